Source: an optimization exercise on an open RTL-to-GDS flow (aim: a short achievable clock period). Production flows keep margins and buffers that such runs may drop. Where RTL was checked, it was by simulation tests only, not by an equivalence proof against the original. Runs are listed by start time; runs that overlapped did not see each other's results, and the first one shown may already differ from the original design. The series may have gaps, and a smaller design here may also do less where the tests do not look. For runs 2 to 4, only the layout was checked, not whether the RTL still works. No activity file was given, so power comes from the tool's default toggle rates.

`config.mk`:
```
export PLATFORM = sky130hd
export DESIGN_NAME = datapath
export DESIGN_NICKNAME = datapath
export VERILOG_FILES = /design/flow/design.v
export SDC_FILE = /design/flow/constraint.sdc
export NUM_CORES = 4
export LEC_CHECK = 0
export CAP_MARGIN = 20
export CORE_MARGIN = 2
export CORE_UTILIZATION = 40
export SETUP_SLACK_MARGIN = 3.0
export SLEW_MARGIN = 20
```
`constraint.sdc`:
```
create_clock -name core_clock -period 4.0 [get_ports {Clock}]
set_input_delay 0.8000 -clock core_clock [delete_from_list [all_inputs] [get_ports {Clock}]]
set_output_delay 0.8000 -clock core_clock [all_outputs]
set_load 0.01 [all_outputs]
```
`design.v`:
```
module Mux4to1_8bits(selector, in0, in1,in2,outData);
input[1:0] selector;
input[7:0] in0,in1,in2;
output reg[7:0] outData;
always @ (*)
	if( selector == 2'b00)
		outData = in0;
	else if( selector == 2'b01)
		outData = in1;
	else if( selector == 2'b10)
		outData = in2;
	else
		outData = 8'b00000000;
endmodule
module Register_8bits(load, register_input, out,clear,clock);
input load, clock,clear;
input [7:0] register_input;
output reg[7:0] out;
always @ (posedge clock)
	if(clear == 1 )
		out <= 8'b00000000;
	else
	begin
      if(load == 1)
        out <= register_input;
      else
        out <= out;
	end
endmodule
module Register_5bits(register_in, load, out ,clear,clock);
input[4:0] register_in;
input load, clear, clock;
output reg[4:0] out;
always @ (posedge clock)
	if(clear == 1 )
		out <= 5'b00000;
	else
	begin
      if(load == 1)
        out <= register_in;
      else
        out <= out;
	end
endmodule
module RAM_8bits(address, WE,dataIn, dataOut, clock);
input [7:0] dataIn;
input [4:0] address;
input WE, clock;
output reg[7:0] dataOut;
reg [7:0] RAM[0:31];
always @ (posedge clock)
	if( WE == 1)
		RAM[address] <= dataIn;
	else
		dataOut <= RAM[address];
endmodule
module datapath(PCload,JMPmux,IRload,Meminst,MemWr,Aload,Reset,Clock,Sub,Asel,Aeq0,Apos,IR,data_in,dataOut);
input PCload, JMPmux, IRload, Meminst, MemWr,Aload,Reset,Clock,Sub;
input[7:0] data_in;
wire[7:0] data_out;
output[7:0] dataOut;
input[1:0] Asel;
output Apos,Aeq0;
output[2:0] IR;
wire[7:0] RAM_out, IR_out;
wire[7:0] mux4to1_out;
wire[4:0] increment_out, PC_out, RAM_address;
reg[4:0] JMPmux_out, Meminst_out;
reg[7:0] subadd_out;
Mux4to1_8bits mux4to1(Asel, subadd_out, data_in , RAM_out ,mux4to1_out);
Register_8bits ARegister(Aload, mux4to1_out, data_out, Reset, Clock);
assign dataOut = data_out;
assign Aeq0 = data_out == 0 ? 1:0;
assign Apos = ~data_out[7];
RAM_8bits RAM(Meminst_out, MemWr , data_out, RAM_out, Clock);
always @ (Sub, data_out, RAM_out)
	if(Sub == 1)
		subadd_out = data_out - RAM_out;
	else
		subadd_out = data_out + RAM_out;
Register_8bits IRRegister(IRload, RAM_out, IR_out, Reset, Clock);
assign IR = IR_out[7:5];
always @ (*)
    if(JMPmux == 1)
        JMPmux_out = IR_out[4:0];
    else
        JMPmux_out = increment_out;
Register_5bits registerPC(JMPmux_out, PCload, PC_out , Reset, Clock);
always @ (Meminst , IR_out[4:0] , PC_out)
    if(Meminst == 1)
        Meminst_out = IR_out[4:0];
    else
        Meminst_out = PC_out;
assign increment_out = PC_out + 1'b1;
endmodule
```
`run.sh`:
```
#!/bin/bash
# synth_recipe.tcl (not shown) runs the flow's synth.tcl, then flattens the netlist and writes it again
# the make line also repeats each setting of config.mk as NAME=value (left out here)
make -C /OpenROAD-flow-scripts/flow DESIGN_CONFIG=/design/flow/config.mk WORK_HOME=/design/flow/orfs CLKGATE_MAP_FILE= SYNTH_SCRIPT=/design/flow/synth_recipe.tcl finish
```
==> impl_metrics.py, run 1 <==
metrics = {
    "status": {
        "status": "finished clean",
    },
    "clock_tree": {
        "clock_path_buffers": 3,
        "clockRootBuffer": "clkbuf_16",
        "tritoncts": "built",
        "clk_latency_ns": 0.55,
        "clk_pin_slew_ns": 0.06,
        "clkSinkCount": 285,
        "htree_levels": 1,
        "cts_made_buffers": 30,
    },
    "sta": {
        "fmax_mhz": 385,
        "min_period_ns": 2.60,
        "finalSetupTns_ns": 0,
        "finalSetupViolations": 0,
        "clock_skew_ns": 0.0158,
        "tightest_slew_ns": 0.543,
        "hold_violations": 0,
        "slew_viol_final": 0,
        "rsz0062_at_grt": "true",
        "maxSlewHeadroom": 0.637,
        "fin_crit_sh": 0.650,
    },
    "critical_path": {
        "crit_path_end_kind": "output port",
        "reg2reg_setup_slack_ns": 1.54,
        "critPathMaxFanout": 2,
        "rr_worst_depth": 10,
        "timing.rr.start": "RAM.dataOut[0]$_DFFE_PN_",
        "reg2reg_to": "ARegister.out[6]$_SDFFE_PP0P_",
        "critPathRequiredTime_ns": 3.20,
        "cp-start-kind": "register",
        "worstSetupPathType": "reg2out",
        "cp.arrival_ns": 1.80,
    },
    "cells_and_area": {
        "drive_gt1_frac": 0.483,
        "nets": 1006,
        "n_fill_cell": 2049,
        "largest_reg_flops": 256,
        "multi_input_area_mm2": 0.00505,
        "regArea_mm2": 0.00841,
        "area_delta_synth_final_pct": 52.4,
        "regMostFlops": "RAM.RAM",
    },
    "global_route": {
        "antenna_found_initial": 2,
        "grt_first_pass_wirelength_mm": 55.1,
        "grt_usage": 0.247,
        "grt_overflow_total": 0,
        "grt_pass1_vias": 7866,
        "grt_max_degree": 23,
    },
    "yosys": {
        "async_reset_ff_frac": 0,
        "synth_cell_type_count": 54,
        "syn-cell-area_mm2": 0.0119,
        "synth_common_cells": "edfxtp_1 (264), mux2i_1 (142), nor2_1 (70)",
        "yosys.area.top_type": "edfxtp_1",
        "syn_inst": 761,
        "yosys-top-cells-area": "edfxtp_1 (67%), mux2i_1 (12%), dfxtp_1 (3.5%)",
        "avgSynthCellArea_um2": 15.6,
        "yosysMostFrequentCell": "edfxtp_1",
        "ys_seq_area_frac": 0.701,
        "synthFlopType": "edfxtp_1",
        "synth_edf_count": 264,
        "synth_nets": 790,
        "synth_seq_cells": 285,
        "synth_top_area_frac": 0.666,
        "ys_warn_count": 5,
    },
    "drt": {
        "wirelength_mm": 41.1,
        "drc": 0,
        "drtIter0Drc": 929,
        "avgViaCountPerCell": 5.96,
        "first_pass_iters": 5,
        "wire_per_inst_um": 29.6,
        "drtAntennaViolNets": 0,
        "num_vias": 8279,
    },
    "worst_hold_path": {
        "hold_depth": 2,
        "hp-class": "reg2reg",
        "whs_endpoint": "IRRegister.out[7]$_SDFFE_PP0P_",
        "hold_start": "IRRegister.out[7]$_SDFFE_PP0P_",
    },
    "power": {
        "p_leak_uw": 0.00606,
        "vdd_ir_drop_max_uv": 312,
        "power.total_uw": 7750,
        "power_density_mw_per_mm2": 427,
    },
    "floorplanning": {
        "die-width_um": 176,
        "start_util": 0.404,
        "io_pins": 32,
        "die_area_mm2": 0.0311,
        "chipHeight_um": 176,
        "rows": 63,
        "core_area_mm2": 0.0295,
    },
    "place": {
        "hpwl_mm": 18.8,
        "gp_congestion": 0.857,
        "port_buffers": 31,
    },
    "run": {
        "cap_viol_max_count": 0,
    },
}
-- area by class of cell --
class                   count  area share
inverters                  11     0.00276
diodes                      1    0.000138
multi-input cells         433       0.278
well taps                 390      0.0269
flip-flops and latches    285       0.464
repair buffers            216       0.177
clock inverters            15     0.00669
clock buffers              39      0.0444
-- worst max-delay path, cell delays in order, from the launching register on --
cell,delay [ns]
dfxtp_4,0.35
or4_4,0.54
nor2_4,0.22
buf_6,0.13
-- where the power goes --
part / internal, uW / switching (uW)
Clock: 1540 / 1110
Combinational: 864 / 806
Sequential: 3360 / 75.3
-- metrics by stage --
step           hold slack, ns  std cells  area (um2)  setup slack [ns]  utilization
5_1_grt                 0.540       1390       18100              1.40        0.615
4_1_cts                 0.507       1333       16900              1.41        0.574
3_3_place_gp            0.465       1157       13100             0.237        0.444
2_1_floorplan           0.466        761       12600              1.69            -
6_report                0.502       1390       18100              1.40        0.615
3_5_place_dp            0.478       1157       13100             0.246        0.444
-- cells by family (layout without fill, tap and decap cells) --
logic type	count (synthesis)	count (layout)	synth area share
multiplexers	145	148	0.124
XOR/XNOR	11	11	0.00809
other	0	1	0
adder cells (fa/ha/maj)	10	10	0.0111
AND/OR/NAND/NOR	140	140	0.0631
AO/OA/AOI/OAI	124	124	0.0698
buffers and inverters	46	281	0.0226
flip-flops	285	285	0.701
-- how the worst max path moves through the flow --
stage	startpoint	endpoint	slack (ns)	cells after the start
6_report	ARegister.out[6]$_SDFFE_PP0P_	Aeq0	1.40	3
5_1_grt	ARegister.out[6]$_SDFFE_PP0P_	Aeq0	1.40	3
4_1_cts	ARegister.out[3]$_SDFFE_PP0P_	Aeq0	1.41	3
3_5_place_dp	Meminst	RAM.dataOut[2]$_DFFE_PN_	0.25	7
3_3_place_gp	Meminst	RAM.dataOut[2]$_DFFE_PN_	0.24	7
2_1_floorplan	Meminst	RAM.dataOut[1]$_DFFE_PN_	1.69	8
-- timing repair --
item / in CTS / in global routing
pin swaps: 76 / 62
gates cloned: 21 / 15
hold buffers: 0 / 0
endpoints found under the setup margin: 434 / 500
gates resized for setup: 354 / 117
buffers inserted: 101 / 41
-- metal layers --
metal | global-route usage | up-vias | part of all wire
li1 | - | 3482 | -
met2 | 0.374 | 500 | 0.44
met3 | 0.0312 | 125 | 0.10
met5 | 0 | - | 0.00066
met4 | 0.0806 | 4 | 0.049
met1 | 0.371 | 4168 | 0.40
-- layout by cell type, fill, tap and decap left out, types with 5 or more instances in the layout --
| master | count |
|---|---|
| buf_16 | 26 |
| o22ai_1 | 30 |
| buf_6 | 58 |
| clkinv_1 | 9 |
| o21ai_4 | 14 |
| o22ai_2 | 31 |
| buf_2 | 6 |
| dfxtp_2 | 7 |
| mux2i_2 | 20 |
| nor2_4 | 41 |
| nor4_4 | 9 |
| xnor2_1 | 7 |
| clkbuf_16 | 41 |
| clkdlybuf4s50_1 | 11 |
| clkbuf_1 | 8 |
| edfxtp_1 | 264 |
| mux2i_4 | 45 |
| inv_1 | 7 |
| nor2_1 | 27 |
| ha_1 | 6 |
| buf_12 | 43 |
| buf_4 | 49 |
| buf_8 | 10 |
| dfxtp_4 | 13 |
| mux2i_1 | 78 |
| o21ai_1 | 5 |
| and4bb_2 | 5 |
| nor4_2 | 5 |
| nand2_1 | 13 |
==> run 2: changes to the inputs <==
==> design.v (replaced) <==
module datapath(PCload,JMPmux,IRload,Meminst,MemWr,Aload,Reset,Clock,Sub,Asel,Aeq0,Apos,IR,data_in,dataOut);
input PCload, JMPmux, IRload, Meminst, MemWr, Aload, Reset, Clock, Sub;
input [7:0] data_in;
input [1:0] Asel;
output [7:0] dataOut;
output Apos, Aeq0;
output [2:0] IR;
reg [7:0] A, IR_reg, R;
reg [4:0] PC;
reg       Aeq0_r, Apos_r;
reg [7:0] M [0:31];
reg       pend_v;
reg [4:0] pend_a;
reg [7:0] pend_d;
assign dataOut = A;
assign Aeq0 = Aeq0_r;
assign Apos = Apos_r;
assign IR = IR_reg[7:5];
wire [4:0] ia = IR_reg[4:0];
wire [7:0] rdP = (pend_v && pend_a == PC) ? pend_d : M[PC];
wire [7:0] rdI = (pend_v && pend_a == ia) ? pend_d : M[ia];
wire [7:0] sum = A + R;
wire [7:0] dif = A - R;
wire [7:0] axr = A ^ R;
wire [7:0] aor = A | R;
wire zsum = (axr == {aor[6:0], 1'b0});
wire zdif = (axr == 8'd0);
reg [7:0] A_n;
reg       z_n;
always @(*) begin
  case (Asel)
    2'd0: begin A_n = Sub ? dif : sum; z_n = Sub ? zdif : zsum; end
    2'd1: begin A_n = data_in;         z_n = (data_in == 8'd0); end
    2'd2: begin A_n = R;               z_n = (R == 8'd0); end
    default: begin A_n = 8'd0;         z_n = 1'b1; end
  endcase
end
always @(posedge Clock) begin
  if (Reset) begin
    A <= 8'd0; Aeq0_r <= 1'b1; Apos_r <= 1'b1;
  end else if (Aload) begin
    A <= A_n; Aeq0_r <= z_n; Apos_r <= ~A_n[7];
  end
  if (Reset) IR_reg <= 8'd0;
  else if (IRload) IR_reg <= R;
  if (Reset) PC <= 5'd0;
  else if (PCload) PC <= JMPmux ? ia : PC + 5'd1;
  if (!MemWr) R <= Meminst ? rdI : rdP;
  pend_v <= MemWr;
  pend_a <= Meminst ? ia : PC;
  pend_d <= A;
  if (pend_v) M[pend_a] <= pend_d;
end
endmodule
==> impl_metrics.py, run 2 <==
metrics = {
    "status": {
        "status": "finished clean",
    },
    "power": {
        "power_density_mw_per_mm2": 435,
        "power.total_uw": 8640,
        "p_leak_uw": 0.00649,
        "vdd_ir_drop_max_uv": 366,
    },
    "sta": {
        "fin_crit_sh": 0.622,
        "finalSetupTns_ns": 0,
        "finalSetupViolations": 0,
        "clock_skew_ns": 0.0210,
        "fmax_mhz": 402,
        "maxSlewHeadroom": 0.483,
        "slew_viol_final": 0,
        "rsz0062_at_grt": "true",
        "tightest_slew_ns": 0.773,
        "min_period_ns": 2.49,
        "fin_ws_ns": 1.51,
        "hold_violations": 0,
    },
    "cells_and_area": {
        "diodes": 0,
        "layout_common_cells": "edfxtp_1 (264), mux4_2 (124), buf_4 (80)",
        "area_delta_synth_final_pct": 32.2,
        "largest_reg_flops": 256,
        "layout.cells.non_filler": 1594,
        "regMostFlops": "M",
        "nets": 1136,
        "layout_commonest_cell": "edfxtp_1",
        "drive_gt1_frac": 0.489,
    },
    "critical_path": {
        "reg2reg_setup_slack_ns": 1.51,
        "cp-start-kind": "register",
        "endpoint": "A[5]$_SDFFE_PP0P_",
        "critPathMaxFanout": 4,
        "critPathLaunch": "R[0]$_DFFE_PN_",
        "timing.rr.start": "R[0]$_DFFE_PN_",
        "worstSetupPathType": "reg2reg",
        "critPathRequiredTime_ns": 4.40,
        "rr_worst_depth": 11,
        "reg2reg_to": "A[5]$_SDFFE_PP0P_",
        "cp.arrival_ns": 2.89,
        "crit_path_end_kind": "register",
    },
    "yosys": {
        "async_reset_ff_frac": 0,
        "synth_top_area_frac": 0.529,
        "ys_warn_count": 1,
        "yosysMostFrequentCell": "edfxtp_1",
        "syn-cell-area_mm2": 0.0150,
        "synth_cell_type_count": 66,
        "syn_inst": 930,
        "ys_seq_area_frac": 0.591,
        "synth_edf_count": 264,
        "yosys.area.top_type": "edfxtp_1",
        "avgSynthCellArea_um2": 16.1,
        "synth_common_cells": "edfxtp_1 (264), mux4_2 (124), nor2_1 (77)",
        "synthFlopType": "edfxtp_1",
        "yosys-top-cells-area": "edfxtp_1 (53%), mux4_2 (19%), dfxtp_1 (6.3%)",
        "synth_nets": 966,
        "synth_seq_cells": 311,
    },
    "drt": {
        "avgViaCountPerCell": 6.13,
        "drtAntennaViolNets": 0,
        "drc": 0,
        "drtIter0Drc": 1087,
        "wirelength_mm": 44.3,
        "num_vias": 9776,
        "first_pass_iters": 6,
        "wire_per_inst_um": 27.8,
    },
    "place": {
        "pre_cts_slack_ns": 0.749,
        "dp.cells": 1396,
        "gp_congestion": 0.963,
        "port_buffers": 31,
        "hpwl_mm": 27.2,
    },
    "global_route": {
        "grt_first_pass_wirelength_mm": 64.2,
        "grt_max_degree": 35,
        "grt_pass1_vias": 9806,
        "grt_overflow_total": 0,
        "grt_usage": 0.226,
        "antenna_found_initial": 0,
    },
    "floorplanning": {
        "chipHeight_um": 198,
        "start_util": 0.408,
        "die-width_um": 198,
        "core_area_mm2": 0.0368,
        "die_area_mm2": 0.0391,
        "rows": 70,
        "io_pins": 32,
    },
    "clock_tree": {
        "tritoncts": "built",
        "htree_levels": 2,
        "clockRootBuffer": "clkbuf_16",
        "clk_pin_slew_ns": 0.06,
        "clkSinkCount": 311,
        "cts_made_buffers": 35,
        "clk_latency_ns": 0.52,
        "clock_path_buffers": 3,
        "hold_buffers": 0,
    },
    "worst_hold_path": {
        "hp-class": "in2reg",
    },
    "run": {
        "cap_viol_max_count": 0,
    },
}
-- run 2: cell count changes in the layout (fill, tap and decap cells not counted), moves of 12 or more --
| cell | delta |
|---|---|
| mux4_2 | +124 |
| mux2i_2 | -16 |
| buf_16 | -22 |
| o21ai_4 | -14 |
| dfxtp_4 | +13 |
| mux2i_4 | -37 |
| o22ai_1 | -21 |
| a22oi_2 | +12 |
| nor2_1 | +15 |
| buf_4 | +31 |
| o22ai_2 | -27 |
| mux2i_1 | -61 |
| nor2b_1 | +13 |
-- run 2: how the worst min path moves through the flow --
stage | from | endpoint | slack, ns | cells after the start
after floorplan | A[0]$_SDFFE_PP0P_ | pend_d[0]$_DFF_P_ | 0.39 | 0
after global placement | A[0]$_SDFFE_PP0P_ | pend_d[0]$_DFF_P_ | 0.39 | 0
after detailed placement | A[0]$_SDFFE_PP0P_ | pend_d[0]$_DFF_P_ | 0.38 | 0
after CTS | IR_reg[7]$_SDFFE_PP0P_ | IR_reg[7]$_SDFFE_PP0P_ | 0.50 | 2
after global routing | MemWr | pend_v$_DFF_P_ | 0.44 | 1
final | MemWr | pend_v$_DFF_P_ | 0.45 | 1
-- run 2: kinds of logic after synthesis --
| logic type | synth area share |
|---|---|
| buf+inv | 0.0312 |
| mux | 0.217 |
| fa+ha+maj | 0.0147 |
| xor+xnor | 0.0140 |
| compound gates | 0.0702 |
| flops | 0.591 |
| simple gates | 0.0615 |
-- run 2: timing repair --
action	in CTS	in global routing
gates cloned	3	2
resized for setup	228	84
pin swaps	63	44
buffers inserted	104	26
setup endpoints to repair	483	360
-- run 2: where the power goes --
group,switching (uW),internal (uW)
logic,836,816
registers,148,3640
clock network,1270,1930
total,2250,6390
-- run 2: stage by stage --
step | area (um2) | hold WS, ns | utilization
2_1_floorplan | 15700 | 0.385 | -
3_3_place_gp | 16200 | 0.389 | 0.441
3_5_place_dp | 16200 | 0.382 | 0.441
4_1_cts | 19100 | 0.502 | 0.520
5_1_grt | 19800 | 0.440 | 0.539
6_report | 19800 | 0.449 | 0.539
-- run 2: critical path, cell delays in order (launching register included) --
cell and delay [ns]:
edfxtp_1 0.49, inv_2 0.13, ha_4 0.20, mux2_4 0.29, inv_4 0.06, ha_4 0.19, nor2b_4 0.12, o21a_1 0.18
o21a_1 0.22, o21a_1 0.19, o311ai_1 0.23, o2bb2ai_1 0.08
-- run 2: layout make-up --
| class | instances | area [um2] |
|---|---|---|
| clock buffer | 44 | 982 |
| clock inverter | 19 | 161 |
| fill | 2864 | 17000 |
| inverter | 18 | 73.8 |
| multi-input combinational | 532 | 6590 |
| sequential | 311 | 8980 |
| tap | 468 | 586 |
| timing repair buffer | 202 | 2460 |
-- run 2: routing by layer --
| layer | wire (um) | track usage | share of wire |
|---|---|---|---|
| met2 | 20800 | 0.362 | 0.47 |
| met1 | 17700 | 0.312 | 0.40 |
| met3 | 3960 | 0.0429 | 0.089 |
| met4 | 1830 | 0.0780 | 0.041 |
| met5 | 0 | 0 | 0 |
==> run 3: changes to the inputs <==
==> design.v (replaced) <==
module datapath(PCload,JMPmux,IRload,Meminst,MemWr,Aload,Reset,Clock,Sub,Asel,Aeq0,Apos,IR,data_in,dataOut);
input PCload, JMPmux, IRload, Meminst, MemWr, Aload, Reset, Clock, Sub;
input [7:0] data_in;
input [1:0] Asel;
output [7:0] dataOut;
output Apos, Aeq0;
output [2:0] IR;
reg [7:0]  A;         
reg        Aeq0_r;    
reg        Apos_r;    
reg [2:0]  op;        
reg [31:0] ia_oh;     
reg [31:0] pc_oh;     
reg [7:0]  R;         
assign dataOut = A;
assign Aeq0 = Aeq0_r;
assign Apos = Apos_r;
assign IR = op;
wire [31:0] we;
wire [7:0]  M [0:31];
genvar gi;
generate
  for (gi = 0; gi < 32; gi = gi + 1) begin : word
    reg [7:0] w;
    assign we[gi] = MemWr & (Meminst ? ia_oh[gi] : pc_oh[gi]);
    always @(posedge Clock)
      if (we[gi]) w <= A;
    assign M[gi] = w;
  end
endgenerate
reg [7:0] rdP, rdI;
integer k;
always @(*) begin
  rdP = 8'd0;
  rdI = 8'd0;
  for (k = 0; k < 32; k = k + 1) begin
    rdP = rdP | ({8{pc_oh[k]}} & M[k]);
    rdI = rdI | ({8{ia_oh[k]}} & M[k]);
  end
end
wire selR = MemWr;
wire selI = ~MemWr & Meminst;
wire selP = ~MemWr & ~Meminst;
wire [7:0] R_n = ({8{selR}} & R) | ({8{selI}} & rdI) | ({8{selP}} & rdP);
function [7:0] padd;
  input [7:0] a, b;
  input       cin;
  reg [7:0] g, p, G, P, G2, P2, G3, P3;
  reg [8:0] c;
  integer i;
  begin
    g = a & b;
    p = a ^ b;
    g[0] = g[0] | (p[0] & cin);
    for (i = 0; i < 8; i = i + 1) begin
      if (i >= 1) begin G[i] = g[i] | (p[i] & g[i-1]); P[i] = p[i] & p[i-1]; end
      else        begin G[i] = g[i];                   P[i] = p[i]; end
    end
    for (i = 0; i < 8; i = i + 1) begin
      if (i >= 2) begin G2[i] = G[i] | (P[i] & G[i-2]); P2[i] = P[i] & P[i-2]; end
      else        begin G2[i] = G[i];                    P2[i] = P[i]; end
    end
    for (i = 0; i < 8; i = i + 1) begin
      if (i >= 4) begin G3[i] = G2[i] | (P2[i] & G2[i-4]); P3[i] = P2[i] & P2[i-4]; end
      else        begin G3[i] = G2[i];                      P3[i] = P2[i]; end
    end
    padd[0] = a[0] ^ b[0] ^ cin;
    for (i = 1; i < 8; i = i + 1)
      padd[i] = p[i] ^ G3[i-1];
  end
endfunction
wire [7:0] sum = padd(A, R, 1'b0);
wire [7:0] dif = padd(A, ~R, 1'b1);
wire [7:0] axr = A ^ R;
wire [7:0] aor = A | R;
wire zsum = (axr == {aor[6:0], 1'b0});    
wire zdif = (axr == 8'd0);                
reg [7:0] A_n;
reg       z_n;
always @(*) begin
  case (Asel)
    2'd0:    begin A_n = Sub ? dif : sum; z_n = Sub ? zdif : zsum; end
    2'd1:    begin A_n = data_in;         z_n = (data_in == 8'd0); end
    2'd2:    begin A_n = R;               z_n = (R == 8'd0); end
    default: begin A_n = 8'd0;            z_n = 1'b1; end
  endcase
end
always @(posedge Clock) begin
  R <= R_n;
  if (Reset) begin
    A <= 8'd0; Aeq0_r <= 1'b1; Apos_r <= 1'b1;
  end else if (Aload) begin
    A <= A_n; Aeq0_r <= z_n; Apos_r <= ~A_n[7];
  end
  if (Reset) begin
    op <= 3'd0; ia_oh <= 32'd1;
  end else if (IRload) begin
    op <= R[7:5]; ia_oh <= 32'd1 << R[4:0];
  end
  if (Reset) pc_oh <= 32'd1;
  else if (PCload) pc_oh <= JMPmux ? ia_oh : {pc_oh[30:0], pc_oh[31]};
end
endmodule
==> impl_metrics.py, run 3 <==
metrics = {
    "sta": {
        "finalSetupViolations": 0,
        "fin_ws_ns": 1.73,
        "tightest_slew_ns": 0.689,
        "finalSetupTns_ns": 0,
        "slew_viol_final": 0,
        "min_period_ns": 2.27,
        "maxSlewHeadroom": 0.537,
        "clock_skew_ns": 0.0339,
        "rsz0062_at_grt": "true",
        "fmax_mhz": 441,
        "hold_violations": 0,
        "fin_crit_sh": 0.567,
    },
    "critical_path": {
        "reg2reg_setup_slack_ns": 1.73,
        "path_cells": "buf_12, clkinv_8, ha_4, inv_2, fa_2, nand2b_4, a211oi_4, o41a_1, or3_1, a311oi_1, a21o_1",
        "max_stage_delay_ns": 0.37,
        "crit_path_end_kind": "register",
        "critPathSlowestCell": "dfxtp_4",
        "reg2reg_to": "A[6]$_SDFFE_PP0P_",
        "cp.arrival_ns": 2.77,
        "critPathRequiredTime_ns": 4.50,
        "critPathBufInv": 3,
        "critPathMaxFanout": 3,
        "rr_worst_depth": 11,
        "critical-path-top-delay-family": "compound AO/OA/AOI/OAI gates",
        "cp-start-kind": "register",
        "worstSetupPathType": "reg2reg",
        "timing.rr.start": "A[0]$_SDFFE_PP0P_",
    },
    "cells_and_area": {
        "layout_common_cells": "edfxtp_1 (256), a22oi_1 (152), buf_4 (138)",
        "post-route-util": 0.609,
        "largest_registers": "word.w x256, ia_oh x32, pc_oh x32",
        "drive_gt1_frac": 0.450,
        "nets": 1539,
        "area_delta_synth_final_pct": 50.3,
        "layout_commonest_cell": "edfxtp_1",
        "regMostFlops": "word.w",
        "largest_reg_flops": 256,
    },
    "clock_tree": {
        "clock_path_buffers": 3,
        "hold_buffers": 0,
        "htree_levels": 2,
        "clkSinkCount": 341,
        "clk_pin_slew_ns": 0.06,
        "clockRootBuffer": "clkbuf_16",
        "clk_latency_ns": 0.59,
        "tritoncts": "built",
        "cts_made_buffers": 39,
    },
    "yosys": {
        "synth_nets": 1255,
        "yosysMostFrequentCell": "edfxtp_1",
        "synth_seq_cells": 341,
        "avgSynthCellArea_um2": 12.6,
        "ys_seq_area_frac": 0.616,
        "async_reset_ff_frac": 0,
        "yosys-top-cells-area": "edfxtp_1 (50%), dfxtp_1 (11%), a22oi_1 (8.9%)",
        "muxShareOfSynthArea": 0.0467,
        "synth_top_family_by_area": "compound AO/OA/AOI/OAI gates",
        "syn_inst": 1213,
        "synth_common_cells": "edfxtp_1 (256), a22oi_1 (181), clkbuf_1 (100)",
        "syn-cell-area_mm2": 0.0152,
        "synth_cell_type_count": 54,
        "yosys.area.top_type": "edfxtp_1",
        "yosys.area_share.adder": 0.0199,
        "synth_top_area_frac": 0.505,
        "ys_warn_count": 1,
        "synthSimpleGateAreaFrac": 0.0908,
        "synth_edf_count": 256,
        "synthFlopType": "edfxtp_1",
        "synth_compound_area_frac": 0.186,
        "synthXorXnorAreaFrac": 0.00747,
    },
    "floorplanning": {
        "core_area_mm2": 0.0376,
        "io_pins": 32,
        "rows": 71,
        "die_area_mm2": 0.0397,
        "start_util": 0.405,
        "chipHeight_um": 199,
        "die-width_um": 199,
    },
    "power": {
        "power_density_mw_per_mm2": 432,
        "p_leak_uw": 0.00809,
        "p_clk_frac": 0.380,
        "vdd_ir_drop_max_uv": 317,
        "p_comb_frac": 0.199,
        "seq_power_share": 0.422,
        "swShare": 0.292,
        "internal-power_uw": 7010,
        "power_switching_uw": 2890,
    },
    "global_route": {
        "grt_first_pass_wirelength_mm": 113,
        "grt_max_degree": 77,
        "use_met3": 0.180,
        "grt_use_met2": 0.589,
        "grt_usage": 0.432,
        "grt_pass1_vias": 13553,
        "antenna_found_initial": 1,
        "grt_overflow_total": 0,
        "busiest_layer": "met2",
        "grt_util_met1": 0.539,
    },
    "worst_hold_path": {
        "hold_start": "op[2]$_SDFFE_PP0P_",
        "whs_endpoint": "op[2]$_SDFFE_PP0P_",
        "hp-class": "reg2reg",
        "hold_depth": 2,
    },
    "drt": {
        "drtAntennaViolNets": 0,
        "drc": 0,
        "wire_per_inst_um": 43.1,
        "num_vias": 14751,
        "drtIter0Drc": 3032,
        "first_pass_iters": 10,
        "avgViaCountPerCell": 7.23,
        "wirelength_mm": 88.0,
    },
    "place": {
        "port_buffers": 31,
        "gp_congestion": 1.02,
        "pre_cts_slack_ns": 1.12,
        "hpwl_mm": 49.7,
    },
    "status": {
        "status": "finished clean",
    },
    "run": {
        "cap_viol_max_count": 0,
    },
}
==> run 3: changes by cell type in the layout (fill, tap and decap cells not counted), sizes merged, moves of 34 or more <==
cell	previous run	this run
dfxtp	47	85
mux4	128	0
a221oi	7	41
nand4	5	46
a22oi	23	181
mux2i	29	71
buf	185	331
==> run 3: layout make-up <==
cell class | instances | area, um2
Clock buffer | 44 | 1030
Clock inverter | 26 | 282
Tap cell | 511 | 639
Timing Repair Buffer | 350 | 4460
Fill cell | 2871 | 14700
Timing Repair inverter | 1 | 8.76
Multi-Input combinational cell | 745 | 6680
Inverter | 19 | 130
Sequential cell | 341 | 9650
Antenna cell | 4 | 10.0
==> run 3: kinds of logic (layout without fill, tap and decap cells) <==
logic type / Yosys count / after routing
AO/OA/AOI/OAI: 363 / 363
buffers and inverters: 127 / 440
multiplexers: 71 / 71
other: 0 / 4
AND/OR/NAND/NOR: 275 / 275
adder cells (fa/ha/maj): 23 / 23
XOR/XNOR: 13 / 13
flip-flops: 341 / 341
==> run 3: metal layers <==
metal	vias up	routed length, um	share of wire
li1	5499	-	-
met1	7266	30600	0.35
met2	1539	34700	0.39
met3	447	14500	0.16
met4	0	8240	0.094
met5	-	0	0
==> run 3: worst reg2reg max path: cells and delay by family (launching register included) <==
| kind | cells | cell delay (ns) |
|---|---|---|
| AO/OA/AOI/OAI | 4 | 0.71 |
| AND/OR/NAND/NOR | 2 | 0.42 |
| flip-flops | 1 | 0.37 |
| adder cells (fa/ha/maj) | 2 | 0.49 |
| buffers and inverters | 3 | 0.21 |
==> run 3: how the worst max path moves through the flow <==
stage                           start                 endpoint  depth (start not counted)
global placement              Meminst  word[16].w[3]$_DFFE_PP_                          3
detailed placement            Meminst  word[16].w[3]$_DFFE_PP_                          3
floorplan           A[0]$_SDFFE_PP0P_        A[6]$_SDFFE_PP0P_                         10
finish              A[0]$_SDFFE_PP0P_        A[6]$_SDFFE_PP0P_                         11
global route        A[0]$_SDFFE_PP0P_        A[6]$_SDFFE_PP0P_                         11
CTS                 A[0]$_SDFFE_PP0P_        A[6]$_SDFFE_PP0P_                         11
==> run 3: timing repair <==
action	4_1_cts	5_1_grt
cloned	10	5
endpoints found under the setup margin	426	415
pin swaps	74	60
buffers inserted	189	71
resized for setup	478	165
==> run 3: through the flow <==
step	area [um2]	power, uW	hold WS, ns	cells
5_1_grt	22900	10100	0.546	2037
3_5_place_dp	16400	5340	0.475	1692
3_3_place_gp	16400	5360	0.464	1692
6_report	22900	9890	0.498	2041
2_1_floorplan	15900	4860	0.493	1213
4_1_cts	21500	9560	0.508	1961
==> run 3: power by group through the flow <==
stage | combinational (uW) | sequential [uW] | clock, uW
floorplan | 715 | 4150 | 0
global placement | 981 | 4380 | 0
detailed placement | 976 | 4370 | 0
CTS | 1650 | 4160 | 3750
global route | 2000 | 4160 | 3900
finish | 1970 | 4170 | 3760
==> run 4: changes to the inputs <==
--- a/config.mk
+++ b/config.mk
@@ -6,4 +6,5 @@
 export NUM_CORES = 4
 export LEC_CHECK = 0
+export ABC_CLOCK_PERIOD_IN_PS = 1000
 export CAP_MARGIN = 20
 export CORE_MARGIN = 2
==> impl_metrics.py, run 4 <==
metrics = {
    "cells_and_area": {
        "largest_reg_flops": 256,
        "largest_registers": "word.w x256, ia_oh x32, pc_oh x32",
        "post-route-util": 0.609,
        "nets": 1539,
        "regMostFlops": "word.w",
        "layout_common_cells": "edfxtp_1 (256), a22oi_1 (152), buf_4 (138)",
        "n_fill_cell": 2871,
        "drive_gt1_frac": 0.450,
        "area_delta_synth_final_pct": 50.3,
        "layout_commonest_cell": "edfxtp_1",
    },
    "clock_tree": {
        "cts_made_buffers": 39,
        "htree_levels": 2,
        "clk_pin_slew_ns": 0.06,
        "clockRootBuffer": "clkbuf_16",
        "hold_buffers": 0,
        "clkSinkCount": 341,
        "clk_latency_ns": 0.59,
        "tritoncts": "built",
        "clock_path_buffers": 3,
    },
    "floorplanning": {
        "die-width_um": 199,
        "die_area_mm2": 0.0397,
        "core_area_mm2": 0.0376,
        "start_util": 0.405,
        "io_pins": 32,
        "chipHeight_um": 199,
        "rows": 71,
    },
    "yosys": {
        "yosysMostFrequentCell": "edfxtp_1",
        "synth_common_cells": "edfxtp_1 (256), a22oi_1 (181), clkbuf_1 (100)",
        "synth_cell_type_count": 54,
        "yosys.area.top_type": "edfxtp_1",
        "syn_inst": 1213,
        "syn-cell-area_mm2": 0.0152,
        "synthFlopType": "edfxtp_1",
        "synth_nets": 1255,
        "avgSynthCellArea_um2": 12.6,
        "synth_edf_count": 256,
        "yosys-top-cells-area": "edfxtp_1 (50%), dfxtp_1 (11%), a22oi_1 (8.9%)",
        "synth_seq_cells": 341,
        "ys_seq_area_frac": 0.616,
        "ys_warn_count": 1,
        "async_reset_ff_frac": 0,
        "synth_top_area_frac": 0.505,
    },
    "sta": {
        "finalSetupTns_ns": 0,
        "hold_violations": 0,
        "min_period_ns": 2.27,
        "finalSetupViolations": 0,
        "tightest_slew_ns": 0.689,
        "maxSlewHeadroom": 0.537,
        "clock_skew_ns": 0.0339,
        "fin_crit_sh": 0.567,
        "rsz0062_at_grt": "true",
        "slew_viol_final": 0,
        "fmax_mhz": 441,
    },
    "place": {
        "port_buffers": 31,
        "gp_congestion": 1.02,
        "hpwl_mm": 49.7,
    },
    "critical_path": {
        "critPathMaxFanout": 3,
        "critPathSlowestCell": "dfxtp_4",
        "cp.arrival_ns": 2.77,
        "reg2reg_setup_slack_ns": 1.73,
        "critical-path-top-delay-family": "compound AO/OA/AOI/OAI gates",
        "crit_path_end_kind": "register",
        "critPathBufInv": 3,
        "worstSetupPathType": "reg2reg",
        "cp-start-kind": "register",
        "max_stage_delay_ns": 0.37,
        "reg2reg_to": "A[6]$_SDFFE_PP0P_",
        "timing.rr.start": "A[0]$_SDFFE_PP0P_",
        "critPathRequiredTime_ns": 4.50,
        "rr_worst_depth": 11,
        "path_cells": "buf_12, clkinv_8, ha_4, inv_2, fa_2, nand2b_4, a211oi_4, o41a_1, or3_1, a311oi_1, a21o_1",
    },
    "drt": {
        "avgViaCountPerCell": 7.23,
        "wirelength_mm": 88.0,
        "wire_per_inst_um": 43.1,
        "drtAntennaViolNets": 0,
        "first_pass_iters": 10,
        "drtIter0Drc": 3032,
        "drc": 0,
        "num_vias": 14751,
    },
    "run": {
        "cap_viol_max_count": 0,
    },
    "global_route": {
        "grt_usage": 0.432,
        "grt_pass1_vias": 13553,
        "antenna_found_initial": 1,
        "grt_max_degree": 77,
        "grt_first_pass_wirelength_mm": 113,
        "grt_overflow_total": 0,
    },
    "worst_hold_path": {
        "hold_depth": 2,
        "hp-class": "reg2reg",
        "whs_endpoint": "op[2]$_SDFFE_PP0P_",
        "hold_start": "op[2]$_SDFFE_PP0P_",
    },
    "status": {
        "status": "finished clean",
    },
    "power": {
        "power.total_uw": 9890,
        "power_density_mw_per_mm2": 432,
        "vdd_ir_drop_max_uv": 317,
        "p_leak_uw": 0.00809,
    },
}
## run 4: metrics by stage
step,setup WS [ns],instance area (um2),hold slack [ns],instances
after global placement,1.12,16400,0.464,1692
final,1.73,22900,0.498,2041
after detailed placement,1.12,16400,0.475,1692
after floorplan,1.85,15900,0.493,1213
after CTS,1.67,21500,0.508,1961
after global routing,1.67,22900,0.546,2037
## run 4: worst reg2reg max path: cells and delay by family, from the launching register on
family          cells  cell delay (ns)
fa+ha+maj           2             0.49
compound gates      4             0.71
simple gates        2             0.42
flops               1             0.37
buf+inv             3             0.21
## run 4: how the worst max path moves through the flow
stage,startpoint,end,depth (start not counted)
after floorplan,A[0]$_SDFFE_PP0P_,A[6]$_SDFFE_PP0P_,10
after global placement,Meminst,word[16].w[3]$_DFFE_PP_,3
after detailed placement,Meminst,word[16].w[3]$_DFFE_PP_,3
after CTS,A[0]$_SDFFE_PP0P_,A[6]$_SDFFE_PP0P_,11
after global routing,A[0]$_SDFFE_PP0P_,A[6]$_SDFFE_PP0P_,11
final,A[0]$_SDFFE_PP0P_,A[6]$_SDFFE_PP0P_,11
## run 4: layout make-up
class / instances / area (um2) / share of cell area
inverter: 19 / 130 / 0.00568
antenna: 4 / 10.0 / 0.000437
clock inverter: 26 / 282 / 0.0123
multi-input combinational: 745 / 6680 / 0.292
timing repair buffer: 350 / 4460 / 0.195
sequential: 341 / 9650 / 0.422
timing repair inverter: 1 / 8.76 / 0.000383
tap: 511 / 639 / 0.0279
clock buffer: 44 / 1030 / 0.0448
## run 4: per-layer routing
metal	up-vias	share of wire	GRT usage
li1	5499	-	-
met1	7266	0.35	0.539
met2	1539	0.39	0.589
met3	447	0.16	0.180
met4	0	0.094	0.327
met5	-	0	0.0153
## run 4: kinds of logic (layout without fill, tap and decap cells)
kind of cell	Yosys count	count (layout)	synth area share
simple gates	275	275	0.0908
xor+xnor	13	13	0.00747
other cells	0	4	0
buf+inv	127	440	0.0327
flops	341	341	0.616
fa+ha+maj	23	23	0.0199
compound gates	363	363	0.186
mux	71	71	0.0467
## run 4: timing repair
action,in CTS,in global routing
gates resized for setup,478,165
pin swaps,74,60
setup buffers,189,71
cloned,10,5
setup endpoints to repair,426,415
## run 4: report_power, final
group / total, uW / internal (uW) / switching [uW]
clock: 3760 / 2180 / 1580
combinational: 1970 / 877 / 1090
sequential: 4170 / 3950 / 220
total: 9890 / 7010 / 2890
==> run 5: changes to the inputs <==
==> design.v (replaced) <==
module datapath(PCload,JMPmux,IRload,Meminst,MemWr,Aload,Reset,Clock,Sub,Asel,Aeq0,Apos,IR,data_in,dataOut);
input PCload, JMPmux, IRload, Meminst, MemWr, Aload, Reset, Clock, Sub;
input [7:0] data_in;
input [1:0] Asel;
output [7:0] dataOut;
output Apos, Aeq0;
output [2:0] IR;
reg [7:0]  A;         
reg        Aeq0_r;    
reg        Apos_r;    
reg [2:0]  op;        
reg [31:0] ia_oh;     
reg [31:0] pc_oh;     
reg [7:0]  R;         
assign dataOut = A;
assign Aeq0 = Aeq0_r;
assign Apos = Apos_r;
assign IR = op;
wire [31:0] we;
wire [7:0]  M [0:31];
genvar gi;
generate
  for (gi = 0; gi < 32; gi = gi + 1) begin : word
    reg [7:0] w;
    assign we[gi] = MemWr & (Meminst ? ia_oh[gi] : pc_oh[gi]);
    always @(posedge Clock)
      if (we[gi]) w <= A;
    assign M[gi] = w;
  end
endgenerate
reg [7:0] rdP, rdI;
integer k;
always @(*) begin
  rdP = 8'd0;
  rdI = 8'd0;
  for (k = 0; k < 32; k = k + 1) begin
    rdP = rdP | ({8{pc_oh[k]}} & M[k]);
    rdI = rdI | ({8{ia_oh[k]}} & M[k]);
  end
end
wire selR = MemWr;
wire selI = ~MemWr & Meminst;
wire selP = ~MemWr & ~Meminst;
wire [7:0] R_n = ({8{selR}} & R) | ({8{selI}} & rdI) | ({8{selP}} & rdP);
wire [7:0] a = A;
wire [7:0] b = R ^ {8{Sub}};
wire [7:0] g = a & b;
wire [7:0] t = a | b;
wire [7:0] G1, T1, G2, T2, G4, c, sum;
assign G1[0] = (a[0] & (R[0] | Sub)) | (Sub & ~R[0]);
assign T1[0] = t[0];
genvar gi2;
generate
  for (gi2 = 1; gi2 < 8; gi2 = gi2 + 1) begin : pfx1
    if (gi2 == 1)
      assign G1[1] = g[1] | (t[1] & a[0] & (R[0] | Sub)) | (t[1] & Sub & ~R[0]);
    else
      assign G1[gi2] = g[gi2] | (t[gi2] & g[gi2-1]);
    assign T1[gi2] = t[gi2] & t[gi2-1];
  end
  for (gi2 = 0; gi2 < 8; gi2 = gi2 + 1) begin : pfx2
    if (gi2 >= 2) begin
      assign G2[gi2] = G1[gi2] | (T1[gi2] & G1[gi2-2]);
      assign T2[gi2] = T1[gi2] & T1[gi2-2];
    end else begin
      assign G2[gi2] = G1[gi2];
      assign T2[gi2] = T1[gi2];
    end
  end
  for (gi2 = 0; gi2 < 8; gi2 = gi2 + 1) begin : pfx4
    if (gi2 >= 4) assign G4[gi2] = G2[gi2] | (T2[gi2] & G2[gi2-4]);
    else          assign G4[gi2] = G2[gi2];
  end
endgenerate
assign c = {G4[6:0], Sub};
assign sum = (a ^ c) ^ b;
wire [7:0] zbit;
assign zbit[0] = ~((a[0] ^ Sub) ^ b[0]);
generate
  for (gi2 = 1; gi2 < 8; gi2 = gi2 + 1) begin : zs
    assign zbit[gi2] = ~((a[gi2] ^ t[gi2-1]) ^ b[gi2]);
  end
endgenerate
wire zsum = &zbit;
wire       aS = ~Reset & Aload & (Asel == 2'd0);    
wire       aD = ~Reset & Aload & (Asel == 2'd1);    
wire       aR = ~Reset & Aload & (Asel == 2'd2);    
wire       aH = ~Reset & ~Aload;                    
wire [7:0] oth = ({8{aD}} & data_in) | ({8{aR}} & R) | ({8{aH}} & A);
wire [7:0] A_n = ({8{aS}} & sum) | oth;
wire zoth = (aD & (data_in == 8'd0)) | (aR & (R == 8'd0)) | (aH & Aeq0_r) | Reset | (Aload & (Asel == 2'd3));
wire z_n  = (aS & zsum) | zoth;
always @(posedge Clock) begin
  R <= R_n;
  A <= A_n;
  Aeq0_r <= z_n;
  Apos_r <= ~A_n[7];
  if (Reset) begin
    op <= 3'd0; ia_oh <= 32'd1;
  end else if (IRload) begin
    op <= R[7:5]; ia_oh <= 32'd1 << R[4:0];
  end
  if (Reset) pc_oh <= 32'd1;
  else if (PCload) pc_oh <= JMPmux ? ia_oh : {pc_oh[30:0], pc_oh[31]};
end
endmodule
--- a/config.mk
+++ b/config.mk
@@ -6,5 +6,4 @@
 export NUM_CORES = 4
 export LEC_CHECK = 0
-export ABC_CLOCK_PERIOD_IN_PS = 1000
 export CAP_MARGIN = 20
 export CORE_MARGIN = 2
==> impl_metrics.py, run 5 <==
metrics = {
    "place": {
        "port_buffers": 31,
        "hpwl_mm": 42.4,
        "gp_congestion": 1.02,
        "placed_area_mm2": 0.0166,
    },
    "critical_path": {
        "cp.arrival_ns": 1.17,
        "crit_path_end_kind": "output port",
        "critPathRequiredTime_ns": 3.20,
        "cp-start-kind": "register",
        "critPathMaxFanout": 2,
        "rr_worst_depth": 5,
        "worstSetupPathType": "reg2out",
    },
    "yosys": {
        "yosys-top-cells-area": "edfxtp_1 (50%), dfxtp_1 (11%), a22oi_1 (9.4%)",
        "synth_edf_count": 256,
        "syn_inst": 1263,
        "synth_cell_type_count": 55,
        "synth_nets": 1283,
        "synth_top_area_frac": 0.501,
        "synth_seq_cells": 341,
        "yosys.area.top_type": "edfxtp_1",
        "synth_common_cells": "edfxtp_1 (256), a22oi_1 (192), clkbuf_1 (95)",
        "ys_seq_area_frac": 0.612,
        "yosysMostFrequentCell": "edfxtp_1",
        "async_reset_ff_frac": 0,
        "avgSynthCellArea_um2": 12.2,
        "syn-cell-area_mm2": 0.0154,
        "synthFlopType": "edfxtp_1",
        "ys_warn_count": 1,
    },
    "floorplanning": {
        "core_area_mm2": 0.0378,
        "die_area_mm2": 0.0400,
        "start_util": 0.407,
        "chipHeight_um": 200,
        "die-width_um": 200,
        "rows": 71,
        "io_pins": 32,
    },
    "clock_tree": {
        "clock_path_buffers": 3,
        "clk_latency_ns": 0.56,
        "tritoncts": "built",
        "clk_pin_slew_ns": 0.06,
        "cts_made_buffers": 39,
        "clkSinkCount": 341,
        "htree_levels": 2,
        "hold_buffers": 0,
        "clockRootBuffer": "clkbuf_16",
    },
    "drt": {
        "wirelength_mm": 82.6,
        "num_vias": 14840,
        "avgViaCountPerCell": 7.18,
        "first_pass_iters": 10,
        "drtAntennaViolNets": 0,
        "wire_per_inst_um": 40.0,
        "drtIter0Drc": 2644,
        "drc": 0,
    },
    "cells_and_area": {
        "layout_commonest_cell": "edfxtp_1",
        "area_delta_synth_final_pct": 49.4,
        "design_area_mm2": 0.0229,
        "drive_gt1_frac": 0.438,
        "n_fill_cell": 2764,
        "nets": 1545,
        "layout_common_cells": "edfxtp_1 (256), a22oi_1 (178), buf_4 (108)",
        "largest_registers": "word.w x256, ia_oh x32, pc_oh x32",
        "largest_reg_flops": 256,
        "regMostFlops": "word.w",
    },
    "power": {
        "power_density_mw_per_mm2": 419,
        "vdd_ir_drop_max_uv": 303,
        "p_leak_uw": 0.00809,
    },
    "sta": {
        "fmax_mhz": 508,
        "rsz0062_at_grt": "true",
        "tightest_slew_ns": 0.539,
        "maxSlewHeadroom": 0.640,
        "finalSetupTns_ns": 0,
        "finalSetupViolations": 0,
        "fin_crit_sh": 0.492,
        "clock_skew_ns": 0.0184,
        "hold_violations": 0,
        "min_period_ns": 1.97,
        "slew_viol_final": 0,
    },
    "global_route": {
        "grt_max_degree": 70,
        "grt_usage": 0.396,
        "grt_first_pass_wirelength_mm": 106,
        "antenna_found_initial": 4,
        "grt_overflow_total": 0,
        "grt_pass1_vias": 13665,
    },
    "worst_hold_path": {
        "hold_depth": 2,
        "hp-class": "reg2reg",
    },
    "run": {
        "cap_viol_max_count": 0,
    },
    "status": {
        "status": "finished clean",
    },
}
==> run 5: changes by cell type in the layout (fill, tap and decap cells not counted), moves of 13 or more <==
cell	previous run	this run
nand3_1	19	3
a21oi_1	6	19
a21oi_2	2	29
nand2_1	24	40
ha_1	13	0
buf_6	74	92
buf_4	138	108
a22oi_1	152	178
nor2b_1	6	32
a22oi_2	29	14
==> run 5: stage by stage <==
| stage | util | hold slack, ns | setup slack (ns) | std cells | total power [uW] |
|---|---|---|---|---|---|
| global route | 0.607 | 0.532 | 2.02 | 2064 | 9760 |
| finish | 0.607 | 0.496 | 2.03 | 2067 | 9610 |
| global placement | 0.440 | 0.466 | 0.912 | 1726 | 5280 |
| detailed placement | 0.440 | 0.479 | 0.852 | 1726 | 5280 |
| CTS | 0.568 | 0.507 | 2.05 | 1989 | 9210 |
| floorplan | - | 0.475 | 1.83 | 1263 | 4900 |
==> run 5: critical path: stages, from the launching register on <==
cell and delay [ns]:
dfxtp_4 0.36, buf_12 0.15, buf_6 0.12
==> run 5: logic make-up after synthesis <==
| kind of cell | count (synthesis) | synth area share |
|---|---|---|
| AOI/OAI and AO/OA | 401 | 0.194 |
| adders and majority gates | 1 | 0.000815 |
| buffers and inverters | 127 | 0.0345 |
| xor gates and xnor gates | 20 | 0.0134 |
| DFF | 341 | 0.612 |
| muxes | 71 | 0.0463 |
| and+or+nand+nor | 302 | 0.0999 |
==> run 5: final timing paths <==
| check | to | slack (ns) | from |
|---|---|---|---|
| min reg2reg | op[2]$_SDFFE_PP0P_ | 0.50 | op[2]$_SDFFE_PP0P_ |
| min | op[2]$_SDFFE_PP0P_ | 0.50 | op[2]$_SDFFE_PP0P_ |
| max reg2reg | R[2]$_DFF_P_ | 2.06 | word[13].w[2]$_DFFE_PP_ |
| max | dataOut[2] | 2.03 | A[2]$_DFF_P_ |
==> run 5: power breakdown <==
part           switching [uW]  total [uW]  internal, uW
clock network            1510        3520          2020
logic                    1010        1870           863
registers                 250        4210          3960
total                    2770        9610          6840
==> run 5: cell type report <==
cell class,instances,area (um2),area share
repair buffers,338,4480,0.195
multi-input cells,795,6870,0.300
clock inverters,17,116,0.00507
inverters,10,50.0,0.00218
clock buffers,52,1110,0.0484
flip-flops and latches,341,9660,0.421
diodes,3,7.51,0.000327
well taps,511,639,0.0279
==> run 5: what timing repair did <==
action / in CTS / in global routing
setup buffers: 188 / 66
cloned: 6 / 9
pin swaps: 45 / 48
hold endpoints to repair: 0 / 0
endpoints found under the setup margin: 418 / 522
resized for setup: 477 / 153
==> run 5: per-layer routing <==
layer	wire length [um]	vias up	GRT usage
met2	33300	1537	0.560
li1	-	5556	-
met4	8160	10	0.284
met1	27600	7175	0.488
met3	13400	562	0.162
met5	137	-	0.00864
==> run 6: changes to the inputs <==
==> design.v (replaced) <==
module dp_inv(input a, output y);                  assign y = ~a;                        endmodule
module dp_nand2(input a, b, output y);             assign y = ~(a & b);                  endmodule
module dp_nor2(input a, b, output y);              assign y = ~(a | b);                  endmodule
module dp_xor2(input a, b, output y);              assign y = a ^ b;                     endmodule
module dp_nand4(input a, b, c, d, output y);       assign y = ~(a & b & c & d);          endmodule
module dp_o21ai(input a1, a2, b1, output y);       assign y = ~((a1 | a2) & b1);         endmodule
module dp_a21oi(input a1, a2, b1, output y);       assign y = ~((a1 & a2) | b1);         endmodule
module dp_a22oi(input a1, a2, b1, b2, output y);   assign y = ~((a1 & a2) | (b1 & b2));  endmodule
module dp_mux2i(input a0, a1, s, output y);        assign y = ~(s ? a1 : a0);            endmodule
module dp_and2(input a, b, output y);              assign y = a & b;                     endmodule
module datapath(PCload,JMPmux,IRload,Meminst,MemWr,Aload,Reset,Clock,Sub,Asel,Aeq0,Apos,IR,data_in,dataOut);
input PCload, JMPmux, IRload, Meminst, MemWr, Aload, Reset, Clock, Sub;
input [7:0] data_in;
input [1:0] Asel;
output [7:0] dataOut;
output Apos, Aeq0;
output [2:0] IR;
reg [7:0]  A;         
reg [7:0]  An;        
reg        Aeq0_r;    
reg        Apos_r;    
reg [2:0]  op;        
reg [31:0] ia_oh;     
reg [31:0] pc_oh;     
reg [7:0]  R;         
reg [7:0]  Rn;        
assign dataOut = A;
assign Aeq0 = Aeq0_r;
assign Apos = Apos_r;
assign IR = op;
genvar i, j;
wire [7:0] M [0:31];
generate
  for (i = 0; i < 32; i = i + 1) begin : word
    reg [7:0] w;
    wire we = MemWr & (Meminst ? ia_oh[i] : pc_oh[i]);
    always @(posedge Clock)
      if (we) w <= A;
    assign M[i] = w;
  end
endgenerate
wire [7:0] rdP, rdI;
generate
  for (j = 0; j < 8; j = j + 1) begin : rbit
    wire [15:0] yP, yI;
    wire [3:0]  zP, zI;
    wire [1:0]  vP, vI;
    for (i = 0; i < 16; i = i + 1) begin : l1
      dp_a22oi gP (.a1(pc_oh[2*i]), .a2(M[2*i][j]), .b1(pc_oh[2*i+1]), .b2(M[2*i+1][j]), .y(yP[i]));
      dp_a22oi gI (.a1(ia_oh[2*i]), .a2(M[2*i][j]), .b1(ia_oh[2*i+1]), .b2(M[2*i+1][j]), .y(yI[i]));
    end
    for (i = 0; i < 4; i = i + 1) begin : l2
      dp_nand4 gP (.a(yP[4*i]), .b(yP[4*i+1]), .c(yP[4*i+2]), .d(yP[4*i+3]), .y(zP[i]));
      dp_nand4 gI (.a(yI[4*i]), .b(yI[4*i+1]), .c(yI[4*i+2]), .d(yI[4*i+3]), .y(zI[i]));
    end
    for (i = 0; i < 2; i = i + 1) begin : l3
      dp_nor2 gP (.a(zP[2*i]), .b(zP[2*i+1]), .y(vP[i]));
      dp_nor2 gI (.a(zI[2*i]), .b(zI[2*i+1]), .y(vI[i]));
    end
    dp_nand2 l4P (.a(vP[0]), .b(vP[1]), .y(rdP[j]));
    dp_nand2 l4I (.a(vI[0]), .b(vI[1]), .y(rdI[j]));
  end
endgenerate
wire mR = MemWr;
wire mI = ~MemWr & Meminst;
wire mP = ~MemWr & ~Meminst;
wire [7:0] R_n, Rn_n;
generate
  for (j = 0; j < 8; j = j + 1) begin : rsel
    wire u, v;
    dp_a22oi gu (.a1(mP), .a2(rdP[j]), .b1(mI), .b2(rdI[j]), .y(u));
    dp_nand2 gv (.a(mR), .b(R[j]), .y(v));
    dp_nand2 gr (.a(u), .b(v), .y(R_n[j]));
    dp_and2  gn (.a(u), .b(v), .y(Rn_n[j]));
  end
endgenerate
wire [7:0] bn, x, g, t;
generate
  for (j = 0; j < 8; j = j + 1) begin : l0
    dp_xor2 gb (.a(R[j]), .b(~Sub), .y(bn[j]));        
    dp_xor2 gx (.a(An[j]), .b(bn[j]), .y(x[j]));      
    dp_nor2 gg (.a(An[j]), .b(bn[j]), .y(g[j]));      
    dp_nand2 gt (.a(An[j]), .b(bn[j]), .y(t[j]));     
  end
endgenerate
wire c1, G1n0;
dp_mux2i gc0  (.a0(An[0] | ~R[0]), .a1(An[0] & R[0]), .s(Sub), .y(c1));
dp_mux2i gc0n (.a0(~An[0] & R[0]), .a1(~An[0] | ~R[0]), .s(Sub), .y(G1n0));
wire [7:0] G1n, T1n, G2, T2, G4n;
assign G1n[0] = G1n0;
generate
  for (j = 1; j < 7; j = j + 1) begin : p1
    dp_a21oi gg (.a1(t[j]), .a2(j == 1 ? c1 : g[j-1]), .b1(g[j]), .y(G1n[j]));
    if (j >= 2) dp_nand2 gt (.a(t[j]), .b(t[j-1]), .y(T1n[j]));
  end
  for (j = 2; j < 7; j = j + 1) begin : p2
    dp_o21ai gg (.a1(T1n[j]), .a2(G1n[j-2]), .b1(G1n[j]), .y(G2[j]));
    if (j >= 4) dp_nor2 gt (.a(T1n[j]), .b(T1n[j-2]), .y(T2[j]));
  end
  for (j = 4; j < 7; j = j + 1) begin : p4
    dp_a21oi gg (.a1(T2[j]), .a2(G2[j-4]), .b1(G2[j]), .y(G4n[j]));
  end
endgenerate
assign G2[0] = c1;
dp_inv gi21 (.a(G1n[1]), .y(G2[1]));
wire [7:0] csel = {G4n[6], G4n[5], G4n[4], G2[3], G2[2], G1n[1], c1, Sub};
localparam [7:0] CINV = 8'b1110_0100;
wire aS = ~Reset & Aload & (Asel == 2'd0);    
wire aD = ~Reset & Aload & (Asel == 2'd1);    
wire aR = ~Reset & Aload & (Asel == 2'd2);    
wire aH = ~Reset & ~Aload;                    
wire [7:0] oth = ({8{aD}} & data_in) | ({8{aR}} & ~Rn) | ({8{aH}} & ~An);
wire [7:0] W0  = ({8{aS}} &  x) | oth;       
wire [7:0] W1  = ({8{aS}} & ~x) | oth;       
wire [7:0] A_n, An_n;
wire Apos_n;
generate
  for (j = 0; j < 8; j = j + 1) begin : fin
    if (CINV[j]) begin
      dp_mux2i gm  (.a0(~W1[j]), .a1(~W0[j]), .s(csel[j]), .y(A_n[j]));
      dp_mux2i gmn (.a0(W1[j]),  .a1(W0[j]),  .s(csel[j]), .y(An_n[j]));
    end else begin
      dp_mux2i gm  (.a0(~W0[j]), .a1(~W1[j]), .s(csel[j]), .y(A_n[j]));
      dp_mux2i gmn (.a0(W0[j]),  .a1(W1[j]),  .s(csel[j]), .y(An_n[j]));
    end
  end
endgenerate
dp_mux2i gpos (.a0(W1[7]), .a1(W0[7]), .s(G4n[6]), .y(Apos_n));
wire [7:0] zbit = ~(x ^ {t[6:0], Sub});
wire zsum = &zbit;
wire zoth = (aD & (data_in == 8'd0)) | (aR & (Rn == 8'hff)) | (aH & Aeq0_r) | Reset | (Aload & (Asel == 2'd3));
wire z_n  = (aS & zsum) | zoth;
always @(posedge Clock) begin
  R  <= R_n;
  Rn <= Rn_n;
  A  <= A_n;
  An <= An_n;
  Aeq0_r <= z_n;
  Apos_r <= Apos_n;
  if (Reset) begin
    op <= 3'd0; ia_oh <= 32'd1;
  end else if (IRload) begin
    op <= ~Rn[7:5]; ia_oh <= 32'd1 << ~Rn[4:0];
  end
  if (Reset) pc_oh <= 32'd1;
  else if (PCload) pc_oh <= JMPmux ? ia_oh : {pc_oh[30:0], pc_oh[31]};
end
endmodule
--- a/config.mk
+++ b/config.mk
@@ -11,2 +11,3 @@
 export SETUP_SLACK_MARGIN = 3.0
 export SLEW_MARGIN = 20
+export SYNTH_HIERARCHICAL = 1
==> impl_metrics.py, run 6 <==
metrics = {
    "cells_and_area": {
        "layout_commonest_cell": "a22oi_2",
        "regMostFlops": "word.w",
        "largest_reg_flops": 256,
        "drive_gt1_frac": 0.526,
        "design_area_mm2": 0.0223,
        "nets": 1427,
        "layout.cells.non_filler": 1981,
        "layout_common_cells": "a22oi_2 (264), edfxtp_1 (256), nor2_1 (104)",
        "largest_registers": "word.w x256, ia_oh x32, pc_oh x32",
        "area_delta_synth_final_pct": 33.2,
    },
    "floorplanning": {
        "io_pins": 32,
        "die_area_mm2": 0.0436,
        "rows": 75,
        "start_util": 0.402,
        "core_area_mm2": 0.0417,
        "die-width_um": 209,
        "chipHeight_um": 209,
    },
    "power": {
        "vdd_ir_drop_max_uv": 372,
        "p_leak_uw": 0.00729,
        "power_density_mw_per_mm2": 449,
    },
    "sta": {
        "hold_violations": 0,
        "clock_skew_ns": 0.0219,
        "fin_crit_sh": 0.479,
        "finalSetupTns_ns": 0,
        "tightest_slew_ns": 0.417,
        "maxSlewHeadroom": 0.722,
        "slew_viol_final": 0,
        "finalSetupViolations": 0,
        "min_period_ns": 1.92,
        "rsz0062_at_grt": "true",
        "fmax_mhz": 522,
    },
    "yosys": {
        "synth_nets": 1261,
        "synth_top_area_frac": 0.458,
        "avgSynthCellArea_um2": 13.5,
        "synth_common_cells": "a22oi_2 (264), edfxtp_1 (256), nor2_1 (126)",
        "synth_edf_count": 256,
        "ys_seq_area_frac": 0.579,
        "syn_inst": 1242,
        "synth_cell_type_count": 36,
        "syn-cell-area_mm2": 0.0168,
        "async_reset_ff_frac": 0,
        "ys_warn_count": 7,
        "synth_seq_cells": 357,
        "yosys-top-cells-area": "edfxtp_1 (46%), a22oi_2 (20%), dfxtp_1 (12%)",
        "yosys.area.top_type": "edfxtp_1",
        "yosysMostFrequentCell": "a22oi_2",
        "synthFlopType": "edfxtp_1",
    },
    "clock_tree": {
        "clkSinkCount": 357,
        "clk_latency_ns": 0.58,
        "htree_levels": 2,
        "clock_path_buffers": 3,
        "clockRootBuffer": "clkbuf_16",
        "clk_pin_slew_ns": 0.07,
        "cts_made_buffers": 41,
        "tritoncts": "built",
    },
    "worst_hold_path": {
        "hp-class": "reg2reg",
        "hold_start": "Rn[5]$_DFF_P_",
        "hold_depth": 1,
        "whs_endpoint": "op[0]$_SDFFE_PP0P_",
    },
    "critical_path": {
        "rr_worst_depth": 7,
        "cp-start-kind": "register",
        "critPathSlowestCell": "dfxtp_4",
        "timing.rr.start": "pc_oh[2]$_SDFFE_PP0P_",
        "worstSetupPathType": "reg2out",
        "reg2reg_to": "Rn[1]$_DFF_P_",
        "cp.arrival_ns": 1.12,
        "path_depth": 1,
        "path_cells": "buf_6",
        "critPathMaxFanout": 2,
        "max_stage_delay_ns": 0.42,
        "critPathBufInv": 1,
        "crit_path_end_kind": "output port",
        "critPathRequiredTime_ns": 3.20,
        "critical-path-top-delay-family": "flip-flops",
        "reg2reg_setup_slack_ns": 2.20,
    },
    "drt": {
        "drc": 0,
        "avgViaCountPerCell": 5.98,
        "wire_per_inst_um": 27.4,
        "drtAntennaViolNets": 0,
        "first_pass_iters": 7,
        "num_vias": 11848,
        "wirelength_mm": 54.3,
        "drtIter0Drc": 1160,
    },
    "global_route": {
        "antenna_found_initial": 0,
        "grt_pass1_vias": 11719,
        "grt_first_pass_wirelength_mm": 77.7,
        "grt_usage": 0.243,
        "grt_max_degree": 68,
        "grt_overflow_total": 0,
    },
    "place": {
        "port_buffers": 31,
        "dp.cells": 1779,
        "hpwl_mm": 30.7,
        "placed_area_mm2": 0.0179,
        "gp_congestion": 0.846,
    },
    "status": {
        "status": "finished clean",
    },
    "run": {
        "cap_viol_max_count": 0,
    },
}
## run 6: changes by cell type after synthesis, sizes merged, moves of 11 or more
cell    change
mux2i      +12
nor2       +32
xor2       +14
nand2      +17
clkbuf     -67
a22oi      +72
buf        -11
and2       +13
a22o       -32
dfxtp      +16
a221oi     -34
## run 6: cell type report
type / instances / area (um2)
repair buffers: 162 / 2220
clock inverters: 17 / 161
inverters: 4 / 18.8
diodes: 1 / 2.50
multi-input cells: 842 / 8100
clock buffers: 59 / 1150
well taps: 539 / 674
flip-flops and latches: 357 / 10000
fillers: 3355 / 19300
## run 6: logic make-up after synthesis
kind of cell,share of synthesized area
compound gates,0.239
simple gates,0.109
flops,0.579
mux,0.0495
buf+inv,0.0107
xor+xnor,0.0125
## run 6: power by group
| group | switching, uW | internal, uW | total (uW) |
|---|---|---|---|
| clock | 1540 | 2150 | 3680 |
| combinational | 1010 | 821 | 1830 |
| sequential | 307 | 4210 | 4520 |
| total | 2860 | 7180 | 10000 |
## run 6: worst max-delay path by stage
stage / end / slack, ns / startpoint
2_1_floorplan: Aeq0_r$_DFF_P_ / 1.85 / Sub
3_3_place_gp: Aeq0_r$_DFF_P_ / 0.75 / Sub
3_5_place_dp: Aeq0_r$_DFF_P_ / 0.68 / Sub
4_1_cts: dataOut[3] / 2.08 / A[3]$_DFF_P_
5_1_grt: Aeq0_r$_DFF_P_ / 2.05 / Sub
6_report: dataOut[3] / 2.08 / A[3]$_DFF_P_
## run 6: layer usage
layer,track usage,up-vias,wire length (um)
met5,0,-,0
li1,-,5278,-
met1,0.337,6093,23800
met2,0.383,398,25600
met4,0.0845,0,1550
met3,0.0458,79,3400
## run 6: what timing repair did
item / CTS / global route
buffers inserted: 85 / 31
hold buffers: 0 / 0
cloned: 8 / 1
setup endpoints to repair: 370 / 490
gates resized for setup: 440 / 102
pin swaps: 74 / 71
## run 6: modules after synthesis (local to each module, per instance), a selection
module	cell area, um2	times used
dp_a22oi	12.5	264
dp_nand4	6.26	64
dp_nor2	3.75	41
dp_and2	6.26	8
dp_nand2	3.75	44
datapath	12300	1
dp_xor2	8.76	16
## run 6: through the flow
stage / total power [uW] / hold slack (ns) / utilization / setup slack, ns
5_1_grt: 10300 / 0.533 / 0.536 / 2.05
3_3_place_gp: 5660 / 0.493 / 0.429 / 0.749
2_1_floorplan: 5240 / 0.443 / - / 1.85
6_report: 10000 / 0.511 / 0.536 / 2.08
4_1_cts: 9810 / 0.504 / 0.517 / 2.08
3_5_place_dp: 5670 / 0.496 / 0.429 / 0.678
==> run 7: changes to the inputs <==
--- a/design.v
+++ b/design.v
@@ -17,4 +17,5 @@
 output [2:0] IR;
 reg [7:0]  A;         
+reg [7:0]  Am;        
 reg [7:0]  An;        
 reg        Aeq0_r;    
@@ -36,5 +37,5 @@
     wire we = MemWr & (Meminst ? ia_oh[i] : pc_oh[i]);
     always @(posedge Clock)
-      if (we) w <= A;
+      if (we) w <= Am;
     assign M[i] = w;
   end
@@ -75,64 +76,81 @@
   end
 endgenerate
-wire [7:0] bn, x, g, t;
+wire [7:0] cs, cd;    
 generate
-  for (j = 0; j < 8; j = j + 1) begin : l0
-    dp_xor2 gb (.a(R[j]), .b(~Sub), .y(bn[j]));        
-    dp_xor2 gx (.a(An[j]), .b(bn[j]), .y(x[j]));      
-    dp_nor2 gg (.a(An[j]), .b(bn[j]), .y(g[j]));      
-    dp_nand2 gt (.a(An[j]), .b(bn[j]), .y(t[j]));     
+  for (i = 0; i < 2; i = i + 1) begin : tree
+    wire [7:0] bn = (i == 0) ? Rn : R;        
+    wire [7:0] g, t;
+    wire [7:0] G1n, T1n, G2, T2, G4n;
+    wire c1;
+    for (j = 0; j < 8; j = j + 1) begin : l0
+      dp_nor2  gg (.a(An[j]), .b(bn[j]), .y(g[j]));      
+      dp_nand2 gt (.a(An[j]), .b(bn[j]), .y(t[j]));      
+    end
+    assign c1 = (i == 0) ? g[0] : t[0];
+    dp_inv gi0 (.a(c1), .y(G1n[0]));
+    for (j = 1; j < 7; j = j + 1) begin : p1
+      dp_a21oi gg (.a1(t[j]), .a2(j == 1 ? c1 : g[j-1]), .b1(g[j]), .y(G1n[j]));
+      if (j >= 2) dp_nand2 gt (.a(t[j]), .b(t[j-1]), .y(T1n[j]));
+    end
+    for (j = 2; j < 7; j = j + 1) begin : p2
+      dp_o21ai gg (.a1(T1n[j]), .a2(G1n[j-2]), .b1(G1n[j]), .y(G2[j]));
+      if (j >= 4) dp_nor2 gt (.a(T1n[j]), .b(T1n[j-2]), .y(T2[j]));
+    end
+    assign G2[0] = c1;
+    dp_inv gi1 (.a(G1n[1]), .y(G2[1]));
+    for (j = 4; j < 7; j = j + 1) begin : p4
+      dp_a21oi gg (.a1(T2[j]), .a2(G2[j-4]), .b1(G2[j]), .y(G4n[j]));
+    end
+    if (i == 0) begin : s
+      assign cs = {G4n[6], G4n[5], G4n[4], G2[3], G2[2], G1n[1], c1, 1'b0};
+    end else begin : d
+      assign cd = {G4n[6], G4n[5], G4n[4], G2[3], G2[2], G1n[1], c1, 1'b1};
+    end
   end
 endgenerate
-wire c1, G1n0;
-dp_mux2i gc0  (.a0(An[0] | ~R[0]), .a1(An[0] & R[0]), .s(Sub), .y(c1));
-dp_mux2i gc0n (.a0(~An[0] & R[0]), .a1(~An[0] | ~R[0]), .s(Sub), .y(G1n0));
-wire [7:0] G1n, T1n, G2, T2, G4n;
-assign G1n[0] = G1n0;
+localparam [7:0] POL = 8'b1110_0100;    
+wire [7:0] esel;
+assign esel[0] = Sub;
 generate
-  for (j = 1; j < 7; j = j + 1) begin : p1
-    dp_a21oi gg (.a1(t[j]), .a2(j == 1 ? c1 : g[j-1]), .b1(g[j]), .y(G1n[j]));
-    if (j >= 2) dp_nand2 gt (.a(t[j]), .b(t[j-1]), .y(T1n[j]));
-  end
-  for (j = 2; j < 7; j = j + 1) begin : p2
-    dp_o21ai gg (.a1(T1n[j]), .a2(G1n[j-2]), .b1(G1n[j]), .y(G2[j]));
-    if (j >= 4) dp_nor2 gt (.a(T1n[j]), .b(T1n[j-2]), .y(T2[j]));
-  end
-  for (j = 4; j < 7; j = j + 1) begin : p4
-    dp_a21oi gg (.a1(T2[j]), .a2(G2[j-4]), .b1(G2[j]), .y(G4n[j]));
+  for (j = 1; j < 8; j = j + 1) begin : cm
+    dp_mux2i g (.a0(cs[j]), .a1(cd[j]), .s(Sub), .y(esel[j]));
   end
 endgenerate
-assign G2[0] = c1;
-dp_inv gi21 (.a(G1n[1]), .y(G2[1]));
-wire [7:0] csel = {G4n[6], G4n[5], G4n[4], G2[3], G2[2], G1n[1], c1, Sub};
-localparam [7:0] CINV = 8'b1110_0100;
+localparam [7:0] EINV = ~POL & 8'b1111_1110;   
+wire [7:0] x  = An ^ Rn;
+wire [7:0] xs = x ^ {8{Sub}};
 wire aS = ~Reset & Aload & (Asel == 2'd0);    
 wire aD = ~Reset & Aload & (Asel == 2'd1);    
 wire aR = ~Reset & Aload & (Asel == 2'd2);    
 wire aH = ~Reset & ~Aload;                    
-wire [7:0] oth = ({8{aD}} & data_in) | ({8{aR}} & ~Rn) | ({8{aH}} & ~An);
-wire [7:0] W0  = ({8{aS}} &  x) | oth;       
-wire [7:0] W1  = ({8{aS}} & ~x) | oth;       
-wire [7:0] A_n, An_n;
+wire [7:0] oth = ({8{aD}} & data_in) | ({8{aR}} & R) | ({8{aH}} & ~An);
+wire [7:0] W0  = ({8{aS}} &  xs) | oth;      
+wire [7:0] W1  = ({8{aS}} & ~xs) | oth;      
+wire [7:0] A_n, Am_n, An_n;
 wire Apos_n;
 generate
   for (j = 0; j < 8; j = j + 1) begin : fin
-    if (CINV[j]) begin
-      dp_mux2i gm  (.a0(~W1[j]), .a1(~W0[j]), .s(csel[j]), .y(A_n[j]));
-      dp_mux2i gmn (.a0(W1[j]),  .a1(W0[j]),  .s(csel[j]), .y(An_n[j]));
+    if (EINV[j]) begin
+      dp_mux2i gm  (.a0(~W1[j]), .a1(~W0[j]), .s(esel[j]), .y(A_n[j]));
+      dp_mux2i gmm (.a0(~W1[j]), .a1(~W0[j]), .s(esel[j]), .y(Am_n[j]));
+      dp_mux2i gmn (.a0(W1[j]),  .a1(W0[j]),  .s(esel[j]), .y(An_n[j]));
     end else begin
-      dp_mux2i gm  (.a0(~W0[j]), .a1(~W1[j]), .s(csel[j]), .y(A_n[j]));
-      dp_mux2i gmn (.a0(W0[j]),  .a1(W1[j]),  .s(csel[j]), .y(An_n[j]));
+      dp_mux2i gm  (.a0(~W0[j]), .a1(~W1[j]), .s(esel[j]), .y(A_n[j]));
+      dp_mux2i gmm (.a0(~W0[j]), .a1(~W1[j]), .s(esel[j]), .y(Am_n[j]));
+      dp_mux2i gmn (.a0(W0[j]),  .a1(W1[j]),  .s(esel[j]), .y(An_n[j]));
     end
   end
 endgenerate
-dp_mux2i gpos (.a0(W1[7]), .a1(W0[7]), .s(G4n[6]), .y(Apos_n));
-wire [7:0] zbit = ~(x ^ {t[6:0], Sub});
-wire zsum = &zbit;
-wire zoth = (aD & (data_in == 8'd0)) | (aR & (Rn == 8'hff)) | (aH & Aeq0_r) | Reset | (Aload & (Asel == 2'd3));
-wire z_n  = (aS & zsum) | zoth;
+dp_mux2i gpos (.a0(W0[7]), .a1(W1[7]), .s(esel[7]), .y(Apos_n));
+wire [7:0] tsum = ~(An & Rn);                
+wire zsum = &(~(x ^ {tsum[6:0], 1'b0}));
+wire zdif = &(~x);
+wire zoth = (aD & (data_in == 8'd0)) | (aR & (R == 8'd0)) | (aH & Aeq0_r) | Reset | (Aload & (Asel == 2'd3));
+wire z_n  = (aS & (Sub ? zdif : zsum)) | zoth;
 always @(posedge Clock) begin
   R  <= R_n;
   Rn <= Rn_n;
   A  <= A_n;
+  Am <= Am_n;
   An <= An_n;
   Aeq0_r <= z_n;
@@ -141,5 +159,5 @@
     op <= 3'd0; ia_oh <= 32'd1;
   end else if (IRload) begin
-    op <= ~Rn[7:5]; ia_oh <= 32'd1 << ~Rn[4:0];
+    op <= R[7:5]; ia_oh <= 32'd1 << R[4:0];
   end
   if (Reset) pc_oh <= 32'd1;
==> impl_metrics.py, run 7 <==
metrics = {
    "critical_path": {
        "timing.rr.start": "ia_oh[0]$_SDFFE_PP1P_",
        "crit_path_end_kind": "output port",
        "cp.arrival_ns": 1.00,
        "max_stage_delay_ns": 0.32,
        "critPathMaxFanout": 2,
        "critPathBufInv": 1,
        "path_depth": 1,
        "reg2reg_to": "Rn[7]$_DFF_P_",
        "cp-start-kind": "register",
        "worstSetupPathType": "reg2out",
        "endpoint": "IR[0]",
        "critPathRequiredTime_ns": 3.20,
        "path_cells": "buf_6",
        "reg2reg_setup_slack_ns": 2.33,
        "critPathLaunch": "op[0]$_SDFFE_PP0P_",
        "critical-path-top-delay-family": "flip-flops",
        "critPathSlowestCell": "dfxtp_2",
        "rr_worst_depth": 7,
    },
    "cells_and_area": {
        "drive_gt1_frac": 0.554,
        "regMostFlops": "word.w",
        "n_fill_cell": 3401,
        "largest_reg_flops": 256,
        "layout_commonest_cell": "a22oi_2",
        "largest_registers": "word.w x256, ia_oh x32, pc_oh x32",
        "nets": 1566,
        "layout.cells.non_filler": 2159,
        "area_delta_synth_final_pct": 36.6,
        "layout_common_cells": "a22oi_2 (264), edfxtp_1 (256), nor2_1 (105)",
        "multi_input_area_mm2": 0.00868,
        "regArea_mm2": 0.0102,
    },
    "drt": {
        "drtIter0Drc": 974,
        "wirelength_mm": 56.6,
        "wire_per_inst_um": 26.2,
        "first_pass_iters": 5,
        "drc": 0,
        "num_vias": 12757,
        "drtAntennaViolNets": 0,
        "avgViaCountPerCell": 5.91,
    },
    "yosys": {
        "synth_edf_count": 256,
        "async_reset_ff_frac": 0,
        "yosys-top-cells-area": "edfxtp_1 (44%), a22oi_2 (19%), dfxtp_1 (13%)",
        "synth_top_area_frac": 0.441,
        "synthFlopType": "edfxtp_1",
        "syn_inst": 1321,
        "synth_nets": 1347,
        "yosysMostFrequentCell": "a22oi_2",
        "synth_cell_type_count": 39,
        "yosys.area.top_type": "edfxtp_1",
        "ys_warn_count": 7,
        "synth_seq_cells": 365,
        "ys_seq_area_frac": 0.566,
        "synth_common_cells": "a22oi_2 (264), edfxtp_1 (256), nor2_1 (138)",
        "syn-cell-area_mm2": 0.0174,
        "avgSynthCellArea_um2": 13.2,
    },
    "sta": {
        "clock_skew_ns": 0.0208,
        "fmax_mhz": 555,
        "fin_crit_sh": 0.451,
        "rsz0062_at_grt": "true",
        "slew_viol_final": 0,
        "maxSlewHeadroom": 0.722,
        "min_period_ns": 1.80,
        "finalSetupTns_ns": 0,
        "holdWs_ns": 0.497,
        "tightest_slew_ns": 0.406,
        "hold_violations": 0,
        "finalSetupViolations": 0,
    },
    "floorplanning": {
        "core_area_mm2": 0.0431,
        "chipHeight_um": 213,
        "io_pins": 32,
        "start_util": 0.405,
        "die-width_um": 213,
        "rows": 76,
        "die_area_mm2": 0.0453,
    },
    "place": {
        "port_buffers": 31,
        "hpwl_mm": 32.3,
        "gp_congestion": 0.877,
        "dp.cells": 1909,
    },
    "global_route": {
        "grt_first_pass_wirelength_mm": 81.2,
        "grt_overflow_total": 0,
        "antenna_found_initial": 0,
        "grt_usage": 0.246,
        "grt_max_degree": 43,
        "grt_pass1_vias": 12587,
    },
    "power": {
        "p_clk_frac": 0.382,
        "p_comb_frac": 0.185,
        "p_leak_uw": 0.00795,
        "power_switching_uw": 2950,
        "power_density_mw_per_mm2": 449,
        "internal-power_uw": 7740,
        "vdd_ir_drop_max_uv": 333,
        "seq_power_share": 0.433,
        "swShare": 0.276,
    },
    "worst_hold_path": {
        "hp-class": "reg2reg",
        "hold_depth": 2,
        "hold_start": "op[1]$_SDFFE_PP0P_",
    },
    "clock_tree": {
        "tritoncts": "built",
        "clockRootBuffer": "clkbuf_16",
        "htree_levels": 2,
        "hold_buffers": 0,
        "clock_path_buffers": 3,
        "cts_made_buffers": 41,
        "clkSinkCount": 365,
        "clk_latency_ns": 0.57,
        "clk_pin_slew_ns": 0.06,
    },
    "status": {
        "status": "finished clean",
    },
    "run": {
        "cap_viol_max_count": 0,
    },
}
[run 7: logic make-up after synthesis]
logic type      share of synthesized area
simple gates                        0.104
flops                               0.566
xor+xnor                           0.0121
fa+ha+maj                         0.00502
buf+inv                            0.0131
mux                                0.0569
compound gates                      0.243
[run 7: power groups by stage]
stage / clock network (uW) / logic, uW / registers (uW)
after floorplan: 0 / 837 / 4640
after global placement: 0 / 1240 / 4700
final: 4080 / 1980 / 4630
after global routing: 4300 / 2080 / 4650
after detailed placement: 0 / 1250 / 4710
after CTS: 4140 / 1730 / 4630
[run 7: cell type report]
type                    instances  area share
diodes                          1    0.000105
clock buffers                  48      0.0472
clock inverters                28      0.0139
inverters                       5     0.00110
multi-input cells             908       0.365
flip-flops and latches        365       0.428
well taps                     585      0.0307
repair buffers                219       0.114
[run 7: repair_timing]
action,CTS,global route
setup buffers,102,56
setup endpoints to repair,442,489
resized for setup,537,136
cloned,14,1
pin swaps,78,98
[run 7: worst min-delay path by stage]
stage	slack [ns]	end
6_report	0.50	op[1]$_SDFFE_PP0P_
5_1_grt	0.51	pc_oh[6]$_SDFFE_PP0P_
4_1_cts	0.50	op[2]$_SDFFE_PP0P_
3_5_place_dp	0.47	op[2]$_SDFFE_PP0P_
3_3_place_gp	0.47	op[2]$_SDFFE_PP0P_
2_1_floorplan	0.46	R[2]$_DFF_P_
[run 7: metrics by stage]
step | power, uW | worst slack, ns | cell area (um2) | utilization
after global routing | 11000 | 2.16 | 23800 | 0.553
after CTS | 10500 | 2.17 | 22800 | 0.529
final | 10700 | 2.20 | 23800 | 0.553
after detailed placement | 5960 | 1.03 | 18600 | 0.432
after global placement | 5940 | 1.05 | 18600 | 0.432
after floorplan | 5470 | 2.00 | 18000 | -
[run 7: modules after synthesis (local to each module, per instance)]
module,area [um2],flip-flops and latches,cells inside
datapath,12700,365,815
dp_a22oi,12.5,0,1
dp_mux2i,10.0,0,1
dp_a21oi,8.76,0,1
dp_and2,6.26,0,1
dp_nand4,6.26,0,1
dp_o21ai,5.00,0,1
dp_inv,3.75,0,1
dp_nand2,3.75,0,1
dp_nor2,3.75,0,1
[run 7: metal layers]
metal	part of all wire	up-vias	GRT usage
met5	0	-	0
met4	0.031	0	0.0762
met3	0.055	105	0.0444
met2	0.49	393	0.408
met1	0.42	6542	0.328
li1	-	5717	-

[static timing again, ports no longer ideal]
Ports are ideal in the flow. The routed layouts listed here were re-timed in OpenROAD.
Step 1, drivers: a clkbuf_16 drives Clock and a buf_2 each remaining input, both assumed.
Step 2, shift: input delay + t, output delay - t, t = (earliest + latest rising clock arrival at the registers) / 2. This alone moves slack from input paths to output paths.
a / b / c = ideal ports / drivers / drivers and shift; a / b = the first two.
| run | t (ns) | setup slack, ns | worst setup path after step 2 | clock arrival spread, ns |
|---|---|---|---|---|
| run 1 | 0.591 | 1.402 / 1.355 / 1.057 | input to register | 0.016 / 0.017 |
| run 2 | 0.558 | 1.514 / 1.514 / 1.000 | input to register | 0.022 / 0.023 |
| run 3 | 0.633 | 1.733 / 1.733 / 1.198 | input to register | 0.034 / 0.034 |
| run 4 | 0.633 | 1.733 / 1.733 / 1.198 | input to register | 0.034 / 0.034 |
| run 5 | 0.607 | 2.031 / 1.974 / 1.507 | input to register | 0.019 / 0.019 |
| run 6 | 0.620 | 2.085 / 2.028 / 1.462 | input to register | 0.026 / 0.026 |
| run 7 | 0.612 | 2.197 / 2.142 / 1.828 | input to register | 0.021 / 0.022 |
After both steps every run listed still meets setup and hold. The setup slack of run 6, which loses most, moves by -0.057 ns with the drivers and by -0.623 ns with both steps.
